Source: an optimization exercise on an open RTL-to-GDS flow (aim: small area). Production flows keep margins and buffers that such runs may drop.
Where RTL was checked, it was by simulation tests only, not by an equivalence proof against the original.
Order is by start time. A run may have started before the one above it ended, and the first run may already hold edits.
Not every run is shown, and edits may drop behaviour that the tests do not exercise.
For run 1, only the layout was checked, not whether the RTL still works.
Power figures rest on the tool's default switching activity, not on a simulated workload.

==> design.v <==
`timescale 1ns / 1ps
module comparer#(
     parameter cache_depth = 8
)(
    input               axis_clk,
    input               axis_rstn,   
    input               cache_key_valid,
    input  [63:0]       cache_key,
    output reg          cache_key_ready,
    input               compare_key_valid,
    input  [63:0]       compare_key,
    input               compare_opcode,   
    output reg          compare_key_ready,
    output reg          out_key_valid,
    output reg [63:0]   out_key,
    input               out_key_ready,
    output reg                          result_valid,
    input                               result_ready,
    output reg [cache_depth-1:0]        result
    );
    reg [63:0]  caches[cache_depth - 1:0];
    reg [cache_depth-1:0] caches_state;   
    reg [31:0]  head, tail;
    integer i;
    always @(posedge axis_clk) begin
        if (!axis_rstn) begin
            compare_key_ready <= 1'b1;
            result_valid      <= 1'b0;
            result            <= '0;
        end else begin
            if (result_valid && result_ready) begin
                result_valid      <= 1'b0;
                result            <= '0;
                compare_key_ready <= 1'b1;
            end
            if (compare_key_valid && compare_key_ready) begin
                compare_key_ready <= 1'b0;  
                result_valid      <= 1'b1;
                result            <= '0;   
                for (i = 0; i < cache_depth; i = i + 1) begin
                    if (caches_state[i] && caches[i] == compare_key) begin
                        if (!compare_opcode) begin
                            result[i] <= 1'b1;
                        end
                    end
                end
            end
        end
    end
    always @(posedge axis_clk) begin
        if (!axis_rstn) begin
            cache_key_ready <= 1'b1;
            head            <= '0;
            caches_state    <= '0;
            for (i = 0; i < cache_depth; i = i + 1) begin
                caches[i] <= '0;
            end
        end else begin
            if (compare_key_valid && compare_key_ready) begin
                for (i = 0; i < cache_depth; i = i + 1) begin
                    if (caches_state[i] && caches[i] == compare_key) begin
                        caches[i]       <= '0;
                        caches_state[i] <= 1'b0;
                    end
                end
            end
            if (cache_key_ready && cache_key_valid) begin
                caches[      head & (cache_depth - 1)] <= cache_key;
                caches_state[head & (cache_depth - 1)] <= 1'b1;
                head <= head + 1;              
            end
        end
    end
    wire [31:0] head_idx = head & (cache_depth - 1);
    wire [31:0] tail_idx = tail & (cache_depth - 1);
    always @(posedge axis_clk) begin
        if (!axis_rstn) begin
            out_key_valid <= 1'b0;
            out_key       <= '0;
            tail          <= '0;
        end else begin
            if (out_key_valid && out_key_ready) begin
                out_key_valid <= 1'b0;
                tail          <= tail + 1;   
            end
            if (head_idx != tail_idx) begin
                if (!out_key_valid) begin
                    if (caches_state[tail_idx]) begin
                        out_key_valid <= 1'b1;
                        out_key       <= caches[tail_idx];
                    end else begin
                        tail <= tail + 1;
                    end
                end
            end else begin
                out_key_valid <= 1'b0;
            end
        end
    end
endmodule
==> run.sh <==
#!/bin/bash
# synth_recipe.tcl (not shown) runs the flow's synth.tcl, then flattens the netlist and writes it again
# the make line also repeats each setting of config.mk as NAME=value (left out here)
make -C /OpenROAD-flow-scripts/flow DESIGN_CONFIG=/design/flow/config.mk WORK_HOME=/design/flow/orfs CLKGATE_MAP_FILE= SYNTH_SCRIPT=/design/flow/synth_recipe.tcl finish
==> config.mk <==
export PLATFORM = sky130hd
export DESIGN_NAME = comparer
export DESIGN_NICKNAME = comparer
export VERILOG_FILES = /design/flow/design.v
export SDC_FILE = /design/flow/constraint.sdc
export NUM_CORES = 4
export LEC_CHECK = 0
export CAP_MARGIN = 20
export CORE_MARGIN = 2
export CORE_UTILIZATION = 40
export SLEW_MARGIN = 20
==> constraint.sdc <==
create_clock -name core_clock -period 5.0 [get_ports {axis_clk}]
set_input_delay 1.0000 -clock core_clock [delete_from_list [all_inputs] [get_ports {axis_clk}]]
set_output_delay 1.0000 -clock core_clock [all_outputs]
set_load 0.01 [all_outputs]
==> impl_results.md, run 1 <==
- Outcome: finished clean
- Switching pwr: 0.00396 W
- Clock power frac: 37.4%
- Crit Path Class: input pin to register
- CTS Sinks: 601
- Multi-input gate area: about 14000 sq um
- Share of post-route cells with drive strength above 1: between 10% and 20%
- P_leak: 13.2 nW
- Worst-path fanout max: 50
- Tmin final: roughly 4.1 ns
- Post-CTS setup buffer count: 0
- Power share of the combinational group: 20.2%
- CORE AREA: 79100 sq um
- Crit-path max cell delay: 0.82 ns
- Seq/Total Area, Yosys: 53.6%
- Power per standard cell area: 371 nW/um^2
- CP Buf/Inv Count: 2
- DR DRC count: 0
- EDFF count, synth: around 510
- Unique masters post-synth: 42
- I/O pin count: roughly 210
- Input/output buffers: 209
- Chip Height: ~290 um
- Register Area: about 17000 sq um
- H-tree depth: 3
- Synth Flop Type: edfxtp_1
- Fin crit share: 81.2%
- TritonCTS clock tree: built
- DP Area: approximately 36000 sq um
- Grt total ovfl: 0
- Routed WL: between 100 and 150 mm
- Vias per cell: ~5.6
- DR WL/cell: 30.1 um
- Nets: 2760
- Worst-path clk slew: 0.06 ns
- Synth Warn #: 1
- Worst Path Required: 5.27 ns
- First-pass GRT wire length: between 150 and 200 mm
- Largest net degree at the start of global routing: 81
- Syn Nets: 2598
- Hold Vio Cnt, Final: 0
- Slew headroom: approximately a fifth
- GPL Wtd Cong: 0.953
- CP arrival: between 4 and 5 ns
- Switching Fraction: 28.1%
- Initial antenna violation count: 7
- Filler instances: 6995
- Share of the synthesized area in the top cell type: roughly half
- Post-CTS Hold Buffers: 0
- Setup Total Neg Slack: 0 ns
- Final worst clock skew: 0.0413 ns
- Max-cap viol count: 0
- GRT Total Usage: between 20% and 30%
- RSZ-0062 raised after global routing: false
- Top post-synthesis cells by area: edfxtp_1, xnor2_1, and2_1
- Initial cell density of the core: 40.4%
- Detail Route Antenna Nets: 0
- Syn avg cell area: 13.0 sq um
- # rows: just over 100
- Post-CTS resize count: 0
- Deepest clock path buffer count: 3
- Fin util: 48.1%
- CP max-delay cell: nor4_1
- Worst path top cell family by delay: simple AND/OR/NAND/NOR gates
- P&R area growth vs syn: 18.9%
- Post-synth ARST share: 0%
- HPWL after DPL: roughly 79 mm
- First DRT Iteration DRCs: around 2300
- Inserted Clock Buffers: about 70
- Hold Crit Class: register to register
- Vias in the first global route: 21300
- Crit-path cells: clkdlybuf4s50_1, xnor2_1, nand4_1, nor4_1, nand3_1, o21ai_4, buf_12
- Achievable frequency: roughly 250 MHz
- Worst-Margin Slew: between 1 and 1.5 ns
- Worst setup SP type: input pin
- Internal Power: 0.0101 W
- Design area: 38000 sq um
- Maximum vdd drop: 0.206 mV
- Seq pwr share: 42.4%
- #FFs+latches synth: ~600
- Clock Latency Late Sink: 0.64 ns
- Die W: 287 um
- DR pass1 iterations: 5
- Clock Root Buffer: clkbuf_16
- Mapped cell area: approximately 32000 sq um
- Post-synthesis cell count: 2456
- Cell taking the most area after synthesis: edfxtp_1
- Die area: 82300 sq um
- Max Transition Viols Final: 0
- Via Count: 20900
- Critical path endpoint category: register
- Final setup vio count: 0
==> sequential cells by signal, indices dropped and copies added, names as in the netlist <==
signal,flops
caches,512
result,8
tail,3
result_valid,1
caches_state,8
compare_key_ready,1
out_key,64
out_key_valid,1
head,3
==> final cells by class <==
type | count | share of cell area, %
Sequential cell | 601 | 45.1
Multi-Input combinational cell | 1660 | 37.4
Timing Repair Buffer | 278 | 7.81
Clock buffer | 99 | 5.27
Tap cell | 1050 | 3.45
Clock inverter | 31 | 0.869
Inverter | 6 | 0.0592
Antenna cell | 2 | 0.0132
==> power groups by stage <==
stage / logic [W] / registers (W) / clock network [W]
3_5_place_dp: 0.00286 / 0.00609 / 0
5_1_grt: 0.00299 / 0.00602 / 0.00554
2_1_floorplan: 0.00179 / 0.00598 / 0
3_3_place_gp: 0.00286 / 0.00608 / 0
4_1_cts: 0.00287 / 0.00599 / 0.00533
6_report: 0.00284 / 0.00599 / 0.00528
==> worst reg2reg max path, stage by stage (launching register included) <==
cell      delay [ns]
edfxtp_1        0.41
xnor2_1         0.77
nand4_1         0.31
nor4_1          0.58
nand3_1         0.21
o21ai_4         0.20
buf_12          0.38
==> worst paths after layout <==
path | from | to | slack, ns | cells after the start
worst max-delay path | compare_key[29] | caches[7][11]$_SDFFCE_PN0P_ | 0.94 | 7
worst min-delay path | out_key[24]$_SDFFE_PN0P_ | out_key[24]$_SDFFE_PN0P_ | 0.50 | 1
worst max register to register | caches[0][23]$_SDFFCE_PN0P_ | caches[0][10]$_SDFFCE_PN0P_ | 1.74 | 6
worst min register to register | out_key[24]$_SDFFE_PN0P_ | out_key[24]$_SDFFE_PN0P_ | 0.50 | 1
==> cells by family (layout without fill, tap and decap cells) <==
kind of cell             Yosys count  count (layout)  synth area share (%)
other                              1               3                0.0117
AO/OA/AOI/OAI                    100             100                  2.80
buffers and inverters            195             414                  2.42
adder cells (fa/ha/maj)            7               7                 0.274
multiplexers                     196             196                  11.2
XOR/XNOR                         517             517                  14.2
AND/OR/NAND/NOR                  839             839                  15.5
flip-flops                       601             601                  53.6
==> synthesized netlist by cell type (2+ instances only) <==
| library cell | count |
|---|---|
| a21boi_0 | 2 |
| and2_1 | 520 |
| and3_1 | 2 |
| buf_1 | 17 |
| buf_2 | 24 |
| clkbuf_1 | 146 |
| dfxtp_1 | 89 |
| edfxtp_1 | 512 |
| ha_1 | 7 |
| inv_1 | 6 |
| mux2i_1 | 65 |
| mux4_2 | 130 |
| nand2_1 | 87 |
| nand2b_1 | 3 |
| nand3_1 | 27 |
| nand4_1 | 128 |
| nor2_1 | 9 |
| nor2b_1 | 10 |
| nor3_1 | 18 |
| nor4_1 | 24 |
| o211a_1 | 64 |
| o21ai_0 | 18 |
| o311a_1 | 8 |
| o31a_1 | 2 |
| or2_2 | 6 |
| xnor2_1 | 509 |
| xor2_1 | 8 |
==> cell usage in the layout (no fill, tap or decap), types with 3 or more instances in the layout <==
| cell | count |
|---|---|
| o311a_1 | 8 |
| clkdlybuf4s50_1 | 208 |
| o21ai_4 | 8 |
| nor3_1 | 16 |
| ha_1 | 7 |
| inv_6 | 4 |
| inv_1 | 6 |
| nand2b_1 | 3 |
| or2_2 | 6 |
| clkbuf_16 | 72 |
| nor2_1 | 3 |
| bufinv_16 | 6 |
| mux4_2 | 130 |
| edfxtp_1 | 512 |
| dfxtp_1 | 86 |
| clkinv_2 | 10 |
| nand2_1 | 87 |
| nor2_4 | 6 |
| xor2_1 | 8 |
| mux2i_1 | 65 |
| dfxtp_4 | 3 |
| buf_4 | 41 |
| xnor2_1 | 509 |
| clkbuf_8 | 10 |
| clkinv_1 | 7 |
| o211a_1 | 64 |
| o21ai_0 | 10 |
| nor2b_1 | 10 |
| buf_12 | 29 |
| clkbuf_1 | 17 |
| nor4_1 | 24 |
| nand4_1 | 128 |
| and2_1 | 520 |
| clkinvlp_4 | 3 |
| nand3_1 | 27 |
==> through the flow <==
step,power [W],hold slack [ns],worst slack [ns],cells
2_1_floorplan,0.00778,0.468,0.712,2456
3_3_place_gp,0.00894,0.474,0.346,3595
3_5_place_dp,0.00895,0.485,0.268,3595
4_1_cts,0.0142,0.498,0.911,3725
5_1_grt,0.0146,0.513,0.628,3726
6_report,0.0141,0.495,0.938,3727
==> metal layers <==
layer  track usage, %  vias to the layer above  wire length, um
li1                 -                     9121                -
met1             36.3                    10700            46000
met2             44.2                      838            53100
met3             5.67                      177             8730
met4             10.1                       10             4210
met5                0                        -               60
==> inputs of run 2 (changes only) <==
==> design.v (replaced) <==
`timescale 1ns / 1ps
module comparer#(
     parameter cache_depth = 8
)(
    input               axis_clk,
    input               axis_rstn,
    input               cache_key_valid,
    input  [63:0]       cache_key,
    output              cache_key_ready,
    input               compare_key_valid,
    input  [63:0]       compare_key,
    input               compare_opcode,   
    output              compare_key_ready,
    output reg          out_key_valid,
    output     [63:0]   out_key,
    input               out_key_ready,
    output reg                          result_valid,
    input                               result_ready,
    output reg [cache_depth-1:0]        result
    );
    reg [63:0]            caches [0:7];
    reg [7:0]             caches_state;
    reg [2:0]             head, tail;
    assign cache_key_ready   = 1'b1;
    assign compare_key_ready = ~result_valid;
    wire cmp_fire = compare_key_valid & ~result_valid;
    wire [7:0] head_oh = 8'd1 << head;
    wire [7:0] tail_oh = 8'd1 << tail;
    reg  [7:0] match;
    integer i;
    always @* begin
        for (i = 0; i < 8; i = i + 1)
            match[i] = caches_state[i] & (caches[i] == compare_key);
    end
    always @(posedge axis_clk) begin
        for (i = 0; i < 8; i = i + 1)
            if (cache_key_valid && head_oh[i])
                caches[i] <= cache_key;
    end
    always @(posedge axis_clk) begin
        if (!axis_rstn) begin
            head         <= 3'd0;
            caches_state <= 8'd0;
        end else begin
            for (i = 0; i < 8; i = i + 1)
                if (cache_key_valid && head_oh[i])
                    caches_state[i] <= 1'b1;
                else if (cmp_fire && match[i])
                    caches_state[i] <= 1'b0;
            if (cache_key_valid)
                head <= head + 3'd1;
        end
    end
    always @(posedge axis_clk) begin
        if (!axis_rstn) begin
            result_valid <= 1'b0;
        end else if (result_valid) begin
            if (result_ready) result_valid <= 1'b0;
        end else if (compare_key_valid) begin
            result_valid <= 1'b1;
        end
    end
    always @(posedge axis_clk) begin
        if (!result_valid)
            result <= compare_opcode ? 8'd0 : match;
    end
    reg [63:0] rd;
    always @* begin
        rd = 64'd0;
        for (i = 0; i < 8; i = i + 1)
            rd = rd | (caches[i] & {64{tail_oh[i]}});
    end
    assign out_key = rd;
    wire tail_state = |(caches_state & tail_oh);
    always @(posedge axis_clk) begin
        if (!axis_rstn) begin
            out_key_valid <= 1'b0;
            tail          <= 3'd0;
        end else begin
            if (out_key_valid && out_key_ready) begin
                out_key_valid <= 1'b0;
                tail          <= tail + 3'd1;
            end
            if (head != tail) begin
                if (!out_key_valid) begin
                    if (tail_state)
                        out_key_valid <= 1'b1;
                    else
                        tail <= tail + 3'd1;
                end
            end else begin
                out_key_valid <= 1'b0;
            end
        end
    end
endmodule
==> run 2 against run 1 <==
Compared with the run above: still clean on timing, DRC and antenna; clock skew decreased by 0.024 ns; clock-buffer cell count decreased by 25; power decreased by 5.0%; synthesized cell count decreased by 30%; hold slack improved by 0.058 ns; core utilization increased by 0.29 points; first-iteration DRC count increased by 37%; critical path depth unchanged; global-route usage increased by 4.6 points; sequential share of layout area increased by 7.2 points.
==> impl_results.md, run 2 <==
- Most frequent cell after synthesis: edfxtp_1 (was and2_1)
- Largest net degree at the start of global routing: 71 (was 81)
- Cell taking the most area after synthesis: edfxtp_1 (unchanged)
- Worst-path fanout max: 59 (was 50)
- First DRT Iteration DRCs: 3132 (was 2286)
- Worst-path clk slew: 0.06 ns (about the same)
- Nets: 2048 (was 2760)
- R2R setup slack: 1.92 ns (was 1.74 ns)
- Design area: 30400 sq um (was 38000 sq um)
- Synth Warn #: 2 (was 1)
- Largest Register: caches (unchanged)
- TritonCTS clock tree: built (unchanged)
- RSZ-0062 raised after global routing: false (unchanged)
- Most common cell after layout, fill and taps aside: edfxtp_1 (was and2_1)
- H-tree depth: 2 (was 3)
- EDFF count, synth: 520 (was 512)
- Fin util: 48.3% (was 48.1%)
- Via Count: 17900 (was 20900)
- Register Area: 15900 sq um (was 17200 sq um)
- Clock Latency Late Sink: 0.64 ns (about the same)
- Filler instances: 5470 (was 6995)
- DR WL/cell: 38.4 um (was 30.1 um)
- Hold Crit Class: register to register (unchanged)
- Unique masters post-synth: 42 (unchanged)
- Outcome: finished clean (unchanged)
- Deepest clock path buffer count: 3 (unchanged)
- DP Area: 28500 sq um (was 35700 sq um)
- Syn Nets: 1871 (was 2598)
- Post-CTS Hold Buffers: 0 (unchanged)
- RR Endpoint: tail[2]$_SDFF_PN0_ (was caches[0][10]$_SDFFCE_PN0P_)
- Initial cell density of the core: 40.4% (about the same)
- Final setup vio count: 0 (unchanged)
- Share of the synthesized area in the top cell type: 61.5% (was 48.1%)
- R2R depth: 8 (was 6)
- Mapped cell area: 25400 sq um (was 32000 sq um)
- Syn avg cell area: 14.7 sq um (was 13.0 sq um)
- Worst path top cell family by delay: buffers and inverters (was simple AND/OR/NAND/NOR gates)
- Worst Path Required: 4.00 ns (was 5.27 ns)
- Critical path endpoint category: output port (was register)
- Most frequent cells in the layout: edfxtp_1, xnor2_1, clkdlybuf4s50_1 (was and2_1, edfxtp_1, xnor2_1)
- Dpl ws: 0.916 ns (was 0.268 ns)
- CP arrival: 3.59 ns (was 4.33 ns)
- Maximum vdd drop: 0.337 mV (was 0.206 mV)
- Grt total ovfl: 0 (unchanged)
- Die W: 256 um (was 287 um)
- Crit-path max cell delay: 0.80 ns (was 0.82 ns)
- Routed WL: 107 mm (was 112 mm)
- Post-CTS resize count: 0 (unchanged)
- Slew headroom: 29.5% (was 20.0%)
- DR pass1 iterations: 8 (was 5)
- Detail Route Antenna Nets: 0 (unchanged)
- #FFs+latches synth: 536 (was 601)
- Post-CTS setup buffer count: 0 (unchanged)
- Max-cap viol count: 0 (unchanged)
- GPL Wtd Cong: 1.14 (was 0.953)
- CP max-delay cell: ha_4 (was nor4_1)
- Critical path depth: 7 (unchanged)
- I/O pin count: 211 (unchanged)
- Synth Flop Type: edfxtp_1 (unchanged)
- Worst setup SP type: register (was input pin)
- Launch point of the worst reg-to-reg path: tail[1]$_SDFF_PN0_ (was caches[0][23]$_SDFFCE_PN0P_)
- Die area: 65500 sq um (was 82300 sq um)
- Seq/Total Area, Yosys: 62.7% (was 53.6%)
- Initial antenna violation count: 4 (was 7)
- Post-synthesis cell count: 1724 (was 2456)
- First-pass GRT wire length: 144 mm (was 160 mm)
- CP Buf/Inv Count: 3 (was 2)
- Critical path destination: out_key[0] (was caches[7][11]$_SDFFCE_PN0P_)
- Achievable frequency: 218 MHz (was 246 MHz)
- Crit path from: tail[1]$_SDFF_PN0_ (was compare_key[29])
- Vias in the first global route: 17100 (was 21300)
- Inserted Clock Buffers: 58 (was 71)
- # rows: 92 (was 103)
- Tmin final: 4.59 ns (was 4.06 ns)
- Vias per cell: 6.39 (was 5.60)
- Fin crit share: 91.7% (was 81.2%)
- Multi-input gate area: 8950 sq um (was 14200 sq um)
- Power per standard cell area: 441 nW/um^2 (was 371 nW/um^2)
- Largest register FFs: 512 (unchanged)
- Share of post-route cells with drive strength above 1: 7.34% (was 12.5%)
- HPWL after DPL: 79.8 mm (was 79.3 mm)
- Clock Root Buffer: clkbuf_16 (unchanged)
- Post-synth ARST share: 0% (unchanged)
- Max Transition Viols Final: 0 (unchanged)
- Crit Path Class: register to output port (was input pin to register)
- Input/output buffers: 209 (unchanged)
- Worst Slack Setup Final: 0.413 ns (was 0.938 ns)
- Chip Height: 256 um (was 287 um)
- CTS Sinks: 536 (was 601)
- DR DRC count: 0 (unchanged)
- Top flop regs: caches (512), caches_state (8), result (8) (was caches (512), out_key (64))
- P&R area growth vs syn: 19.8% (was 18.9%)
- Top post-synthesis cells by area: edfxtp_1, xnor2_1, a222oi_1 (was edfxtp_1, xnor2_1, and2_1)
- Crit-path cells: inv_1, ha_4, buf_4, a222oi_1, mux2i_1, a221o_1, clkdlybuf4s50_1 (was clkdlybuf4s50_1, xnor2_1, nand4_1, nor4_1, nand3_1, o21ai_4, buf_12)
- GRT Total Usage: 31.9% (was 27.3%)
- Worst-Margin Slew: 1.05 ns (was 1.20 ns)
- Final worst clock skew: 0.0173 ns (was 0.0413 ns)
- P_leak: 9.48 nW (was 13.2 nW)
- CORE AREA: 63000 sq um (was 79100 sq um)
- Top cells by count, synth: edfxtp_1, xnor2_1, nand4_1 (was and2_1, edfxtp_1, xnor2_1)
- Setup Total Neg Slack: 0 ns (unchanged)
- Hold Vio Cnt, Final: 0 (unchanged)
==> run 2: power by group <==
group | total [W] | internal [W] | switching [W]
logic | 0.00388 | 0.00168 | 0.00220
clock network | 0.00438 | 0.00255 | 0.00183
registers | 0.00515 | 0.00506 | 0.0000864
==> run 2: kinds of logic after synthesis <==
family | after synthesis | synth area share [%]
buffers and inverters | 149 | 2.32
flip-flops | 536 | 62.7
adder cells (fa/ha/maj) | 12 | 0.591
AO/OA/AOI/OAI | 215 | 8.39
XOR/XNOR | 507 | 17.5
AND/OR/NAND/NOR | 235 | 5.76
multiplexers | 69 | 2.72
other | 1 | 0.0148
==> run 2: worst register-to-register path, cell delays in order (launching register included) <==
cell     delay [ns]
dfxtp_1        0.37
inv_1          0.16
ha_4           0.80
buf_12         0.36
a22o_1         0.25
o21ai_0        0.13
a32oi_1        0.55
mux2i_1        0.15
and2_1         0.19
==> run 2: metrics by stage <==
| step | total power, W | instances | hold slack [ns] |
|---|---|---|---|
| 6_report | 0.0134 | 2796 | 0.553 |
| 3_5_place_dp | 0.00903 | 2687 | 0.541 |
| 3_3_place_gp | 0.00904 | 2687 | 0.528 |
| 4_1_cts | 0.0134 | 2794 | 0.556 |
| 5_1_grt | 0.0137 | 2794 | 0.587 |
| 2_1_floorplan | 0.00718 | 1724 | 0.517 |
==> run 2: worst min-delay path by stage <==
stage,slack (ns),startpoint,cells after the start,endpoint
floorplan,0.52,caches_state[6]$_SDFFE_PN0P_,1,caches_state[6]$_SDFFE_PN0P_
global placement,0.53,result_valid$_SDFF_PN0_,2,result_valid$_SDFF_PN0_
detailed placement,0.54,caches_state[6]$_SDFFE_PN0P_,1,caches_state[6]$_SDFFE_PN0P_
CTS,0.56,caches_state[6]$_SDFFE_PN0P_,1,caches_state[6]$_SDFFE_PN0P_
global route,0.59,caches_state[0]$_SDFFE_PN0P_,1,caches_state[0]$_SDFFE_PN0P_
finish,0.55,caches_state[6]$_SDFFE_PN0P_,1,caches_state[6]$_SDFFE_PN0P_
==> run 2: final cells by class <==
class                   instances  area share [%]
flip-flops and latches        536            52.3
multi-input cells            1039            29.4
diodes                          2          0.0164
clock buffers                  74            5.10
repair buffers                248            8.24
inverters                      18           0.230
clock inverters                33            1.18
well taps                     846            3.48
==> run 2: metal layers <==
layer,up-vias,GRT usage [%],share of wire (%)
met3,242,8.05,11
met2,1280,48.4,44
met1,9128,42.5,38
met5,-,0,0.027
met4,4,16.3,6.0
li1,7202,-,-
==> inputs of run 3 (changes only) <==
==> flow/run.sh (new file) <==
#!/bin/bash
# Standard ORFS layout with three changes:
#  - port buffers use buf_1 instead of the default delay buffer,
#  - CTS uses larger sink clusters and no dummy loads,
# everything else (synthesis, floorplan, power grid, placement, routing) as standard.sh runs it.
set -euo pipefail
cat >> config.mk <<'EOF'
export BUFFER_PORTS_ARGS = -buffer_cell sky130_fd_sc_hd__buf_1
export CTS_ARGS = -sink_clustering_enable -repair_clock_nets -dont_use_dummy_load -sink_clustering_size 30 -sink_clustering_max_diameter 80 -buf_list sky130_fd_sc_hd__clkbuf_16
EOF
bash standard.sh finish > standard_flow.log 2>&1
==> standard.sh (new file) <==
#!/bin/bash
# synth_recipe.tcl (not shown) runs the flow's synth.tcl, then flattens the netlist and writes it again
# the make line also repeats each setting of config.mk as NAME=value (left out here)
make -C /OpenROAD-flow-scripts/flow DESIGN_CONFIG=/design/flow/config.mk WORK_HOME=/design/flow/orfs CLKGATE_MAP_FILE= SYNTH_SCRIPT=/design/flow/synth_recipe.tcl "${@:-finish}"
--- a/config.mk
+++ b/config.mk
@@ -10,2 +10,4 @@
 export CORE_UTILIZATION = 40
 export SLEW_MARGIN = 20
+export BUFFER_PORTS_ARGS = -buffer_cell sky130_fd_sc_hd__buf_1
+export CTS_ARGS = -sink_clustering_enable -repair_clock_nets -dont_use_dummy_load -sink_clustering_size 30 -sink_clustering_max_diameter 80 -buf_list sky130_fd_sc_hd__clkbuf_16
removed: run.sh
==> run 3 against run 2 <==
Compared with the run above: flip-flop and latch count is the same; non-clock buffer count shrank 9; cell count shrank 2.9%; via count shrank 2.4%; still clean on timing, DRC and antenna; maximum frequency grew 6.2%; sequential power is essentially flat; critical endpoint is now out_key[63].
==> impl_results.md, run 3 <==
- Setup Total Neg Slack: 0 ns (unchanged)
- Detail Route Antenna Nets: 0 (unchanged)
- Share of post-route cells with drive strength above 1: 4.46% (was 7.34%)
- Max-cap viol count: 0 (unchanged)
- CP arrival: 3.32 ns (was 3.59 ns)
- Internal Power: 0.00736 W (was 0.00929 W)
- Maximum vdd drop: 0.319 mV (was 0.337 mV)
- Initial antenna violation count: 1 (was 4)
- EDFF count, synth: 520 (unchanged)
- Worst path top cell family by delay: buffers and inverters (unchanged)
- Top cells by count, synth: edfxtp_1, xnor2_1, nand4_1 (unchanged)
- Most frequent cells in the layout: edfxtp_1, xnor2_1, buf_1 (was edfxtp_1, xnor2_1, clkdlybuf4s50_1)
- TritonCTS clock tree: built (unchanged)
- Routed wl met3: 11.2 mm (was 12.3 mm)
- Post-CTS Hold Buffers: 0 (unchanged)
- Top flop regs: caches (512), caches_state (8), result (8) (unchanged)
- Max layer used: met4 (was met5)
- Die area: 65500 sq um (unchanged)
- Largest Register: caches (unchanged)
- R2R setup slack: 1.72 ns (was 1.92 ns)
- Post-CTS setup buffer count: 0 (unchanged)
- DR WL/cell: 39.5 um (was 38.4 um)
- Power per standard cell area: 396 nW/um^2 (was 441 nW/um^2)
- Hold Vio Cnt, Final: 0 (unchanged)
- Synth Flop Type: edfxtp_1 (unchanged)
- Switching pwr: 0.00369 W (was 0.00412 W)
- Inserted Clock Buffers: 31 (was 58)
- Seq/Total Area, Yosys: 62.7% (unchanged)
- Deepest clock path buffer count: 3 (unchanged)
- Via Count: 17400 (was 17900)
- Most common cell after layout, fill and taps aside: edfxtp_1 (unchanged)
- Critical path endpoint category: output port (unchanged)
- Unique masters post-synth: 42 (unchanged)
- Die W: 256 um (unchanged)
- Chip Height: 256 um (unchanged)
- Share of the synthesized area in the top cell type: 61.5% (unchanged)
- Hold Crit Class: register to register (unchanged)
- RSZ-0062 raised after global routing: false (unchanged)
- DR pass1 iterations: 11 (was 8)
- Crit Path Class: register to output port (unchanged)
- Most frequent cell after synthesis: edfxtp_1 (unchanged)
- Fin crit share: 86.4% (was 91.7%)
- Top post-synthesis cells by area: edfxtp_1, xnor2_1, a222oi_1 (unchanged)
- DR DRC count: 0 (unchanged)
- GRT Total Usage: 32.0% (was 31.9%)
- Grt total ovfl: 0 (unchanged)
- Wire length on met1: 42.2 mm (was 41.3 mm)
- Routed WL: 107 mm (about the same)
- Tmin final: 4.32 ns (was 4.59 ns)
- Achievable frequency: 232 MHz (was 218 MHz)
- Nets: 2012 (was 2048)
- Synth Warn #: 2 (unchanged)
- CP Buf/Inv Count: 3 (unchanged)
- Worst setup SP type: register (unchanged)
- Crit-path cells: inv_4, buf_4, mux2i_1, a221o_1, buf_1 (was inv_1, ha_4, buf_4, a222oi_1, mux2i_1, a221o_1, clkdlybuf4s50_1)
- Slew headroom: 24.2% (was 29.5%)
- # rows: 92 (unchanged)
- Worst-path fanout max: 42 (was 59)
- GPL Wtd Cong: 1.07 (was 1.14)
- Crit path from: tail[2]$_SDFF_PN0_ (was tail[1]$_SDFF_PN0_)
- Power share of the combinational group: 30.6% (was 28.9%)
- First-pass GRT wire length: 145 mm (was 144 mm)
- Largest register FFs: 512 (unchanged)
- Syn Nets: 1871 (unchanged)
- Vias per cell: 6.42 (was 6.39)
- Clock power frac: 22.9% (was 32.7%)
- P_leak: 8.32 nW (was 9.48 nW)
- Post-CTS resize count: 0 (unchanged)
- Clock Root Buffer: clkbuf_16 (unchanged)
- P&R area growth vs syn: 9.89% (was 19.8%)
- I/O pin count: 211 (unchanged)
- CP max-delay cell: buf_4 (was ha_4)
- Final worst clock skew: 0.0571 ns (was 0.0173 ns)
- Max Transition Viols Final: 0 (unchanged)
- Worst-path clk slew: 0.07 ns (was 0.06 ns)
- CTS Sinks: 536 (unchanged)
- Post-synthesis cell count: 1724 (unchanged)
- Syn avg cell area: 14.7 sq um (unchanged)
- Post-synth ARST share: 0% (unchanged)
- Seq pwr share: 46.5% (was 38.4%)
- #FFs+latches synth: 536 (unchanged)
- Launch point of the worst reg-to-reg path: tail[2]$_SDFF_PN0_ (was tail[1]$_SDFF_PN0_)
- Largest net degree at the start of global routing: 68 (was 71)
- Final setup vio count: 0 (unchanged)
- Cell taking the most area after synthesis: edfxtp_1 (unchanged)
- Input/output buffers: 209 (unchanged)
- Initial cell density of the core: 40.4% (unchanged)
- DP Area: 27100 sq um (was 28500 sq um)
- HPWL after DPL: 80.4 mm (was 79.8 mm)
- Design area: 27900 sq um (was 30400 sq um)
- Vias in the first global route: 17000 (was 17100)
- Mapped cell area: 25400 sq um (unchanged)
- Switching Fraction: 33.4% (was 30.7%)
- CORE AREA: 63000 sq um (unchanged)
- First DRT Iteration DRCs: 3209 (was 3132)
- Filler instances: 5737 (was 5470)
- Worst Path Required: 4.00 ns (about the same)
- Crit-path max cell delay: 0.83 ns (was 0.80 ns)
- Outcome: finished clean (unchanged)
- HP Start: result_valid$_SDFF_PN0_ (was caches_state[6]$_SDFFE_PN0P_)
- Clock Latency Late Sink: 0.65 ns (was 0.64 ns)
- H-tree depth: 1 (was 2)
- Metal2 WL: 48.2 mm (was 47.3 mm)
- Worst-Margin Slew: 1.14 ns (was 1.05 ns)
-- run 3: cell counts after synthesis --
Identical to the previous run, type by type.
-- run 3: path summary, 6_finish.rpt --
| check | endpoint | depth (start not counted) |
|---|---|---|
| min reg2reg | result_valid$_SDFF_PN0_ | 1 |
| max | out_key[63] | 5 |
| max reg2reg | tail[2]$_SDFF_PN0_ | 8 |
| min | result_valid$_SDFF_PN0_ | 1 |
-- run 3: kinds of logic (layout without fill, tap and decap cells) --
kind of cell,after synthesis,count (layout),share of synthesized area [%]
AOI/OAI and AO/OA,215,215,8.39
xor gates and xnor gates,507,507,17.5
adders and majority gates,12,12,0.591
buffers and inverters,149,288,2.32
DFF,536,536,62.7
muxes,69,69,2.72
other,1,6,0.0148
and+or+nand+nor,235,235,5.76
-- run 3: power groups by stage --
stage | Combinational (W) | Clock (W) | Sequential, W
floorplan | 0.00195 | 0 | 0.00523
global placement | 0.00328 | 0 | 0.00523
detailed placement | 0.00330 | 0 | 0.00524
CTS | 0.00332 | 0.00254 | 0.00514
global route | 0.00350 | 0.00268 | 0.00515
finish | 0.00338 | 0.00252 | 0.00514
-- run 3: layer usage --
layer / global-route usage (%) / vias up
met5: 0 / -
met4: 13.7 / 0
met3: 6.38 / 188
met2: 50.1 / 1159
met1: 43.3 / 9024
li1: - / 7063
-- run 3: per-stage QoR --
step	util [%]	cells	hold WS, ns	power, W	worst slack [ns]
floorplan	-	1724	0.517	0.00718	1.53
global placement	43.0	2677	0.527	0.00852	1.28
detailed placement	43.1	2678	0.540	0.00854	1.35
CTS	44.3	2709	0.561	0.0110	0.715
global route	44.3	2709	0.574	0.0113	0.605
finish	44.3	2714	0.560	0.0110	0.681
-- run 3: final cells by class --
class	count	area (sq um)	share of cell area, %
Antenna cell	5	12.5	0.0448
Sequential cell	536	15900	57.1
Tap cell	846	1060	3.79
Inverter	18	70.1	0.251
Timing Repair Buffer	239	1120	4.00
Multi-Input combinational cell	1039	8950	32.1
Clock buffer	31	776	2.78
==> inputs of run 4 (changes only) <==
--- a/design.v
+++ b/design.v
@@ -27,10 +27,14 @@
     wire [7:0] head_oh = 8'd1 << head;
     wire [7:0] tail_oh = 8'd1 << tail;
-    reg  [7:0] match;
+    wire [63:0] kn = ~compare_key;
+    wire [7:0]  key_eq;
+    genvar g;
+    generate
+        for (g = 0; g < 8; g = g + 1) begin : g_eq
+            key_eq_64 u_eq (.q(caches[g]), .kn(kn), .eq(key_eq[g]));
+        end
+    endgenerate
+    wire [7:0] match = caches_state & key_eq;
     integer i;
-    always @* begin
-        for (i = 0; i < 8; i = i + 1)
-            match[i] = caches_state[i] & (caches[i] == compare_key);
-    end
     always @(posedge axis_clk) begin
         for (i = 0; i < 8; i = i + 1)
@@ -49,5 +53,5 @@
                     caches_state[i] <= 1'b0;
             if (cache_key_valid)
-                head <= head + 3'd1;
+                head <= {head[2] ^ (head[1] & head[0]), head[1] ^ head[0], ~head[0]};
         end
     end
@@ -65,12 +69,15 @@
             result <= compare_opcode ? 8'd0 : match;
     end
-    reg [63:0] rd;
-    always @* begin
-        rd = 64'd0;
-        for (i = 0; i < 8; i = i + 1)
-            rd = rd | (caches[i] & {64{tail_oh[i]}});
-    end
-    assign out_key = rd;
+    generate
+        for (g = 0; g < 64; g = g + 1) begin : g_rd
+            sel8 u_rd (.s(tail_oh),
+                       .d({caches[7][g], caches[6][g], caches[5][g], caches[4][g],
+                           caches[3][g], caches[2][g], caches[1][g], caches[0][g]}),
+                       .y(out_key[g]));
+        end
+    endgenerate
     wire tail_state = |(caches_state & tail_oh);
+    wire not_empty  = head != tail;
+    wire tail_adv   = out_key_valid ? out_key_ready : (not_empty & ~tail_state);
     always @(posedge axis_clk) begin
         if (!axis_rstn) begin
@@ -78,19 +85,85 @@
             tail          <= 3'd0;
         end else begin
-            if (out_key_valid && out_key_ready) begin
-                out_key_valid <= 1'b0;
-                tail          <= tail + 3'd1;
-            end
-            if (head != tail) begin
-                if (!out_key_valid) begin
-                    if (tail_state)
-                        out_key_valid <= 1'b1;
-                    else
-                        tail <= tail + 3'd1;
-                end
-            end else begin
-                out_key_valid <= 1'b0;
-            end
+            out_key_valid <= not_empty & (out_key_valid ? ~out_key_ready : tail_state);
+            if (tail_adv)
+                tail <= {tail[2] ^ (tail[1] & tail[0]), tail[1] ^ tail[0], ~tail[0]};
         end
     end
 endmodule
+module key_eq_64 (
+    input  [63:0] q,
+    input  [63:0] kn,
+    output        eq
+);
+    wire [31:0] o_n;    
+    wire [21:0] a_n;    
+    genvar j;
+    generate
+        for (j = 0; j < 32; j = j + 1) begin : g_o
+            or_pair u_o (.q(q[2*j+1:2*j]), .kn(kn[2*j+1:2*j]), .y_n(o_n[j]));
+        end
+        for (j = 0; j < 21; j = j + 1) begin : g_a
+            and_trip u_a (.q(q[3*j+2:3*j]), .kn(kn[3*j+2:3*j]), .y_n(a_n[j]));
+        end
+    endgenerate
+    nand2_m u_a21 (.a({q[63], kn[63]}), .y(a_n[21]));
+    wire [7:0] r;
+    nor16_n u_r0 (.a(o_n[15:0]),  .y(r[0]));
+    nor16_n u_r1 (.a(o_n[31:16]), .y(r[1]));
+    generate
+        for (j = 0; j < 5; j = j + 1) begin : g_r
+            nand4_m u_r (.a(a_n[4*j+3:4*j]), .y(r[2+j]));
+        end
+    endgenerate
+    nand2_m u_r7 (.a(a_n[21:20]), .y(r[7]));
+    assign eq = ~|r;
+endmodule
+module or_pair (
+    input  [1:0] q,
+    input  [1:0] kn,
+    output       y_n
+);
+    assign y_n = ~((q[0] | kn[0]) & (q[1] | kn[1]));
+endmodule
+module and_trip (
+    input  [2:0] q,
+    input  [2:0] kn,
+    output       y_n
+);
+    assign y_n = ~((q[0] & kn[0]) | (q[1] & kn[1]) | (q[2] & kn[2]));
+endmodule
+module nor16_n (
+    input  [15:0] a,
+    output        y
+);
+    assign y = ~&{~|a[3:0], ~|a[7:4], ~|a[11:8], ~|a[15:12]};
+endmodule
+module nand4_m (
+    input  [3:0] a,
+    output       y
+);
+    assign y = ~&a;
+endmodule
+module nand2_m (
+    input  [1:0] a,
+    output       y
+);
+    assign y = ~&a;
+endmodule
+module sel8 (
+    input  [7:0] s,
+    input  [7:0] d,
+    output       y
+);
+    wire [1:0] p_n;
+    aoi222_m u_p0 (.a(d[2:0]), .b(s[2:0]), .y(p_n[0]));
+    aoi222_m u_p1 (.a(d[5:3]), .b(s[5:3]), .y(p_n[1]));
+    assign y = ~(p_n[0] & p_n[1] & ~((d[6] & s[6]) | (d[7] & s[7])));
+endmodule
+module aoi222_m (
+    input  [2:0] a,
+    input  [2:0] b,
+    output       y
+);
+    assign y = ~|(a & b);
+endmodule
--- a/config.mk
+++ b/config.mk
@@ -8,6 +8,8 @@
 export CAP_MARGIN = 20
 export CORE_MARGIN = 2
-export CORE_UTILIZATION = 40
+export CORE_UTILIZATION = 55
 export SLEW_MARGIN = 20
+export SYNTH_HIERARCHICAL = 1
+export SYNTH_MINIMUM_KEEP_SIZE = 0
 export BUFFER_PORTS_ARGS = -buffer_cell sky130_fd_sc_hd__buf_1
 export CTS_ARGS = -sink_clustering_enable -repair_clock_nets -dont_use_dummy_load -sink_clustering_size 30 -sink_clustering_max_diameter 80 -buf_list sky130_fd_sc_hd__clkbuf_16
==> run 4 against run 3 <==
Compared with the run above: final area decreased by 7.5%; first-iteration DRC count grew 78%; non-clock buffer count is the same; setup slack improved by 0.21 ns; combinational power decreased by about 20%; synthesized area down 8.4%; wire length fell by 16%; largest cell class unchanged; largest power group unchanged.
==> impl_results.md, run 4 <==
- DR pass1 iterations: 17 (was 11)
- Most common cell after layout, fill and taps aside: edfxtp_1 (unchanged)
- Post-CTS Hold Buffers: 0 (unchanged)
- Seq/Total Area, Yosys: 68.4% (was 62.7%)
- EDFF count, synth: 520 (unchanged)
- Fin crit share: 82.1% (was 86.4%)
- Post-synth ARST share: 0% (unchanged)
- Top cells by count, synth: edfxtp_1, a222oi_1, o22ai_1 (was edfxtp_1, xnor2_1, nand4_1)
- Crit-path max cell delay: 0.78 ns (was 0.83 ns)
- Power per standard cell area: 397 nW/um^2 (was 396 nW/um^2)
- CTS Sinks: 536 (unchanged)
- Nets: 1959 (was 2012)
- Inserted Clock Buffers: 28 (was 31)
- Critical path endpoint category: output port (unchanged)
- Final setup vio count: 0 (unchanged)
- Hold Crit Class: register to register (unchanged)
- Top post-synthesis cells by area: edfxtp_1, a222oi_1, o22ai_1 (was edfxtp_1, xnor2_1, a222oi_1)
- Via Count: 19700 (was 17400)
- Worst hold slack: 0.577 ns (was 0.560 ns)
- # rows: 75 (was 92)
- Largest Register: caches (unchanged)
- Clock Root Buffer: clkbuf_16 (unchanged)
- Worst-path fanout max: 37 (was 42)
- Setup Total Neg Slack: 0 ns (unchanged)
- TritonCTS clock tree: built (unchanged)
- Most frequent cell after synthesis: edfxtp_1 (unchanged)
- Post-CTS resize count: 0 (unchanged)
- Crit-path cells: and2_2, buf_12, a222oi_1, nand3_1, buf_1 (was inv_4, buf_4, mux2i_1, a221o_1, buf_1)
- Syn avg cell area: 15.0 sq um (was 14.7 sq um)
- Worst path top cell family by delay: simple AND/OR/NAND/NOR gates (was buffers and inverters)
- Deepest clock path buffer count: 3 (unchanged)
- Final worst clock skew: 0.0402 ns (was 0.0571 ns)
- Worst-path clk slew: 0.11 ns (was 0.07 ns)
- First DRT Iteration DRCs: 5702 (was 3209)
- Routed WL: 90.5 mm (was 107 mm)
- Share of post-route cells with drive strength above 1: 4.25% (was 4.46%)
- Maximum vdd drop: 0.301 mV (was 0.319 mV)
- First-pass GRT wire length: 128 mm (was 145 mm)
- Worst setup SP type: register (unchanged)
- Max Transition Viols Final: 0 (unchanged)
- DR DRC count: 0 (unchanged)
- GRT Total Usage: 40.1% (was 32.0%)
- #FFs+latches synth: 536 (unchanged)
- CORE AREA: 41900 sq um (was 63000 sq um)
- I/O pin count: 211 (unchanged)
- Outcome: finished clean (unchanged)
- CP arrival: 3.11 ns (was 3.32 ns)
- Mapped cell area: 23300 sq um (was 25400 sq um)
- Initial antenna violation count: 9 (was 1)
- DR WL/cell: 38.4 um (was 39.5 um)
- Synth Warn #: 9 (was 2)
- Largest register FFs: 512 (unchanged)
- Die W: 210 um (was 256 um)
- HPWL after DPL: 62.5 mm (was 80.4 mm)
- Top flop regs: caches (512), caches_state (8), result (8) (unchanged)
- Initial cell density of the core: 55.6% (was 40.4%)
- GPL Wtd Cong: 1.03 (was 1.07)
- Detail Route Antenna Nets: 0 (unchanged)
- Most frequent cells in the layout: edfxtp_1, a222oi_1, o22ai_1 (was edfxtp_1, xnor2_1, buf_1)
- Slew headroom: 27.8% (was 24.2%)
- Fin util: 61.7% (was 44.3%)
- Vias per cell: 8.38 (was 6.42)
- Clock Latency Late Sink: 0.61 ns (was 0.65 ns)
- Cell taking the most area after synthesis: edfxtp_1 (unchanged)
- Synth Flop Type: edfxtp_1 (unchanged)
- RSZ-0062 raised after global routing: false (unchanged)
- Die area: 44000 sq um (was 65500 sq um)
- Grt total ovfl: 0 (unchanged)
- Largest net degree at the start of global routing: 62 (was 68)
- P_leak: 7.74 nW (was 8.32 nW)
- Max-cap viol count: 0 (unchanged)
- Worst-Margin Slew: 1.07 ns (was 1.14 ns)
- Post-CTS setup buffer count: 0 (unchanged)
- Crit Path Class: register to output port (unchanged)
- Tmin final: 4.11 ns (was 4.32 ns)
- Unique masters post-synth: 38 (was 42)
- H-tree depth: 1 (unchanged)
- Chip Height: 210 um (was 256 um)
- Vias in the first global route: 18300 (was 17000)
- Achievable frequency: 243 MHz (was 232 MHz)
- Hold Vio Cnt, Final: 0 (unchanged)
- CP Buf/Inv Count: 2 (was 3)
- Syn Nets: 1695 (was 1871)
- Input/output buffers: 209 (unchanged)
- Share of the synthesized area in the top cell type: 67.1% (was 61.5%)
- Worst Path Required: 4.00 ns (about the same)
- Post-synthesis cell count: 1548 (was 1724)
- CP max-delay cell: dfxtp_1 (was buf_4)
- P&R area growth vs syn: 11.0% (was 9.89%)
[run 4: cell count changes after synthesis, sizes merged, moves of 66 or more]
cell,delta
clkbuf,-112
mux2i,-67
nand4,-86
a222oi,+168
o22ai,+255
xnor2,-493
a22oi,+66
[run 4: final timing paths]
check | from | cells past startpoint | to | slack, ns
min | result_valid$_SDFF_PN0_ | 2 | result_valid$_SDFF_PN0_ | 0.58
min reg2reg | result_valid$_SDFF_PN0_ | 2 | result_valid$_SDFF_PN0_ | 0.58
max reg2reg | caches[6][23]$_DFFE_PP_ | 7 | caches_state[6]$_SDFFE_PN0P_ | 2.06
max | tail[2]$_SDFFE_PN0P_ | 5 | out_key[63] | 0.89
[run 4: metrics by stage]
step | area, sq um | total power (W) | cells | setup slack, ns
final | 25800 | 0.0102 | 2356 | 0.893
after global routing | 25800 | 0.0105 | 2351 | 0.841
after CTS | 25800 | 0.0102 | 2348 | 1.00
after detailed placement | 25100 | 0.00792 | 2320 | 1.11
after global placement | 25100 | 0.00790 | 2320 | 1.12
after floorplan | 23300 | 0.00671 | 1548 | 0.803
[run 4: worst reg2reg max path, stage by stage (launching register included)]
cell      delay (ns)
edfxtp_1        0.44
o22ai_1         0.13
nor4_1          0.79
nand4_1         0.36
or4_1           0.66
nor2_1          0.16
a21boi_0        0.11
o21a_1          0.22
[run 4: cell families after synthesis]
| group | Yosys count | synth area share, % |
|---|---|---|
| compound gates | 651 | 22.9 |
| xor+xnor | 4 | 0.183 |
| fa+ha+maj | 12 | 0.645 |
| buf+inv | 77 | 1.26 |
| flops | 536 | 68.4 |
| mux | 1 | 0.0430 |
| other cells | 1 | 0.0161 |
| simple gates | 266 | 6.51 |
[run 4: per-module statistics from Yosys, one instance, submodules excluded, excerpt]
module     area [sq um]  flops+latches
comparer          17000            536
nor16_n            31.3              0
key_eq_64          18.8              0
aoi222_m           10.0              0
and_trip           10.0              0
nand4_m            6.26              0
or_pair            6.26              0
nand2_m            3.75              0
[run 4: where the power goes]
group | switching, W | internal [W] | leakage [nW]
clock network | 0.00135 | 0.000993 | 0.345
logic | 0.00182 | 0.000871 | 2.53
registers | 0.000139 | 0.00508 | 4.87
[run 4: cell type report]
type                            instances  area, sq um
Fill cell                            3275        16000
Sequential cell                       536        15900
Multi-Input combinational cell        935         7110
Timing Repair Buffer                  239         1120
Clock buffer                           28          701
Tap cell                              539          674
Inverter                               72          270
Antenna cell                            7         17.5
[run 4: metal layers]
metal	wire (um)	global-route usage [%]
met3	11900	7.56
met5	46	0
met4	5800	19.6
met1	30800	53.0
met2	41900	64.6
==> inputs of run 5 (changes only) <==
--- a/design.v
+++ b/design.v
@@ -25,6 +25,7 @@
     assign compare_key_ready = ~result_valid;
     wire cmp_fire = compare_key_valid & ~result_valid;
-    wire [7:0] head_oh = 8'd1 << head;
-    wire [7:0] tail_oh = 8'd1 << tail;
+    wire [7:0] head_oh, tail_oh;
+    dec3 u_hdec (.a(head), .y(head_oh));
+    dec3 u_tdec (.a(tail), .y(tail_oh));
     wire [63:0] kn = ~compare_key;
     wire [7:0]  key_eq;
@@ -168,2 +169,8 @@
     assign y = ~|(a & b);
 endmodule
+module dec3 (
+    input  [2:0] a,
+    output [7:0] y
+);
+    assign y = 8'd1 << a;
+endmodule
--- a/flow/run.sh
+++ b/flow/run.sh
@@ -7,5 +7,5 @@
 cat >> config.mk <<'EOF'
 export BUFFER_PORTS_ARGS = -buffer_cell sky130_fd_sc_hd__buf_1
-export CTS_ARGS = -sink_clustering_enable -repair_clock_nets -dont_use_dummy_load -sink_clustering_size 30 -sink_clustering_max_diameter 80 -buf_list sky130_fd_sc_hd__clkbuf_16
+export CTS_ARGS = -sink_clustering_enable -repair_clock_nets -dont_use_dummy_load -sink_clustering_size 28 -sink_clustering_max_diameter 120 -buf_list sky130_fd_sc_hd__clkbuf_16
 EOF
 bash standard.sh finish > standard_flow.log 2>&1
--- a/config.mk
+++ b/config.mk
@@ -13,3 +13,3 @@
 export SYNTH_MINIMUM_KEEP_SIZE = 0
 export BUFFER_PORTS_ARGS = -buffer_cell sky130_fd_sc_hd__buf_1
-export CTS_ARGS = -sink_clustering_enable -repair_clock_nets -dont_use_dummy_load -sink_clustering_size 30 -sink_clustering_max_diameter 80 -buf_list sky130_fd_sc_hd__clkbuf_16
+export CTS_ARGS = -sink_clustering_enable -repair_clock_nets -dont_use_dummy_load -sink_clustering_size 28 -sink_clustering_max_diameter 120 -buf_list sky130_fd_sc_hd__clkbuf_16
==> run 5 against run 4 <==
Compared with the run above: clock skew grew 0.021 ns; register-to-register slack about the same; final area is 1.2% lower; sequential power barely moved; power down 4.2%; synthesized area shrank 0.37%; core utilization is 0.60 points lower; sequential share of layout area is 0.74 points higher; still clean on timing, DRC and antenna; highest routed layer unchanged; die area shrank 0.36%; critical endpoint is now out_key[26]; via count hardly changed; wire length is 0.96% higher; non-clock buffer count fell by 1.
==> impl_results.md, run 5 <==
- R2R depth: 7 (unchanged)
- Launch point of the worst reg-to-reg path: caches[4][53]$_DFFE_PP_ (was caches[6][23]$_DFFE_PP_)
- First DRT Iteration DRCs: 5926 (was 5702)
- Final worst clock skew: 0.0610 ns (was 0.0402 ns)
- Worst Path Required: 4.00 ns (about the same)
- Top flop regs: caches (512), caches_state (8), result (8) (unchanged)
- Syn Nets: 1680 (was 1695)
- Chip Height: 209 um (was 210 um)
- HP Start: caches_state[5]$_SDFFE_PN0P_ (was result_valid$_SDFF_PN0_)
- DR WL/cell: 39.0 um (was 38.4 um)
- Post-CTS resize count: 0 (unchanged)
- Tmin final: 4.38 ns (was 4.11 ns)
- Worst-path fanout max: 28 (was 37)
- DR pass1 iterations: 17 (unchanged)
- WHS Endpoint: result[5]$_SDFFCE_PP0N_ (was result_valid$_SDFF_PN0_)
- Die area: 43800 sq um (was 44000 sq um)
- RR Endpoint: caches_state[4]$_SDFFE_PN0P_ (was caches_state[6]$_SDFFE_PN0P_)
- Synth Warn #: 9 (unchanged)
- H-tree depth: 1 (unchanged)
- P_leak: 7.56 nW (was 7.74 nW)
- EDFF count, synth: 520 (unchanged)
- Initial antenna violation count: 11 (was 9)
- Via Count: 19700 (about the same)
- # rows: 75 (unchanged)
- Most common cell after layout, fill and taps aside: edfxtp_1 (unchanged)
- Syn avg cell area: 15.0 sq um (about the same)
- Largest register FFs: 512 (unchanged)
- Synth Flop Type: edfxtp_1 (unchanged)
- Worst setup SP type: register (unchanged)
- DR DRC count: 0 (unchanged)
- Top cells by count, synth: edfxtp_1, a222oi_1, o22ai_1 (unchanged)
- Mapped cell area: 23200 sq um (was 23300 sq um)
- #FFs+latches synth: 536 (unchanged)
- Final setup vio count: 0 (unchanged)
- Inserted Clock Buffers: 23 (was 28)
- Most frequent cells in the layout: edfxtp_1, a222oi_1, o22ai_1 (unchanged)
- P&R area growth vs syn: 10.0% (was 11.0%)
- RSZ-0062 raised after global routing: false (unchanged)
- Worst Hold Depth: 2 (unchanged)
- Post-synthesis cell count: 1543 (was 1548)
- Deepest clock path buffer count: 3 (unchanged)
- Vias per cell: 8.42 (was 8.38)
- Power per standard cell area: 385 nW/um^2 (was 397 nW/um^2)
- Post-synth ARST share: 0% (unchanged)
- Worst-Margin Slew: 1.22 ns (was 1.07 ns)
- Vias in the first global route: 18100 (was 18300)
- Share of the synthesized area in the top cell type: 67.3% (was 67.1%)
- Maximum vdd drop: 0.399 mV (was 0.301 mV)
- Seq/Total Area, Yosys: 68.7% (was 68.4%)
- CORE AREA: 41800 sq um (was 41900 sq um)
- Initial cell density of the core: 55.5% (was 55.6%)
- I/O pin count: 211 (unchanged)
- Grt total ovfl: 0 (unchanged)
- CP arrival: 3.38 ns (was 3.11 ns)
- CTS Sinks: 536 (unchanged)
- Unique masters post-synth: 39 (was 38)
- Top post-synthesis cells by area: edfxtp_1, a222oi_1, o22ai_1 (unchanged)
- Most frequent cell after synthesis: edfxtp_1 (unchanged)
- Post-CTS Hold Buffers: 0 (unchanged)
- Crit Path Class: register to output port (unchanged)
- Slew headroom: 18.9% (was 27.8%)
- Critical path endpoint category: output port (unchanged)
- Cell taking the most area after synthesis: edfxtp_1 (unchanged)
- First-pass GRT wire length: 129 mm (was 128 mm)
- Worst-path clk slew: 0.11 ns (about the same)
- Share of post-route cells with drive strength above 1: 4.06% (was 4.25%)
- HPWL after DPL: 62.3 mm (was 62.5 mm)
- Clock Latency Late Sink: 0.61 ns (about the same)
- R2R setup slack: 2.05 ns (was 2.06 ns)
- Achievable frequency: 229 MHz (was 243 MHz)
- Outcome: finished clean (unchanged)
- Nets: 1939 (was 1959)
- Fin crit share: 87.5% (was 82.1%)
- Max-cap viol count: 0 (unchanged)
- Routed WL: 91.4 mm (was 90.5 mm)
- Hold Vio Cnt, Final: 0 (unchanged)
- Die W: 209 um (was 210 um)
- Worst hold slack: 0.576 ns (was 0.577 ns)
- Detail Route Antenna Nets: 0 (unchanged)
- GPL Wtd Cong: 1.03 (about the same)
- Clock Root Buffer: clkbuf_16 (unchanged)
- TritonCTS clock tree: built (unchanged)
- GRT Total Usage: 40.6% (was 40.1%)
- Post-CTS setup buffer count: 0 (unchanged)
- Largest net degree at the start of global routing: 66 (was 62)
- Largest Register: caches (unchanged)
- Hold Crit Class: register to register (unchanged)
- Max Transition Viols Final: 0 (unchanged)
- Input/output buffers: 209 (unchanged)
- Setup Total Neg Slack: 0 ns (unchanged)
==> run 5: final cells by class <==
type	instances	area (sq um)
diodes	7	17.5
multi-input cells	938	7060
well taps	539	674
clock buffers	23	576
inverters	65	244
flip-flops and latches	536	15900
repair buffers	238	1010
fillers	3226	16200
==> run 5: worst max-delay path by stage <==
stage                     cells after the start                            to                 start  slack (ns)
after CTS                                     5                   out_key[25]  tail[2]$_SDFFE_PN0P_        0.77
final                                         5                   out_key[26]  tail[2]$_SDFFE_PN0P_        0.62
after global placement                        9  caches_state[7]$_SDFFE_PN0P_       compare_key[59]        1.01
after detailed placement                      9  caches_state[7]$_SDFFE_PN0P_       compare_key[58]        1.04
after floorplan                               3                    out_key[0]  tail[1]$_SDFFE_PN0P_        1.15
after global routing                          5                   out_key[26]  tail[2]$_SDFFE_PN0P_        0.63
==> run 5: logic make-up (layout without fill, tap and decap cells) <==
logic type / count (synthesis) / after routing / synth area share, %
compound gates: 642 / 642 / 22.6
xor+xnor: 5 / 5 / 0.189
fa+ha+maj: 2 / 2 / 0.108
buf+inv: 69 / 326 / 1.13
flops: 536 / 536 / 68.7
mux: 3 / 3 / 0.129
other cells: 1 / 8 / 0.0162
simple gates: 285 / 285 / 7.14
==> run 5: report_power, final <==
group	total (W)	internal, W	leakage [nW]	switching (W)
Sequential	0.00520	0.00506	4.87	0.000140
Combinational	0.00245	0.000756	2.41	0.00170
Clock	0.00217	0.000829	0.283	0.00134
Total	0.00982	0.00664	7.56	0.00318
==> run 5: worst max-delay path, stage by stage, from the launching register on <==
cell	delay (ns)
dfxtp_1	0.74
and3b_2	0.93
buf_4	0.50
a222oi_1	0.16
nand3_1	0.17
buf_1	0.27
==> run 5: modules after synthesis, one instance, submodules excluded, a selection <==
| module | flip-flops and latches | area (sq um) | times used |
|---|---|---|---|
| and_trip | 0 | 10.0 | 168 |
| aoi222_m | 0 | 10.0 | 128 |
| nand2_m | 0 | 3.75 | 16 |
| nand4_m | 0 | 6.26 | 40 |
| nor16_n | 0 | 31.3 | 16 |
| or_pair | 0 | 6.26 | 256 |
==> run 5: per-layer routing <==
layer / share of wire, % / track usage [%]
met5: 0.066 / 0
met4: 6.2 / 18.7
met3: 14 / 6.03
met2: 45 / 64.4
met1: 35 / 56.0
==> run 5: metrics by stage <==
| step | utilization, % | std cells | setup WS (ns) | power, W | instance area (sq um) |
|---|---|---|---|---|---|
| finish | 61.1 | 2346 | 0.624 | 0.00982 | 25500 |
| global route | 61.1 | 2343 | 0.628 | 0.0100 | 25500 |
| CTS | 61.1 | 2339 | 0.773 | 0.00973 | 25500 |
| detailed placement | 59.7 | 2316 | 1.04 | 0.00766 | 24900 |
| global placement | 59.7 | 2316 | 1.01 | 0.00764 | 24900 |
| floorplan | - | 1543 | 1.15 | 0.00657 | 23200 |
==> inputs of run 6 (changes only) <==
--- a/flow/run.sh
+++ b/flow/run.sh
@@ -7,5 +7,5 @@
 cat >> config.mk <<'EOF'
 export BUFFER_PORTS_ARGS = -buffer_cell sky130_fd_sc_hd__buf_1
-export CTS_ARGS = -sink_clustering_enable -repair_clock_nets -dont_use_dummy_load -sink_clustering_size 28 -sink_clustering_max_diameter 120 -buf_list sky130_fd_sc_hd__clkbuf_16
+export CTS_ARGS = -sink_clustering_enable -repair_clock_nets -dont_use_dummy_load -sink_clustering_size 30 -sink_clustering_max_diameter 80 -buf_list sky130_fd_sc_hd__clkbuf_16
 EOF
 bash standard.sh finish > standard_flow.log 2>&1
--- a/config.mk
+++ b/config.mk
@@ -13,3 +13,3 @@
 export SYNTH_MINIMUM_KEEP_SIZE = 0
 export BUFFER_PORTS_ARGS = -buffer_cell sky130_fd_sc_hd__buf_1
-export CTS_ARGS = -sink_clustering_enable -repair_clock_nets -dont_use_dummy_load -sink_clustering_size 28 -sink_clustering_max_diameter 120 -buf_list sky130_fd_sc_hd__clkbuf_16
+export CTS_ARGS = -sink_clustering_enable -repair_clock_nets -dont_use_dummy_load -sink_clustering_size 30 -sink_clustering_max_diameter 80 -buf_list sky130_fd_sc_hd__clkbuf_16
==> run 6 against run 5 <==
Compared with the run above: still clean on timing, DRC and antenna; cell count grew 0.13%; wire length shrank 0.35%; flip-flop and latch count is the same; synthesized area is the same; clock skew shrank 0.010 ns; clock-buffer cell count grew 3; hold slack lost 0.041 ns; critical path type unchanged.
==> impl_results.md, run 6 <==
- Unique masters post-synth: 39 (unchanged)
- Cell taking the most area after synthesis: edfxtp_1 (unchanged)
- Crit-path max cell delay: 0.93 ns (about the same)
- Worst Path Required: 4.00 ns (about the same)
- Clock Latency Late Sink: 0.62 ns (was 0.61 ns)
- Hold Vio Cnt, Final: 0 (unchanged)
- P_leak: 7.60 nW (was 7.56 nW)
- Achievable frequency: 228 MHz (was 229 MHz)
- Syn avg cell area: 15.0 sq um (unchanged)
- Post-synth ARST share: 0% (unchanged)
- Top flop regs: caches (512), caches_state (8), result (8) (unchanged)
- Worst-path fanout max: 28 (unchanged)
- Worst-path clk slew: 0.11 ns (about the same)
- Final worst clock skew: 0.0508 ns (was 0.0610 ns)
- I/O pin count: 211 (unchanged)
- Largest net degree at the start of global routing: 66 (unchanged)
- Synth Flop Type: edfxtp_1 (unchanged)
- Share of the synthesized area in the top cell type: 67.3% (unchanged)
- Max Transition Viols Final: 0 (unchanged)
- Vias per cell: 8.36 (was 8.42)
- Post-CTS setup buffer count: 0 (unchanged)
- Die W: 209 um (unchanged)
- Input/output buffers: 209 (unchanged)
- Grt total ovfl: 0 (unchanged)
- Hold Crit Class: register to register (unchanged)
- CORE AREA: 41800 sq um (unchanged)
- Detail Route Antenna Nets: 0 (unchanged)
- Maximum vdd drop: 0.404 mV (was 0.399 mV)
- Tmin final: 4.39 ns (was 4.38 ns)
- First DRT Iteration DRCs: 5775 (was 5926)
- GPL Wtd Cong: 1.03 (unchanged)
- Worst Slack Setup Final: 0.605 ns (was 0.624 ns)
- Post-CTS Hold Buffers: 0 (unchanged)
- Outcome: finished clean (unchanged)
- Most frequent cell after synthesis: edfxtp_1 (unchanged)
- Crit-path cells: and3b_2, buf_4, a222oi_1, nand3_1, buf_1 (unchanged)
- CP arrival: 3.39 ns (was 3.38 ns)
- GRT Total Usage: 40.6% (about the same)
- Most common cell after layout, fill and taps aside: edfxtp_1 (unchanged)
- Slew headroom: 22.1% (was 18.9%)
- TritonCTS clock tree: built (unchanged)
- Worst hold slack: 0.536 ns (was 0.576 ns)
- Via Count: 19600 (was 19700)
- Mapped cell area: 23200 sq um (unchanged)
- Largest register FFs: 512 (unchanged)
- Top post-synthesis cells by area: edfxtp_1, a222oi_1, o22ai_1 (unchanged)
- Share of post-route cells with drive strength above 1: 4.22% (was 4.06%)
- EDFF count, synth: 520 (unchanged)
- First-pass GRT wire length: 129 mm (about the same)
- Placed cell count: 2316 (unchanged)
- Worst setup SP type: register (unchanged)
- DR pass1 iterations: 17 (unchanged)
- Seq/Total Area, Yosys: 68.7% (unchanged)
- Worst-Margin Slew: 1.17 ns (was 1.22 ns)
- Die area: 43800 sq um (unchanged)
- Most frequent cells in the layout: edfxtp_1, a222oi_1, o22ai_1 (unchanged)
- Final setup vio count: 0 (unchanged)
- #FFs+latches synth: 536 (unchanged)
- CP max-delay cell: and3b_2 (unchanged)
- RSZ-0062 raised after global routing: false (unchanged)
- Filler instances: 3217 (was 3226)
- Synth Warn #: 9 (unchanged)
- Inserted Clock Buffers: 26 (was 23)
- Top cells by count, synth: edfxtp_1, a222oi_1, o22ai_1 (unchanged)
- HPWL after DPL: 62.3 mm (unchanged)
- H-tree depth: 1 (unchanged)
- # rows: 75 (unchanged)
- Deepest clock path buffer count: 3 (unchanged)
- DR DRC count: 0 (unchanged)
- Syn Nets: 1680 (unchanged)
- Crit Path Class: register to output port (unchanged)
- Nets: 1942 (was 1939)
- DR WL/cell: 38.8 um (was 39.0 um)
- Post-synthesis cell count: 1543 (unchanged)
- Initial antenna violation count: 7 (was 11)
- Non-Filler Instances: 2349 (was 2346)
- Fin crit share: 87.9% (was 87.5%)
- Tot Pwr: 0.00992 W (was 0.00982 W)
- Vias in the first global route: 18200 (was 18100)
- Chip Height: 209 um (unchanged)
- Max-cap viol count: 0 (unchanged)
- Initial cell density of the core: 55.5% (unchanged)
- Critical path endpoint category: output port (unchanged)
- P&R area growth vs syn: 10.4% (was 10.0%)
- Power per standard cell area: 387 nW/um^2 (was 385 nW/um^2)
- Dpl ws: 1.04 ns (unchanged)
- Routed WL: 91.1 mm (was 91.4 mm)
- Post-CTS resize count: 0 (unchanged)
- Largest Register: caches (unchanged)
- Setup Total Neg Slack: 0 ns (unchanged)
- Clock Root Buffer: clkbuf_16 (unchanged)
- CTS Sinks: 536 (unchanged)
run 6: worst max-delay path: cells and delay by family (launching register included):
kind	cells	cell delay, ns
AOI/OAI and AO/OA	1	0.16
and+or+nand+nor	2	1.19
DFF	1	0.73
buffers and inverters	2	0.69
run 6: layout make-up:
class | instances | area [sq um] | area share (%)
well taps | 539 | 674 | 2.63
flip-flops and latches | 536 | 15900 | 62.2
diodes | 7 | 17.5 | 0.0684
inverters | 65 | 244 | 0.953
multi-input cells | 938 | 7060 | 27.6
clock buffers | 26 | 651 | 2.54
repair buffers | 238 | 1010 | 3.96
run 6: Yosys stat by module, one instance, submodules excluded:
module	flip-flops and latches	cells inside	times used	area [sq um]
or_pair	0	1	256	6.26
and_trip	0	1	168	10.0
nand4_m	0	1	40	6.26
key_eq_64	0	3	8	18.8
comparer	536	687	1	16700
sel8	0	2	64	12.5
nand2_m	0	1	16	3.75
nor16_n	0	5	16	31.3
dec3	0	8	2	65.1
aoi222_m	0	1	128	10.0
run 6: per-stage QoR:
stage | util (%) | area (sq um)
4_1_cts | 61.3 | 25600
6_report | 61.3 | 25600
3_5_place_dp | 59.7 | 24900
5_1_grt | 61.3 | 25600
2_1_floorplan | - | 23200
3_3_place_gp | 59.7 | 24900
run 6: kinds of logic (layout without fill, tap and decap cells):
kind of cell    Yosys count  after routing  share of synthesized area (%)
compound gates          642            642                           22.6
xor+xnor                  5              5                          0.189
fa+ha+maj                 2              2                          0.108
buf+inv                  69            329                           1.13
flops                   536            536                           68.7
mux                       3              3                          0.129
other cells               1              8                         0.0162
simple gates            285            285                           7.14
run 6: power breakdown:
part | internal (W) | total, W | switching, W
Combinational | 0.000756 | 0.00245 | 0.00169
Sequential | 0.00506 | 0.00519 | 0.000139
Clock | 0.000928 | 0.00228 | 0.00135
Total | 0.00674 | 0.00992 | 0.00318
run 6: worst paths after layout:
| kind | slack (ns) | cells after the start | start | to |
|---|---|---|---|---|
| max | 0.61 | 5 | tail[2]$_SDFFE_PN0P_ | out_key[63] |
| min | 0.54 | 2 | caches_state[4]$_SDFFE_PN0P_ | result[4]$_SDFFCE_PP0N_ |
| max reg2reg | 2.05 | 7 | caches[4][53]$_DFFE_PP_ | caches_state[4]$_SDFFE_PN0P_ |
| min reg2reg | 0.54 | 2 | caches_state[4]$_SDFFE_PN0P_ | result[4]$_SDFFCE_PP0N_ |
run 6: routing by layer:
metal	global-route usage, %	routed length [um]	part of all wire (%)	up-vias
li1	-	-	-	7887
met1	55.8	31400	34	9443
met2	65.0	41800	46	1977
met3	6.36	12700	14	320
met4	17.6	5160	5.7	2
met5	0	18	0.020	-
==> inputs of run 7 (changes only) <==
--- a/flow/run.sh
+++ b/flow/run.sh
@@ -7,5 +7,5 @@
 cat >> config.mk <<'EOF'
 export BUFFER_PORTS_ARGS = -buffer_cell sky130_fd_sc_hd__buf_1
-export CTS_ARGS = -sink_clustering_enable -repair_clock_nets -dont_use_dummy_load -sink_clustering_size 30 -sink_clustering_max_diameter 80 -buf_list sky130_fd_sc_hd__clkbuf_16
+export CTS_ARGS = -sink_clustering_enable -repair_clock_nets -dont_use_dummy_load -sink_clustering_size 28 -sink_clustering_max_diameter 120 -buf_list sky130_fd_sc_hd__clkbuf_16
 EOF
 bash standard.sh finish > standard_flow.log 2>&1
--- a/config.mk
+++ b/config.mk
@@ -9,7 +9,8 @@
 export CORE_MARGIN = 2
 export CORE_UTILIZATION = 55
+export PLACE_DENSITY = 0.7
 export SLEW_MARGIN = 20
 export SYNTH_HIERARCHICAL = 1
 export SYNTH_MINIMUM_KEEP_SIZE = 0
 export BUFFER_PORTS_ARGS = -buffer_cell sky130_fd_sc_hd__buf_1
-export CTS_ARGS = -sink_clustering_enable -repair_clock_nets -dont_use_dummy_load -sink_clustering_size 30 -sink_clustering_max_diameter 80 -buf_list sky130_fd_sc_hd__clkbuf_16
+export CTS_ARGS = -sink_clustering_enable -repair_clock_nets -dont_use_dummy_load -sink_clustering_size 28 -sink_clustering_max_diameter 120 -buf_list sky130_fd_sc_hd__clkbuf_16
==> run 7 against run 6 <==
Compared with the run above: largest cell class unchanged; core utilization decreased by 0.27 points; wire length decreased by 3.1%; setup slack improved by 0.062 ns; maximum frequency increased by 1.4%; global-route usage decreased by 1.7 points; clock-buffer cell count decreased by 3; highest routed layer unchanged; largest power group unchanged; critical path depth unchanged; first-iteration DRC count decreased by 11%; synthesized area unchanged; non-clock buffer count decreased by 4.
==> impl_results.md, run 7 <==
- Tmin final: 4.33 ns (was 4.39 ns)
- Crit Path Class: register to output port (unchanged)
- Post-CTS resize count: 0 (unchanged)
- GRT Total Usage: 38.9% (was 40.6%)
- Synth Flop Type: edfxtp_1 (unchanged)
- Power per standard cell area: 382 nW/um^2 (was 387 nW/um^2)
- CTS Sinks: 536 (unchanged)
- P_leak: 7.54 nW (was 7.60 nW)
- Tot Pwr: 0.00975 W (was 0.00992 W)
- DR pass1 iterations: 17 (unchanged)
- Most frequent cell after synthesis: edfxtp_1 (unchanged)
- Initial cell density of the core: 55.5% (unchanged)
- Achievable frequency: 231 MHz (was 228 MHz)
- Hold Crit Class: register to register (unchanged)
- Grt total ovfl: 0 (unchanged)
- Met2 GRT Util: 64.5% (was 65.0%)
- Via Count: 19400 (was 19600)
- Deepest clock path buffer count: 3 (unchanged)
- Syn avg cell area: 15.0 sq um (unchanged)
- Max-cap viol count: 0 (unchanged)
- #FFs+latches synth: 536 (unchanged)
- Nets: 1935 (was 1942)
- I/O pin count: 211 (unchanged)
- CORE AREA: 41800 sq um (unchanged)
- Share of the synthesized area in the top cell type: 67.3% (unchanged)
- Share of post-route cells with drive strength above 1: 3.84% (was 4.22%)
- DR WL/cell: 37.8 um (was 38.8 um)
- First DRT Iteration DRCs: 5150 (was 5775)
- Critical path endpoint category: output port (unchanged)
- Top cells by count, synth: edfxtp_1, a222oi_1, o22ai_1 (unchanged)
- Hold Vio Cnt, Final: 0 (unchanged)
- HPWL after DPL: 61.1 mm (was 62.3 mm)
- Routed WL: 88.3 mm (was 91.1 mm)
- Outcome: finished clean (unchanged)
- Met1 Resource Use GR: 51.8% (was 55.8%)
- Max Transition Viols Final: 0 (unchanged)
- Setup Total Neg Slack: 0 ns (unchanged)
- TritonCTS clock tree: built (unchanged)
- Clock Root Buffer: clkbuf_16 (unchanged)
- Post-CTS setup buffer count: 0 (unchanged)
- P&R area growth vs syn: 9.88% (was 10.4%)
- Vias in the first global route: 18000 (was 18200)
- H-tree depth: 1 (unchanged)
- Inserted Clock Buffers: 23 (was 26)
- RSZ-0062 raised after global routing: false (unchanged)
- Seq/Total Area, Yosys: 68.7% (unchanged)
- Worst Path Required: 4.00 ns (about the same)
- Slew headroom: 21.5% (was 22.1%)
- # rows: 75 (unchanged)
- Cell taking the most area after synthesis: edfxtp_1 (unchanged)
- Final setup vio count: 0 (unchanged)
- Detail Route Antenna Nets: 0 (unchanged)
- Maximum vdd drop: 0.410 mV (was 0.404 mV)
- Largest register FFs: 512 (unchanged)
- GPL Wtd Cong: 1.06 (was 1.03)
- Most Crowded Layer GR: met2 (unchanged)
- Chip Height: 209 um (unchanged)
- EDFF count, synth: 520 (unchanged)
- Unique masters post-synth: 39 (unchanged)
- Worst setup SP type: register (unchanged)
- Input/output buffers: 209 (unchanged)
- Largest Register: caches (unchanged)
- Top flop regs: caches (512), caches_state (8), result (8) (unchanged)
- Fin crit share: 86.7% (was 87.9%)
- DR DRC count: 0 (unchanged)
- Die area: 43800 sq um (unchanged)
- DP Area: 24900 sq um (about the same)
- Syn Nets: 1680 (unchanged)
- Top post-synthesis cells by area: edfxtp_1, a222oi_1, o22ai_1 (unchanged)
- Final worst clock skew: 0.0682 ns (was 0.0508 ns)
- Post-CTS Hold Buffers: 0 (unchanged)
- Synth Warn #: 9 (unchanged)
- Initial antenna violation count: 6 (was 7)
- M3 GR Usage: 6.22% (was 6.36%)
- Worst-path fanout max: 36 (was 28)
- Die W: 209 um (unchanged)
- Most common cell after layout, fill and taps aside: edfxtp_1 (unchanged)
- Worst-Margin Slew: 1.18 ns (was 1.17 ns)
- First-pass GRT wire length: 124 mm (was 129 mm)
- Largest net degree at the start of global routing: 66 (unchanged)
- Post-synth ARST share: 0% (unchanged)
- CP arrival: 3.33 ns (was 3.39 ns)
- Most frequent cells in the layout: edfxtp_1, a222oi_1, o22ai_1 (unchanged)
- Vias per cell: 8.30 (was 8.36)
- Clock Latency Late Sink: 0.61 ns (was 0.62 ns)
- Worst-path clk slew: 0.10 ns (was 0.11 ns)
- Design area: 25500 sq um (was 25600 sq um)
- Mapped cell area: 23200 sq um (unchanged)
- Post-synthesis cell count: 1543 (unchanged)
[run 7: cell counts after synthesis]
No cell type changed its count.
[run 7: kinds of logic after synthesis]
| family | synth area share, % |
|---|---|
| compound gates | 22.6 |
| flops | 68.7 |
| simple gates | 7.14 |
| buf+inv | 1.13 |
| xor+xnor | 0.189 |
| mux | 0.129 |
| fa+ha+maj | 0.108 |
| other cells | 0.0162 |
[run 7: routing by layer]
layer | share of wire (%) | wire length, um
met1 | 35 | 30700
met3 | 13 | 11300
met4 | 5.3 | 4700
met5 | 0.037 | 33
met2 | 47 | 41600
[run 7: through the flow]
stage          util (%)  instances  worst slack (ns)  hold WS [ns]
6_report           61.0       2339             0.667         0.581
5_1_grt            61.0       2336             0.678         0.606
4_1_cts            61.0       2335             0.829         0.583
3_5_place_dp       59.6       2312              1.12         0.559
3_3_place_gp       59.6       2312              1.14         0.525
2_1_floorplan         -       1543              1.15         0.538
[run 7: path summary, 6_finish.rpt]
kind	startpoint	endpoint	slack, ns	depth (start not counted)
setup / recovery	tail[2]$_SDFFE_PN0P_	out_key[48]	0.67	5
hold / removal	result_valid$_SDFF_PN0_	result_valid$_SDFF_PN0_	0.58	2
setup reg to reg	caches[7][22]$_DFFE_PP_	caches_state[7]$_SDFFE_PN0P_	1.97	7
hold reg to reg	result_valid$_SDFF_PN0_	result_valid$_SDFF_PN0_	0.58	2
[run 7: power breakdown]
part,switching [W],internal (W)
registers,0.000135,0.00506
clock network,0.00132,0.000828
logic,0.00166,0.000750
[run 7: critical path: stages, from the launching register on]
cell and delay (ns):
dfxtp_1 0.73, and3b_2 1.11, buf_4 0.43, a222oi_1 0.15, nand3_1 0.15, buf_1 0.17
[run 7: cell type report]
cell class	count	area, sq um
Antenna cell	4	10.0
Multi-Input combinational cell	938	7060
Fill cell	3208	16300
Inverter	65	244
Sequential cell	536	15900
Timing Repair Buffer	234	985
Clock buffer	23	576
Tap cell	539	674
[run 7: Yosys stat by module (local to each module, per instance)]
| module | area (sq um) | flops+latches |
|---|---|---|
| key_eq_64 | 18.8 | 0 |
| comparer | 16700 | 536 |
| and_trip | 10.0 | 0 |
| nand4_m | 6.26 | 0 |
| aoi222_m | 10.0 | 0 |
| nor16_n | 31.3 | 0 |
| sel8 | 12.5 | 0 |
| dec3 | 65.1 | 0 |
| or_pair | 6.26 | 0 |
| nand2_m | 3.75 | 0 |
==> inputs of run 8 (changes only) <==
--- a/config.mk
+++ b/config.mk
@@ -9,5 +9,5 @@
 export CORE_MARGIN = 2
 export CORE_UTILIZATION = 55
-export PLACE_DENSITY = 0.7
+export PLACE_DENSITY = 0.8
 export SLEW_MARGIN = 20
 export SYNTH_HIERARCHICAL = 1
==> run 8 against run 7 <==
Compared with the run above: die area unchanged; combinational power rose by 2%; non-clock buffer count down 7; clock-buffer cell count did not move; synthesized cell count unchanged; clock skew increased by 0.0020 ns; via count up 1.5%; largest power group unchanged; clock power is essentially flat; flip-flop and latch count unchanged; setup slack worse by 0.11 ns; cell count fell by 0.17%; wire length fell by 4.2%.
==> impl_results.md, run 8 <==
- Mux contribution to synthesized area: 0.129% (unchanged)
- Die W: 209 um (unchanged)
- Synth Area in Compound Gates: 22.6% (unchanged)
- DR pass1 iterations: 27 (was 17)
- First-pass GRT wire length: 121 mm (was 124 mm)
- Cell taking the most area after synthesis: edfxtp_1 (unchanged)
- WHS Endpoint: result_valid$_SDFF_PN0_ (unchanged)
- I/O pin count: 211 (unchanged)
- EDFF count, synth: 520 (unchanged)
- Outcome: finished clean (unchanged)
- Post-Synth XOR/XNOR Area: 0.189% (unchanged)
- Seq/Total Area, Yosys: 68.7% (unchanged)
- Hold Crit Class: register to register (unchanged)
- Via Count: 19700 (was 19400)
- Worst Hold Depth: 2 (unchanged)
- Die area: 43800 sq um (unchanged)
- Largest net degree at the start of global routing: 66 (unchanged)
- Grt total ovfl: 0 (unchanged)
- Top post-synthesis cells by area: edfxtp_1, a222oi_1, o22ai_1 (unchanged)
- CORE AREA: 41800 sq um (unchanged)
- Final setup vio count: 0 (unchanged)
- Crit-path cells: and3b_2, buf_4, a22oi_1, nand3_1, buf_1 (was and3b_2, buf_4, a222oi_1, nand3_1, buf_1)
- Tmin final: 4.44 ns (was 4.33 ns)
- Largest Register: caches (unchanged)
- Clock power frac: 22.0% (about the same)
- Top flop regs: caches (512), caches_state (8), result (8) (unchanged)
- Worst-path fanout max: 38 (was 36)
- Unique masters post-synth: 39 (unchanged)
- DR WL/cell: 36.2 um (was 37.8 um)
- Max Transition Viols Final: 0 (unchanged)
- Maximum vdd drop: 0.416 mV (was 0.410 mV)
- Internal Power: 0.00663 W (was 0.00664 W)
- Post-CTS resize count: 0 (unchanged)
- Achievable frequency: 225 MHz (was 231 MHz)
- Share of the synthesized area in the top cell type: 67.3% (unchanged)
- Inserted Clock Buffers: 23 (unchanged)
- Nets: 1928 (was 1935)
- Switching Fraction: 32.2% (was 31.9%)
- Slew headroom: 23.4% (was 21.5%)
- Most frequent cells in the layout: edfxtp_1, a222oi_1, o22ai_1 (unchanged)
- Input/output buffers: 209 (unchanged)
- RSZ-0062 raised after global routing: false (unchanged)
- Fin util: 61.0% (about the same)
- Initial cell density of the core: 55.5% (unchanged)
- Clock Latency Late Sink: 0.59 ns (was 0.61 ns)
- CP Buf/Inv Count: 2 (unchanged)
- Crit-path max cell delay: 1.05 ns (was 1.11 ns)
- Initial antenna violation count: 7 (was 6)
- GRT Total Usage: 37.4% (was 38.9%)
- Worst-Margin Slew: 1.15 ns (was 1.18 ns)
- Top cells by count, synth: edfxtp_1, a222oi_1, o22ai_1 (unchanged)
- R2R depth: 7 (unchanged)
- Worst-path clk slew: 0.11 ns (was 0.10 ns)
- GPL Wtd Cong: 1.10 (was 1.06)
- Chip Height: 209 um (unchanged)
- Critical path depth: 5 (unchanged)
- Largest register FFs: 512 (unchanged)
- CP max-delay cell: and3b_2 (unchanged)
- Deepest clock path buffer count: 3 (unchanged)
- TritonCTS clock tree: built (unchanged)
- Vias in the first global route: 18300 (was 18000)
- Max-cap viol count: 0 (unchanged)
- Worst Path Required: 4.00 ns (about the same)
- Hold Vio Cnt, Final: 0 (unchanged)
- Post-CTS Hold Buffers: 0 (unchanged)
- Worst setup SP type: register (unchanged)
- HPWL after DPL: 57.4 mm (was 61.1 mm)
- Share of post-route cells with drive strength above 1: 3.47% (was 3.84%)
- Power per standard cell area: 384 nW/um^2 (was 382 nW/um^2)
- Crit Path Class: register to output port (unchanged)
- Fin crit share: 88.9% (was 86.7%)
- P&R area growth vs syn: 9.77% (was 9.88%)
- Adder-Cell Fraction of Synth Area: 0.108% (unchanged)
- Post-synth ARST share: 0% (unchanged)
- HP Start: result_valid$_SDFF_PN0_ (unchanged)
- Switching pwr: 0.00315 W (was 0.00311 W)
- DR DRC count: 0 (unchanged)
- R2R setup slack: 1.89 ns (was 1.97 ns)
- Seq pwr share: 53.0% (was 53.3%)
- Synth Warn #: 9 (unchanged)
- Largest family of logic cells by synthesized area: compound AO/OA/AOI/OAI gates (unchanged)
- #FFs+latches synth: 536 (unchanged)
- Detail Route Antenna Nets: 0 (unchanged)
- P_leak: 7.51 nW (was 7.54 nW)
- RR Endpoint: caches_state[4]$_SDFFE_PN0P_ (was caches_state[7]$_SDFFE_PN0P_)
- Most frequent cell after synthesis: edfxtp_1 (unchanged)
- Syn avg cell area: 15.0 sq um (unchanged)
- Power share of the combinational group: 25.0% (was 24.7%)
- Most common cell after layout, fill and taps aside: edfxtp_1 (unchanged)
- Syn Nets: 1680 (unchanged)
- Worst path top cell family by delay: simple AND/OR/NAND/NOR gates (unchanged)
- Final worst clock skew: 0.0702 ns (was 0.0682 ns)
- Post-CTS setup buffer count: 0 (unchanged)
- H-tree depth: 1 (unchanged)
- CTS Sinks: 536 (unchanged)
- CP arrival: 3.44 ns (was 3.33 ns)
- Synth Flop Type: edfxtp_1 (unchanged)
- Crit path from: tail[2]$_SDFFE_PN0P_ (unchanged)
- First DRT Iteration DRCs: 7195 (was 5150)
- # rows: 75 (unchanged)
- Vias per cell: 8.44 (was 8.30)
- Critical path endpoint category: output port (unchanged)
- Setup Total Neg Slack: 0 ns (unchanged)
- Routed WL: 84.6 mm (was 88.3 mm)
- Post-synthesis cell count: 1543 (unchanged)
- Mapped cell area: 23200 sq um (unchanged)
- Simple logic cell fraction of the synthesized area: 7.14% (unchanged)
- Launch point of the worst reg-to-reg path: caches[4][0]$_DFFE_PP_ (was caches[7][22]$_DFFE_PP_)
- Clock Root Buffer: clkbuf_16 (unchanged)
[run 8: cell counts after synthesis]
Identical to the previous run, type by type.
[run 8: kinds of logic (layout without fill, tap and decap cells)]
group / Yosys count / after routing
DFF: 536 / 536
muxes: 3 / 3
other: 1 / 8
buffers and inverters: 69 / 315
and+or+nand+nor: 285 / 285
AOI/OAI and AO/OA: 642 / 642
adders and majority gates: 2 / 2
xor gates and xnor gates: 5 / 5
[run 8: layer usage]
layer  part of all wire (%)  vias to the layer above  global-route usage [%]  wire length (um)
li1                       -                     7871                       -                 -
met1                     32                     9195                    49.5             27100
met2                     46                     2206                    60.4             38600
met3                     16                      426                    8.51             13700
met4                    6.1                        6                    15.6              5150
met5                  0.047                        -                       0                40
[run 8: metrics by stage]
stage	hold WS [ns]	worst slack (ns)	area, sq um	std cells	total power (W)
2_1_floorplan	0.538	1.15	23200	1543	0.00657
3_5_place_dp	0.541	1.03	24800	2304	0.00761
3_3_place_gp	0.531	0.990	24800	2304	0.00758
6_report	0.559	0.557	25500	2335	0.00979
5_1_grt	0.584	0.535	25400	2329	0.00999
4_1_cts	0.565	0.731	25400	2327	0.00963
[run 8: worst max-delay path by stage]
| stage | to | slack, ns |
|---|---|---|
| finish | out_key[26] | 0.56 |
| global route | out_key[8] | 0.54 |
| CTS | out_key[8] | 0.73 |
| detailed placement | caches_state[7]$_SDFFE_PN0P_ | 1.03 |
| global placement | caches_state[7]$_SDFFE_PN0P_ | 0.99 |
| floorplan | out_key[0] | 1.15 |
[run 8: final cells by class]
type	instances	area (sq um)
timing repair buffer	227	952
sequential	536	15900
fill	3247	16300
antenna	7	17.5
clock buffer	23	576
inverter	65	244
multi-input combinational	938	7060
tap	539	674
[run 8: worst min-delay path, cell delays in order, from the launching register on]
cell and delay [ns]:
dfxtp_1 0.35, nand2_1 0.07, o211a_1 0.12
[run 8: modules after synthesis, one instance, submodules excluded]
module     flops+latches  times used  cells
nand4_m                0          40      1
or_pair                0         256      1
aoi222_m               0         128      1
dec3                   0           2      8
comparer             536           1    687
and_trip               0         168      1
key_eq_64              0           8      3
sel8                   0          64      2
nor16_n                0          16      5
nand2_m                0          16      1
[run 8: power groups by stage]
stage / Sequential [W] / Combinational [W] / Clock, W
4_1_cts: 0.00518 / 0.00233 / 0.00212
5_1_grt: 0.00520 / 0.00251 / 0.00228
3_5_place_dp: 0.00529 / 0.00232 / 0
3_3_place_gp: 0.00528 / 0.00231 / 0
2_1_floorplan: 0.00524 / 0.00133 / 0
6_report: 0.00519 / 0.00245 / 0.00215

[what the ideal ports hide]
No port has a modelled driver above. Below, the same layouts with a new extraction and two added sets of constraints.
Step 1 assumes that a clkbuf_16 drives the clock port and a buf_2 every other input.
Step 2 also shifts input and output timing later by t, the mid clock arrival at the registers, as if the neighbouring blocks saw the same clock.
Slacks: no drivers / after step 1 / after step 2; pairs: no drivers / after step 1.
run | shift t [ns] | setup WS [ns] | worst setup path after step 2 | worst register clock-pin slew, ns
run 1 | 0.688 | 0.938 / 0.982 / 0.295 | input to register | 0.06 / 0.06
run 2 | 0.692 | 0.413 / 0.351 / 0.571 | input to register | 0.07 / 0.07
run 3 | 0.677 | 0.681 / 0.616 / 1.107 | input to register | 0.11 / 0.11
run 4 | 0.659 | 0.893 / 0.834 / 0.941 | input to register | 0.11 / 0.11
run 5 | 0.640 | 0.624 / 0.566 / 0.925 | input to register | 0.12 / 0.12
run 6 | 0.649 | 0.605 / 0.549 / 0.867 | input to register | 0.12 / 0.12
run 7 | 0.635 | 0.667 / 0.609 / 0.792 | input to register | 0.11 / 0.11
run 8 | 0.617 | 0.557 / 0.501 / 0.800 | input to register | 0.11 / 0.11
After both steps setup and hold are still met in every run listed. For run 1, which loses most, drivers alone change the setup slack by +0.044 ns; drivers and shift together by -0.643 ns.
